Source: an optimization exercise on an open RTL-to-GDS flow (aim: small area). Production flows keep margins and buffers that such runs may drop.
Where RTL was checked, it was by simulation tests only, not by an equivalence proof against the original.
Runs are listed by start time; runs that overlapped did not see each other's results, and the first one shown may already differ from the original design.
The series may have gaps, and a smaller design here may also do less where the tests do not look.
Function not checked in run 3: the RTL went through the layout flow alone.
No activity file was given, so power comes from the tool's default toggle rates.

--- flow/config.mk ---
export PLATFORM = sky130hd
export DESIGN_NAME = Snake
export DESIGN_NICKNAME = Snake
export VERILOG_FILES = /design/flow/design.v
export SDC_FILE = /design/flow/constraint.sdc
export NUM_CORES = 4
export LEC_CHECK = 0
export CAP_MARGIN = 20
export CORE_MARGIN = 2
export CORE_UTILIZATION = 40
export SLEW_MARGIN = 20
--- flow/constraint.sdc ---
create_clock -name core_clock -period 40.0 [get_ports {clk}]
set_input_delay 8.0000 -clock core_clock [delete_from_list [all_inputs] [get_ports {clk}]]
set_output_delay 8.0000 -clock core_clock [all_outputs]
set_load 0.01 [all_outputs]
--- flow/design.v ---
`timescale 1ns / 1ps
module BCD (input [15:0] binary, output reg [15:0] BCDcode);
	reg [3:0] Thousands;
	reg [3:0] Hundreds;
	reg [3:0] Tens;
	reg [3:0] Ones;
	integer i;
	always @ (*)
	begin
		Thousands = 4'd0;
		Hundreds = 4'd0;
		Tens = 4'd0;
		Ones = 4'd0;
		for (i=10; i>=0; i = i-1)
		begin
			if (Thousands >= 5)
				Thousands = Thousands +3;
			if (Hundreds >= 5)
				Hundreds = Hundreds + 3;
			if (Tens >= 5)
				Tens = Tens + 3;
			if (Ones >= 5)
				Ones = Ones + 3;
			Thousands = Thousands << 1;
			Thousands[0] = Hundreds[3];
			Hundreds = Hundreds << 1;
			Hundreds[0] = Tens[3];
			Tens = Tens << 1;
			Tens[0] = Ones[3];
			Ones = Ones << 1;
			Ones[0] = binary[i];
		end
		BCDcode = {Thousands, Hundreds, Tens, Ones};
	end
endmodule
`timescale 1ns / 1ps
module bin27(bin, seven);
	input [3:0] bin; 
	output reg [6:0] seven;
	always @ (*)
	case (bin)
		4'b0000: seven= 7'b1000000;
		4'b0001: seven= 7'b1111001;
		4'b0010: seven= 7'b0100100;
		4'b0011: seven= 7'b0110000;
		4'b0100: seven= 7'b0011001;
		4'b0101: seven= 7'b0010010;
		4'b0110: seven= 7'b0000010;
		4'b0111: seven= 7'b1111000;
		4'b1000: seven= 7'b0000000;
		4'b1001: seven= 7'b0010000;
		4'b1010: seven= 7'b0001000;
		4'b1011: seven= 7'b0000011;
		4'b1100: seven= 7'b1000110;
		4'b1101: seven= 7'b0100001;
		4'b1110: seven= 7'b0000110;
		4'b1111: seven= 7'b0001110;
		default: seven= 7'b1111111;
	endcase
endmodule
module clk1khz(clk, reset, oclk, tick);
	input clk;
	input reset;
	output reg oclk;
	output tick;
	reg [15:0] count;  
	wire oclk_n = (count >= 16'b1100001101010000);  
	assign tick = oclk_n & ~oclk;
	always @ (posedge clk) begin
		if (reset) begin
			count <= 16'd0;
			oclk <= 1'b0;
		end
		else begin
			count<=count+ 1'b1;
			oclk <= oclk_n;
		end
	end
endmodule
`timescale 1ns / 1ps
module big2small(bigbin, smallbin, AN, clk, reset, en);
	input [15:0] bigbin;
	output reg [3:0] smallbin;
	output reg [3:0] AN;
	input clk;
	input reset;
	input en;
	reg [1:0] count; 
	always @(posedge clk) begin
		if (reset) begin
			AN <= 0;
			smallbin <= 0;
			count <= 2'b00;
		end
		else if (en) begin
			case (count)
			2'b00: begin 
				AN<=4'b1110;
				smallbin <= bigbin[3:0];
			end
			2'b01: begin 
				AN<=4'b1101;
				smallbin<=bigbin[7:4];
			end
			2'b10: begin 
				AN<=4'b1011;
				smallbin<=bigbin[11:8];
			end
			default: begin 
				AN<=4'b0111;
				smallbin<=bigbin[15:12];
			end
			endcase
			count <= count+1'b1;
		end
	end
endmodule
`timescale 1ns / 1ps
module vga_controller (pixel_clk,reset,HS,VS,hcounter,vcounter,blank);
	input pixel_clk;
	input reset;
	output reg HS, VS;
	output reg blank;
	output reg [10:0] hcounter, vcounter;
	parameter HMAX = 800;
	parameter VMAX = 525;
	parameter HLINES = 640;
	parameter HFP = 648;
	parameter HSP = 744;
	parameter VLINES = 480;
	parameter VFP = 482;
	parameter VSP = 484;
	parameter SPP = 0;
	wire video_enable;
	always@(posedge pixel_clk)begin
		if (reset) blank <= 1'b1;
		else blank <= ~video_enable; 
	end
	always@(posedge pixel_clk)begin
		if (reset) hcounter <= 0;
		else if(hcounter == HMAX) hcounter <= 0;
		else hcounter <= hcounter + 1'b1;
	end
	always@(posedge pixel_clk)begin
		if (reset) vcounter <= 0;
		else if(hcounter == HMAX) begin
			if(vcounter == VMAX) vcounter <= 0;
			else vcounter <= vcounter + 1'b1; 
		end
	end
	always@(posedge pixel_clk)begin
		if (reset) HS <= ~SPP;
		else if(hcounter >= HFP && hcounter < HSP) HS <= SPP;
		else HS <= ~SPP; 
	end
	always@(posedge pixel_clk)begin
		if (reset) VS <= ~SPP;
		else if(vcounter >= VFP && vcounter < VSP) VS <= SPP;
		else VS <= ~SPP; 
	end
	assign video_enable = (hcounter < HLINES && vcounter < VLINES) ? 1'b1 : 1'b0;
endmodule
`timescale 1ns / 1ps
module Snake(
	input up, 
	input down, 
	input left, 
	input right, 
	input reset, 
	input clk,
	output reg B, 
	output reg R, 
	output reg G,
	output VS, 
	output HS,  
	output [3:0] AN, 
	output [6:0] seven,
	input speed);
	parameter SLOW_BIT = 17;
	parameter FAST_BIT = 14;
	parameter S_IDLE = 0;
	parameter S_UP = 1;
	parameter S_DOWN = 2;
	parameter S_LEFT = 4;
	parameter S_RIGHT = 8;
	wire [10:0] hcount, vcount;
	wire blank;
	wire snakehead;
	wire food;
	wire [15:0] BCDcode;
	wire [3:0] smallbin;
	wire [15:0] scorewire;
	wire clk1khz;
	wire scan_tick;
	integer i;
	reg [15:0] score;
	reg [10:0] foodx, foody; 
	reg [15:0] foodxcount, foodycount;
	reg [10:0] x, y;
	reg [10:0] x1 [1:25];
	reg [10:0] y1 [1:25];
	reg [SLOW_BIT:0] slow_count;
	reg slow_clk;
	reg [4:0] state, next_state;
	reg d_up, d_down, d_left, d_right;
	reg lose; 
	assign scorewire = score;
	clk1khz 		clock(clk, reset, clk1khz, scan_tick);
	BCD 			bcd(scorewire, BCDcode);
	big2small 	long2short(BCDcode, smallbin, AN, clk, reset, scan_tick);
	bin27 		bin2seven(smallbin, seven);
	vga_controller vc(.pixel_clk(clk), 
							.reset(reset),
							.HS(HS), 
							.VS(VS), 
							.hcounter(hcount), 
							.vcounter(vcount), 
							.blank(blank));
	assign snakehead = ~blank & (hcount >= x & hcount <= x+20 & vcount >= y & vcount <= y+20);
	assign food= ~blank & (hcount >=foodx & hcount <= foodx + 20 &vcount >= foody & vcount <= foody + 20);
	reg [SLOW_BIT:0] n_slow_count;
	reg n_slow_clk, move;
	reg [4:0] n_state, n_next_state;
	reg n_d_up, n_d_down, n_d_left, n_d_right;
	reg n_lose, n_B, n_R, n_G;
	reg [15:0] n_score, n_foodxcount, n_foodycount;
	reg [10:0] n_foodx, n_foody, n_x, n_y;
	reg [25:1] snakeseg;
	reg [4:1] wall;
	reg eaten, is_seg, is_wall, shift;
	always @(*) begin
		n_state = state;
		n_d_up = d_up; n_d_down = d_down; n_d_left = d_left; n_d_right = d_right;
		n_lose = lose;
		n_score = score;
		n_foodx = foodx; n_foody = foody;
		n_foodxcount = foodxcount; n_foodycount = foodycount;
		if (lose==1'b1) begin
			n_d_up =0; n_d_down=0; n_d_left=0; n_d_right =0;
			n_state = next_state;
		end
		else begin
			n_foodxcount = (foodxcount + 5'd20) % 10'd600;
			n_foodycount = (foodycount + 5'd20) % 9'd420;
			if (up==1'b1 && d_down == 1'b0) begin
				n_d_up =1; n_d_down=0; n_d_left=0; n_d_right =0; 
				n_state = next_state;
			end
			else if (down==1'b1 && d_up== 1'b0) begin
				n_d_up =0; n_d_down=1; n_d_left=0; n_d_right =0; 
				n_state = next_state;
			end
			else if (left==1'b1 && d_right==1'b0) begin
				n_d_up =0; n_d_down=0; n_d_left=1; n_d_right =0; 
				n_state = next_state;
			end
			else if (right==1'b1 && d_left==1'b0) begin
				n_d_up =0; n_d_down=0; n_d_left=0; n_d_right =1; 
				n_state = next_state;
			end
		end
		for (i = 1; i<=25; i = i+1)
			snakeseg[i] = (score >= i) & ~blank & (hcount >=x1[i]+1 & hcount <= x1[i] + 19 &vcount >= y1[i]+1 & vcount <= y1[i]+19);
		wall[1]= ~blank & (hcount >= 1 & hcount <= 639 & vcount >= 1 & vcount <= 19);
		wall[2]= ~blank & (hcount >= 1 & hcount <= 639 & vcount >= 461 & vcount <= 479);
		wall[3]= ~blank & (hcount >= 1 & hcount <= 19 & vcount >= 1 & vcount <= 479);
		wall[4]= ~blank & (hcount >= 621 & hcount <= 639 & vcount >= 1 & vcount <= 479);
		for (i = 1; i<=25; i = i+1)
			if (snakehead && snakeseg[i])
				n_lose=1'b1;
		for (i = 1; i<=4; i = i+1)
			if (snakehead && wall[i])
				n_lose=1'b1;
		if (snakehead && food) begin
			n_score = score+1'd1;
			n_foodx = n_foodxcount[10:0];
			n_foody = n_foodycount[10:0];
		end
		eaten = 0;
		for (i = 1; i<=25; i = i+1)
			if (food && snakeseg[i])
				eaten = 1;
		for (i = 1; i<=4; i = i+1)
			if (food && wall[i])
				eaten = 1;
		if(eaten) begin
			n_foodx = n_foodxcount[10:0];
			n_foody = n_foodycount[10:0];
		end
		is_seg = |snakeseg;
		is_wall = |wall;
		n_B = (is_wall||food||((snakehead || is_seg)&&~n_lose));
		n_G = (is_wall||food||((snakehead || is_seg)&&~n_lose));
		n_R = (is_wall||food||(snakehead || is_seg));
		n_slow_count = slow_count + 1'b1;
		n_slow_clk = (speed == 1'b1) ? n_slow_count[FAST_BIT] : n_slow_count[SLOW_BIT];
		move = n_slow_clk & ~slow_clk;
		n_x = x; n_y = y;
		n_next_state = next_state;
		shift = 0;
		if (move) begin
			shift = (state == S_UP || state == S_DOWN || state == S_LEFT || state == S_RIGHT);
			case (state)
				S_UP:
					n_y = y - 11'd20;
				S_DOWN:
					n_y = y + 11'd20;
				S_LEFT:
					n_x = x - 11'd20;
				S_RIGHT:
					n_x = x + 11'd20;
				default: ;
			endcase
			n_next_state = {1'b0, d_right , d_left, d_down, d_up};
		end
	end
	always @(posedge clk) begin
		if (reset == 1'b1) begin
			d_up <=0; d_down<=0; d_left<=0; d_right <=0;
			state <= S_IDLE;
			next_state <= S_IDLE;
			lose <= 1'b0;
			score <= 16'b0;
			foodx <= 11'd400;
			foody <= 11'd400;
			foodxcount <= 16'd400;
			foodycount <= 16'd400;
			slow_count <= 0;
			slow_clk <= 1'b0;
			x <= 11'd100; 
			y <= 11'd100;
			B <= 1'b0; R <= 1'b0; G <= 1'b0;
		end
		else begin
			d_up <= n_d_up; d_down <= n_d_down; d_left <= n_d_left; d_right <= n_d_right;
			state <= n_state;
			next_state <= n_next_state;
			lose <= n_lose;
			score <= n_score;
			foodx <= n_foodx;
			foody <= n_foody;
			foodxcount <= n_foodxcount;
			foodycount <= n_foodycount;
			slow_count <= n_slow_count;
			slow_clk <= n_slow_clk;
			x <= n_x;
			y <= n_y;
			B <= n_B; R <= n_R; G <= n_G;
		end
	end
	always @(posedge clk) begin
		if (reset == 1'b1) begin
			for (i = 1; i<=25; i = i+1) begin
				x1[i] <= 11'd0;
				y1[i] <= 11'd0;
			end
		end
		else if (shift) begin
			for (i = 25; i>1; i = i-1) begin
				x1[i] <= x1[i-1];
				y1[i] <= y1[i-1];
			end
			x1[1] <= x; y1[1] <= y;
		end
	end
endmodule
--- flow/run.sh ---
#!/bin/bash
# synth_recipe.tcl (not shown) runs the flow's synth.tcl, then flattens the netlist and writes it again
# the make line also repeats each setting of config.mk as NAME=value (left out here)
make -C /OpenROAD-flow-scripts/flow DESIGN_CONFIG=/design/flow/config.mk WORK_HOME=/design/flow/orfs CLKGATE_MAP_FILE= SYNTH_SCRIPT=/design/flow/synth_recipe.tcl finish
==> results.json, run 1 <==
{
  "status": "complete, no violations",
  "grt_max_degree": 98,
  "rsz0062_at_grt": "no",
  "syn_area_um2": 57100,
  "cp_top_family": "buffers and inverters",
  "drive_gt1_share_pct": 4.45,
  "pwr_density_cell_nw_per_um2": 28.0,
  "clk_pin_slew_worst_paths_ns": 0.06,
  "wl_per_cell_um": 17.1,
  "finalPower_mw": 1.74,
  "crit_path_cell_trace": "clkdlybuf4s50_1 > mux2_2 > nor2_1 > nor4b_2 > buf_4 > nor2_4 > buf_4 > buf_4 > buf_4 > nand2_1 > a21oi_1",
  "fp.coreArea_um2": 142000,
  "grt_overflow": 0,
  "cts_tree": "done",
  "ys_warn_count": 8,
  "cts_buffers": 78,
  "routed_via_density": 5.50,
  "wl_met1_um": 75100,
  "dr.max_layer_used": "met5",
  "synth_top_cell_by_area": "ha_1",
  "fillCellCount": 14500,
  "finalClockSkew_ns": 0.0238,
  "setup-violations-final": 0,
  "p_leak_nw": 23.7,
  "ys_seq_area_share_pct": 21.8,
  "synth_edf_count": 0,
  "synth_area_leaders": "ha_1 (22%), dfxtp_1 (22%), a21oi_1 (8.0%)",
  "drt_iter0_markers": 2930,
  "cp_num_buf_inv": 5,
  "final_common_cell": "nand2_1",
  "worstSetupPathDepth": 11,
  "wl_met3_um": 6140,
  "ios": 23,
  "start_kind": "input pin",
  "cts.repair.resized": 0,
  "wl_um": 159000,
  "syn_inst": 7481,
  "h-tree-depth": 3,
  "pre_cts_ws_ns": 27.35,
  "slew_viol_final": 0,
  "grt_pass1_vias": 49400,
  "met2_length_um": 74500,
  "final_cell_mix": "nand2_1 (1,104), ha_1 (1,003), a21oi_1 (909)",
  "fin_tns_setup_ns": 0,
  "fin_crit_ns": 11.99,
  "finalHoldViolCount": 0,
  "finalNetCount": 8411,
  "ir_worst_vdd_mv": 0.0316,
  "relSlewSlack_pct": 28.5,
  "drv_cap": 0,
  "port_buffers": 22,
  "period_share_pct": 30.0,
  "place_area_um2": 59200,
  "synthToLayoutAreaGrowth_pct": 8.40,
  "end_kind": "register",
  "min_path_type": "register to register",
  "reg2reg_depth": 42,
  "grt_pass1_wl_um": 261000,
  "avgSynthCellArea_um2": 7.63,
  "drcViolationCount": 0,
  "cts_hold_buffers": 0,
  "ant_nets": 0,
  "setup_slack_ns": 28.01,
  "synth_fp_nets": 8494,
  "clkLatencyLatePin_ns": 0.66,
  "vias": 51400,
  "cts-root-buf": "clkbuf_16",
  "gp_congestion": 0.865,
  "netlist.area_leader.share_pct": 22.0,
  "die_h_um": 382,
  "cpMostUsedCell": "buf_4",
  "hpwl_um": 115000,
  "cts_sinks": 623,
  "clockBufferDepth": 3,
  "initial_core_util_pct": 40.3,
  "async_flop_share_pct": 0,
  "synth-seq-cells": 623,
  "synth_cell_types": 128,
  "worstPathRequired_ns": 40.59,
  "cpMaxStageDelayCell": "buf_4",
  "critPathKind": "input pin to register",
  "final_area_um2": 61900,
  "tightest_slew_ns": 1.07,
  "rows": 138,
  "first_pass_iters": 5,
  "post_cts_buffers": 0,
  "path_max_fanout": 91,
  "max_freq_ghz": 0.0834,
  "slowest_delay_ns": 0.86,
  "ys.flop_type": "dfxtp_1",
  "antenna_found_initial": 4,
  "dieArea_um2": 146000,
  "die_x_um": 382,
  "hold_path_depth": 1,
  "arrival_ns": 12.58,
  "grt_usage_pct": 21.4
}
-- area by class of cell --
cell class	count	area (µm²)	area share [%]
diodes	1	2.50	0.00404
clock buffers	105	2250	3.63
clock inverters	35	418	0.675
inverters	628	2360	3.81
multi-input cells	5986	41300	66.8
flip-flops and latches	623	12500	20.2
well taps	1890	2360	3.82
repair buffers	81	668	1.08
-- metal layers --
metal / vias up / track usage (%)
met1: 24300 / 28.2
met5: - / 0
met3: 219 / 2.35
li1: 25900 / -
met4: 6 / 5.76
met2: 878 / 36.7
-- per-stage QoR --
stage | hold slack [ns] | utilization, % | std cells
detailed placement | 0.439 | 41.8 | 9208
floorplan | 0.418 | - | 7481
global route | 0.475 | 43.7 | 9349
global placement | 0.436 | 41.8 | 9208
finish | 0.449 | 43.7 | 9349
CTS | 0.452 | 43.7 | 9348
-- registers in the layout, indices dropped and copies added, names as in the netlist, 2 cells and up --
signal,cells
x1,225
slow_count,18
clock.count,16
score,16
seven,7
x,9
foody,9
vc.hcounter,11
foodxcount,14
long2short.count,2
vc.vcounter,11
y,9
foodycount,14
next_state,4
state,4
y1,225
long2short.AN,4
foodx,9
long2short.smallbin,4
-- cells by family after synthesis --
logic type / synth area share, %
compound gates: 18.7
xor+xnor: 7.26
fa+ha+maj: 22.1
buf+inv: 5.84
flops: 21.8
mux: 1.32
simple gates: 22.9
-- cells in the mapped netlist (all sizes together), types with 9 or more instances --
master and count:
a31oi 25, inv 620, clkbuf 214, nand2 1104, o221ai 27, nor3 178, and3 90, o311ai 12
o21ai 344, dfxtp 623, ha 1004, nand3 245, nor4b 11, nor2b 216, a21boi 12, a32oi 9
o32ai 27, xnor2 390, mux2 12, o21a 56, or2 15, nand4b 30, o2111ai 16, buf 30
o31ai 21, xor2 69, and4 15, mux2i 62, a21o 114, a2111oi 9, o211ai 24, nor4 38
or4 26, nor2 301, a311oi 16, and2 27, nand2b 244, or3 35, nand4 93, o22ai 20
nor3b 9, a211oi 35, a21oi 919
-- worst reg2reg max path, delay by kind of cell, from the launching register on --
family                     cells  cell delay [ns]
AOI/OAI and AO/OA             13             2.97
and+or+nand+nor                6             0.92
adders and majority gates      9             2.18
muxes                          4             1.38
DFF                            1             0.48
xor gates and xnor gates       5             1.03
buffers and inverters          5             0.51
-- path summary, 6_finish.rpt --
kind | startpoint | endpoint | slack, ns
max reg2reg | score[9] | seven[0] | 30.41
min reg2reg | slow_count[0] | slow_count[0] | 0.45
min | slow_count[0] | slow_count[0] | 0.45
max | speed | x1[10][2] | 28.01
-- power breakdown --
| group | internal (mW) | total, mW | switching, mW | leakage [nW] |
|---|---|---|---|---|
| clock | 0.436 | 0.741 | 0.305 | 1.32 |
| sequential | 0.627 | 0.643 | 0.0160 | 5.03 |
| combinational | 0.130 | 0.352 | 0.222 | 17.4 |
==> run 2: changes to the inputs <==
==> flow/design.v (replaced) <==
`timescale 1ns / 1ps
module Snake(
	input up,
	input down,
	input left,
	input right,
	input reset,
	input clk,
	output reg B,
	output reg R,
	output G,
	output VS,
	output HS,
	output [3:0] AN,
	output [6:0] seven,
	input speed);
	parameter SLOW_BIT = 17;
	parameter FAST_BIT = 14;
	reg [4:0] hr, vr;
	reg [5:0] hq;
	reg [4:0] vq;
	reg blank, hs_r, vs_r;
	assign HS = hs_r;
	assign VS = vs_r;
	wire h_end = (hq == 6'd40) & (hr == 5'd0);
	wire v_end = (vq == 5'd26) & (vr == 5'd5);
	always @(posedge clk) begin
		if (reset) begin
			hq <= 0; hr <= 0; vq <= 0; vr <= 0;
			blank <= 1'b1; hs_r <= 1'b1; vs_r <= 1'b1;
		end else begin
			if (h_end) begin
				hq <= 0; hr <= 0;
				if (v_end) begin
					vq <= 0; vr <= 0;
				end else if (vr == 5'd19) begin
					vr <= 0; vq <= vq + 1'b1;
				end else
					vr <= vr + 1'b1;
			end else if (hr == 5'd19) begin
				hr <= 0; hq <= hq + 1'b1;
			end else
				hr <= hr + 1'b1;
			blank <= ~((hq < 6'd32) & (vq < 5'd24));
			hs_r <= ~(((hq == 6'd32) & (hr >= 5'd8)) | ((hq >= 6'd33) & (hq <= 6'd36)) |
			          ((hq == 6'd37) & (hr <= 5'd3)));
			vs_r <= ~((vq == 5'd24) & (vr[4:1] == 4'd1));
		end
	end
	reg [17:0] sc;
	reg slow_clk;
	reg started;
	reg [3:0] smallbin;
	wire [17:0] n_sc = sc + 1'b1;
	wire n_slow_clk = speed ? n_sc[FAST_BIT] : n_sc[SLOW_BIT];
	wire move = n_slow_clk & ~slow_clk;
	wire tick = (sc[15:0] == 16'd50000);
	wire [1:0] an_idx = sc[17:16] - {1'b0, (sc[15:0] <= 16'd50000)};
	assign AN = started ? ~(4'b0001 << an_idx) : 4'b0000;
	reg [3:0] on, te, hu;
	reg [1:0] th;
	reg [4:0] hi;
	reg [4:0] fxc, fyc, fxi, fyi;
	reg [6:0] xq, yq;                 
	reg [2:0] xr, yr;
	reg d_up, d_down, d_left, d_right;
	reg [3:0] state, next_state;      
	reg lose;
	reg [4:0] ns;                     
	reg [1:0] path [1:25];            
	wire [7:0] Eq = {xq[6], xq} - {2'b0, hq};
	wire [5:0] Er = {1'b0, xr, 2'b0} - {1'b0, hr};
	wire [7:0] Fq = {yq[6], yq} - {3'b0, vq};
	wire [5:0] Fr = {1'b0, yr, 2'b0} - {1'b0, vr};
	wire Er_pos = ~Er[5] & (Er != 0);
	wire Fr_pos = ~Fr[5] & (Fr != 0);
	wire [7:0] ch = Eq + Er_pos;
	wire [7:0] cv = Fq + Fr_pos;
	wire h_ok = (Er != 0) & ~((hq == 0) & Er_pos) & (ch[7:5] == 3'b000 | ch[7:5] == 3'b111);
	wire v_ok = (Fr != 0) & ~((vq == 0) & Fr_pos) & (cv[7:5] == 3'b000 | cv[7:5] == 3'b111);
	wire head_h = ~xq[6] & (((Eq == 0) & (Er[5] | Er == 0)) | ((Eq == 8'hff) & ~Er[5]));
	wire head_v = ~yq[6] & (((Fq == 0) & (Fr[5] | Fr == 0)) | ((Fq == 8'hff) & ~Fr[5]));
	wire snakehead = ~blank & head_h & head_v;
	wire food_h = (hq == {1'b0, fxi}) | ((hq == {1'b0, fxi} + 6'd1) & (hr == 0));
	wire food_v = ({1'b0, vq} == {1'b0, fyi}) | (({1'b0, vq} == {1'b0, fyi} + 6'd1) & (vr == 0));
	wire food = ~blank & food_h & food_v;
	wire v_ge1 = ~((vq == 0) & (vr == 0));
	wire is_wall = ~blank & (
		(~((hq == 6'd32) & (hr == 0)) & (((vq == 0) & (vr != 0)) | ((vq == 5'd23) & (vr != 0)))) |
		(v_ge1 & ((hq == 0) | ((hq == 6'd31) & (hr != 0)))));
	wire sat = (hi != 0) | (th != 0) | (hu != 0) | (te >= 4'd3);
	wire [4:0] s5 = sat ? 5'd31 : te * 4'd10 + on;
	wire [5:0] rx [0:25];
	wire [5:0] ry [0:25];
	wire [25:1] hit;
	assign rx[0] = ch[5:0];
	assign ry[0] = cv[5:0];
	genvar gi;
	generate
		for (gi = 1; gi <= 25; gi = gi + 1) begin : body
			wire [1:0] d = path[gi];
			assign rx[gi] = d[1] ? (d[0] ? rx[gi-1] - 1'b1 : rx[gi-1] + 1'b1) : rx[gi-1];
			assign ry[gi] = d[1] ? ry[gi-1] : (d[0] ? ry[gi-1] - 1'b1 : ry[gi-1] + 1'b1);
			assign hit[gi] = (rx[gi] == 0) & (ry[gi] == 0) & (s5 >= gi) & (ns >= gi);
		end
	endgenerate
	wire is_seg = ~blank & h_ok & v_ok & (|hit);
	wire n_lose = lose | (snakehead & (is_seg | is_wall));
	wire eat = snakehead & food;
	wire eaten = food & (is_seg | is_wall);
	wire [4:0] fxc_inc = (fxc == 5'd29) ? 5'd0 : fxc + 1'b1;
	wire [4:0] fyc_inc = (fyc == 5'd20) ? 5'd0 : fyc + 1'b1;
	wire [4:0] n_fxc = lose ? fxc : fxc_inc;
	wire [4:0] n_fyc = lose ? fyc : fyc_inc;
	wire shift = move & (|state);
	wire [1:0] sdir = {state[3] | state[2], state[3] | state[1]};
	integer i;
	always @(posedge clk) begin
		if (reset) begin
			sc <= 0; slow_clk <= 0; started <= 0; smallbin <= 0;
			on <= 0; te <= 0; hu <= 0; th <= 0; hi <= 0;
			fxc <= 5'd20; fyc <= 5'd20; fxi <= 5'd20; fyi <= 5'd20;
			xq <= 7'd5; xr <= 0; yq <= 7'd5; yr <= 0;
			d_up <= 0; d_down <= 0; d_left <= 0; d_right <= 0;
			state <= 0; next_state <= 0;
			lose <= 0; ns <= 0;
			B <= 0; R <= 0;
		end else begin
			sc <= n_sc;
			slow_clk <= n_slow_clk;
			if (tick) begin
				started <= 1'b1;
				case (sc[17:16])
					2'd0: smallbin <= on;
					2'd1: smallbin <= te;
					2'd2: smallbin <= hu;
					default: smallbin <= {2'b0, th};
				endcase
			end
			if (eat) begin
				if (th == 2'd2 && hu == 4'd0 && te == 4'd4 && on == 4'd7) begin
					th <= 0; hu <= 0; te <= 0; on <= 0; hi <= hi + 1'b1;
				end else if (on != 4'd9)
					on <= on + 1'b1;
				else begin
					on <= 0;
					if (te != 4'd9)
						te <= te + 1'b1;
					else begin
						te <= 0;
						if (hu != 4'd9)
							hu <= hu + 1'b1;
						else begin
							hu <= 0;
							th <= th + 1'b1;
						end
					end
				end
			end
			fxc <= n_fxc; fyc <= n_fyc;
			if (eat | eaten) begin
				fxi <= n_fxc; fyi <= n_fyc;
			end
			lose <= n_lose;
			if (lose) begin
				d_up <= 0; d_down <= 0; d_left <= 0; d_right <= 0;
				state <= next_state;
			end else if (up & ~d_down) begin
				d_up <= 1; d_down <= 0; d_left <= 0; d_right <= 0;
				state <= next_state;
			end else if (down & ~d_up) begin
				d_up <= 0; d_down <= 1; d_left <= 0; d_right <= 0;
				state <= next_state;
			end else if (left & ~d_right) begin
				d_up <= 0; d_down <= 0; d_left <= 1; d_right <= 0;
				state <= next_state;
			end else if (right & ~d_left) begin
				d_up <= 0; d_down <= 0; d_left <= 0; d_right <= 1;
				state <= next_state;
			end
			if (move) begin
				next_state <= {d_right, d_left, d_down, d_up};
				if (state[0]) begin                          
					if (yq == 7'd88) begin
						if (yr >= 3'd3) begin yq <= 7'd62; yr <= yr - 3'd3; end
						else begin yq <= 7'd61; yr <= yr + 3'd2; end
					end else
						yq <= yq - 7'd1;
				end
				if (state[1]) begin                          
					if (yq == 7'd62 || (yq == 7'd61 && yr >= 3'd2)) begin
						if (yr >= 3'd2) begin yq <= 7'd88; yr <= yr - 3'd2; end
						else begin yq <= 7'd88; yr <= yr + 3'd3; end
					end else
						yq <= yq + 7'd1;
				end
				if (state[2]) begin                          
					if (xq == 7'd88) begin
						if (xr >= 3'd3) begin xq <= 7'd62; xr <= xr - 3'd3; end
						else begin xq <= 7'd61; xr <= xr + 3'd2; end
					end else
						xq <= xq - 7'd1;
				end
				if (state[3]) begin                          
					if (xq == 7'd62 || (xq == 7'd61 && xr >= 3'd2)) begin
						if (xr >= 3'd2) begin xq <= 7'd88; xr <= xr - 3'd2; end
						else begin xq <= 7'd88; xr <= xr + 3'd3; end
					end else
						xq <= xq + 7'd1;
				end
			end
			if (shift && ns != 5'd25)
				ns <= ns + 1'b1;
			R <= is_wall | food | snakehead | is_seg;
			B <= is_wall | food | ((snakehead | is_seg) & ~n_lose);
		end
	end
	assign G = B;
	always @(posedge clk) begin
		if (shift) begin
			for (i = 25; i > 1; i = i - 1)
				path[i] <= path[i-1];
			path[1] <= sdir;
		end
	end
	reg [6:0] seg7;
	always @(*) begin
		case (smallbin)
			4'd0: seg7 = 7'b1000000;
			4'd1: seg7 = 7'b1111001;
			4'd2: seg7 = 7'b0100100;
			4'd3: seg7 = 7'b0110000;
			4'd4: seg7 = 7'b0011001;
			4'd5: seg7 = 7'b0010010;
			4'd6: seg7 = 7'b0000010;
			4'd7: seg7 = 7'b1111000;
			4'd8: seg7 = 7'b0000000;
			4'd9: seg7 = 7'b0010000;
			4'd10: seg7 = 7'b0001000;
			4'd11: seg7 = 7'b0000011;
			4'd12: seg7 = 7'b1000110;
			4'd13: seg7 = 7'b0100001;
			4'd14: seg7 = 7'b0000110;
			default: seg7 = 7'b0001110;
		endcase
	end
	assign seven = seg7;
endmodule
==> run 2 against run 1 <==
Net effect:
- fmax decreased by 59%
- flip-flop and latch count decreased by 439
- clock skew decreased by 0.0050 ns
- area after synthesis decreased by 52%
- first-iteration DRC count decreased by 37%
- core utilization decreased by 1.0 points
- sequential power decreased by about 70%
- largest cell class unchanged
==> results.json, run 2 <==
{
  "cts_hold_buffers": 0,
  "reg2reg_depth": 122,
  "max_freq_ghz": 0.0343,
  "netlist.area_leader.share_pct": 15.2,
  "first_pass_iters": 6,
  "hold_slack_ns": 0.472,
  "final_core_util_pct": 42.7,
  "clockBufferDepth": 2,
  "grt_pass1_vias": 23100,
  "avgSynthCellArea_um2": 7.90,
  "die_h_um": 267,
  "grt_pass1_wl_um": 128000,
  "ys_seq_area_share_pct": 15.1,
  "final_common_cell": "ha_1",
  "dpl.cell_count": 4293,
  "worstPathRequired_ns": 40.43,
  "ant_nets": 0,
  "cts.repair.resized": 0,
  "die_x_um": 267,
  "synth_common_cells": "ha_1 (336), nor2_1 (328), nand2_1 (299)",
  "grt_usage_pct": 22.2,
  "slowest_delay_ns": 0.57,
  "cpMostUsedCell": "ha_1",
  "min_to": "sc[0]",
  "cts_sinks": 184,
  "vias": 24900,
  "synthToLayoutAreaGrowth_pct": 5.77,
  "start_kind": "register",
  "fin_tns_setup_ns": 0,
  "r2r_start": "vr[2]",
  "relSlewSlack_pct": 20.7,
  "synth_top_cell_by_area": "ha_1",
  "async_flop_share_pct": 0,
  "syn_inst": 3497,
  "ir_worst_vdd_mv": 0.0518,
  "clkLatencyLatePin_ns": 0.50,
  "rsz0062_at_grt": "no",
  "end_kind": "register",
  "hold_path.startpoint": "sc[0]",
  "synth_area_leaders": "ha_1 (15%), dfxtp_1 (9.7%), xnor2_1 (6.7%)",
  "status": "complete, no violations",
  "routed_via_density": 5.74,
  "setup-violations-final": 0,
  "syn_area_um2": 27600,
  "finalHoldViolCount": 0,
  "largest_reg_flops": 50,
  "ios": 23,
  "synth_edf_count": 50,
  "finalClockSkew_ns": 0.0188,
  "ys.flop_type": "dfxtp_1",
  "synth_fp_nets": 3893,
  "place_area_um2": 28600,
  "synth_cell_types": 103,
  "cts-root-buf": "clkbuf_16",
  "slew_viol_final": 0,
  "drcViolationCount": 0,
  "cts_buffers": 17,
  "cts_tree": "done",
  "cpMaxStageDelayCell": "a21oi_1",
  "min_path_type": "register to register",
  "fin_crit_ns": 29.12,
  "wl_um": 79000,
  "synth-seq-cells": 184,
  "wl_per_cell_um": 18.2,
  "stdcell_count": 4327,
  "pwr_density_cell_nw_per_um2": 33.4,
  "final_cell_mix": "ha_1 (336), nor2_1 (328), nand2_1 (298)",
  "ys_warn_count": 2,
  "tightest_slew_ns": 1.16,
  "initial_core_util_pct": 40.3,
  "pre_cts_ws_ns": 11.38,
  "reg2reg_to": "fyi[1]",
  "post_cts_buffers": 0,
  "dieArea_um2": 71200,
  "p_leak_nw": 12.3,
  "final_area_um2": 29200,
  "path_max_fanout": 6,
  "finalNetCount": 3827,
  "setup_slack_ns": 10.88,
  "period_share_pct": 72.8,
  "drv_cap": 0,
  "grt_overflow": 0,
  "grt_max_degree": 79,
  "reg_top3": "path x50, sc x18",
  "yosysMostFrequentCell": "ha_1",
  "drive_gt1_share_pct": 5.20,
  "largest-register": "path",
  "critPathKind": "register to register",
  "gp_congestion": 0.917,
  "drt_iter0_markers": 1853,
  "fp.coreArea_um2": 68500,
  "arrival_ns": 29.55,
  "hpwl_um": 61400,
  "rows": 96,
  "port_buffers": 22,
  "rrSetupSlack_ns": 10.88,
  "finalPower_mw": 0.977,
  "clk_pin_slew_worst_paths_ns": 0.09,
  "hold_path_depth": 1,
  "antenna_found_initial": 1,
  "h-tree-depth": 4,
  "fillCellCount": 6983
}
-- run 2: cell count changes in the layout (fill, tap and decap cells not counted), moves of 163 or more --
cell      delta
nand2_1    -806
a21oi_1    -679
ha_1       -667
dfxtp_1    -471
inv_1      -372
nand2b_1   -197
xnor2_1    -171
nand3_1    -163
-- run 2: final cells by class --
class | count | area (µm²) | area share [%]
inverter | 255 | 962 | 3.29
antenna | 1 | 2.50 | 0.00856
multi-input combinational | 2922 | 21900 | 75.1
clock inverter | 13 | 156 | 0.535
clock buffer | 19 | 443 | 1.52
tap | 882 | 1100 | 3.78
sequential | 184 | 4180 | 14.3
timing repair buffer | 51 | 435 | 1.49
-- run 2: logic make-up (layout without fill, tap and decap cells) --
group           Yosys count  in the layout  share of synthesized area [%]
xor+xnor                375            375                           14.6
buf+inv                 391            338                           5.49
simple gates           1188           1188                           21.1
fa+ha+maj               389            389                           19.1
other cells               0              1                              0
flops                   184            184                           15.1
mux                      91             91                           3.54
compound gates          879            879                           21.1
-- run 2: critical path: cells and delay by family (launching register included) --
kind,cells,cell delay [ns]
xor gates and xnor gates,14,2.33
buffers and inverters,10,0.94
adders and majority gates,28,10.48
and+or+nand+nor,33,5.20
muxes,3,0.88
DFF,1,0.43
AOI/OAI and AO/OA,34,8.75
-- run 2: worst max-delay path by stage --
stage	from	endpoint	slack [ns]	cells after the start
floorplan	vr[2]	fyi[3]	14.87	113
global placement	vr[2]	fyi[1]	11.20	122
detailed placement	vr[2]	fyi[1]	11.38	112
CTS	vr[2]	fyi[1]	11.22	122
global route	vr[2]	fyi[1]	8.82	122
finish	vr[2]	fyi[1]	10.88	122
-- run 2: power by group --
part / switching (mW) / internal [mW] / leakage, nW
Clock: 0.104 / 0.0863 / 0.293
Sequential: 0.00329 / 0.193 / 1.53
Combinational: 0.331 / 0.260 / 10.5
Total: 0.438 / 0.539 / 12.3
-- run 2: layer usage --
metal / up-vias / global-route usage, % / part of all wire (%)
li1: 12400 / - / -
met1: 11800 / 31.7 / 49
met2: 540 / 35.7 / 45
met3: 89 / 2.24 / 4.2
met4: 2 / 5.33 / 1.9
met5: - / 0 / 0.010
==> run 3: changes to the inputs <==
--- a/flow/design.v
+++ b/flow/design.v
@@ -99,8 +99,16 @@
 	generate
 		for (gi = 1; gi <= 25; gi = gi + 1) begin : body
 			wire [1:0] d = path[gi];
-			assign rx[gi] = d[1] ? (d[0] ? rx[gi-1] - 1'b1 : rx[gi-1] + 1'b1) : rx[gi-1];
-			assign ry[gi] = d[1] ? ry[gi-1] : (d[0] ? ry[gi-1] - 1'b1 : ry[gi-1] + 1'b1);
+			wire [5:0] tx, ty;
+			assign tx[0] = d[1];
+			assign ty[0] = ~d[1];
+			genvar k;
+			for (k = 1; k < 6; k = k + 1) begin : t
+				assign tx[k] = tx[k-1] & (rx[gi-1][k-1] ^ ~d[0]);
+				assign ty[k] = ty[k-1] & (ry[gi-1][k-1] ^ ~d[0]);
+			end
+			assign rx[gi] = rx[gi-1] ^ tx;
+			assign ry[gi] = ry[gi-1] ^ ty;
 			assign hit[gi] = (rx[gi] == 0) & (ry[gi] == 0) & (s5 >= gi) & (ns >= gi);
 		end
 	endgenerate
==> flow/flow/run.sh (new file) <==
#!/bin/bash
set -uo pipefail
HERE=$(pwd)
R=$HERE/orfs/results/$FLOW_PLATFORM/Snake/base
RA=$HERE/orfs_area/results/$FLOW_PLATFORM/Snake/base

# 1. the standard synthesis
bash standard.sh synth > synth_standard.log 2>&1 || { echo "standard synthesis failed"; exit 1; }
cp $R/1_2_yosys.v $HERE/standard_1_2_yosys.v

# 2. the area-oriented synthesis, in a work folder of its own
sed -e "s#log_cmd abc {\*}\$abc_args#log_cmd abc -script $HERE/flow/area.abc {*}[lrange \$abc_args 2 end]#" \
    -e "s#\"-extra-map \$::env(FLOW_HOME)/platforms/common/lcu_kogge_stone.v\"#\"\"#" \
    -e "s#^  extract_fa {\*}\[dont_use_extract_fa_args\]#  \# extract_fa skipped#" \
    $FLOW_HOME/scripts/synth.tcl > $HERE/synth_area.tcl
sed -e "s#source \$::env(SCRIPTS_DIR)/synth.tcl#source $HERE/synth_area.tcl#" synth_recipe.tcl > $HERE/synth_recipe_area.tcl
sed -e "s#WORK_HOME=$HERE/orfs #WORK_HOME=$HERE/orfs_area #" \
    -e "s#SYNTH_SCRIPT=[^ ]*#SYNTH_SCRIPT=$HERE/synth_recipe_area.tcl#" standard.sh > $HERE/standard_area.sh
grep -c "orfs_area" standard_area.sh > /dev/null && grep -c "synth_recipe_area" standard_area.sh > /dev/null && \
  grep -c "extract_fa skipped" synth_area.tcl > /dev/null && \
  bash standard_area.sh synth > synth_area.log 2>&1
ok=0
if [[ -f $RA/1_2_yosys.v ]]; then
  regs() { grep -E '^\s*sky130_fd_sc_hd__(df|edf|sdf|sedf|dl)[a-z0-9_]* ' "$1" | awk '{print $1, $2}' | sort; }
  regs $R/1_2_yosys.v > regs_standard.txt
  regs $RA/1_2_yosys.v > regs_area.txt
  if [[ -s regs_standard.txt ]] && cmp -s regs_standard.txt regs_area.txt; then ok=1; fi
fi
if [[ $ok == 1 ]]; then
  echo "using the area-oriented synthesis ($(wc -l < regs_area.txt) registers match)"
  cp $RA/1_2_yosys.v $R/1_2_yosys.v
  rm -f $R/1_synth.odb $R/1_synth.sdc
else
  echo "registers differ or area synthesis failed: using the standard synthesis"
fi

# 3. the rest of the standard flow
bash standard.sh > layout.log 2>&1 || { echo "layout failed"; tail -20 layout.log; exit 1; }
==> flow/flow/area.abc (new file) <==
strash; &get -n; &fraig -x; &put; scorr; dc2; balance; rewrite; refactor; balance; rewrite; rewrite -z; balance; refactor -z; rewrite -z; balance; dch -f; amap; topo
==> flow/standard.sh (new file) <==
#!/bin/bash
# synth_recipe.tcl (not shown) runs the flow's synth.tcl, then flattens the netlist and writes it again
# the make line also repeats each setting of config.mk as NAME=value (left out here)
make -C /OpenROAD-flow-scripts/flow DESIGN_CONFIG=/design/flow/config.mk WORK_HOME=/design/flow/orfs CLKGATE_MAP_FILE= SYNTH_SCRIPT=/design/flow/synth_recipe.tcl "${@:-finish}"
removed: flow/run.sh
==> run 3 against run 2 <==
Net effect:
- core utilization increased by 1.8 points
- global-route usage decreased by 0.69 points
- die area decreased by 42%
- fmax increased by 68%
- cell count decreased by 29%
- critical endpoint is now fxi[3]
- final area decreased by 41%
- still clean on timing, DRC and antenna
- power decreased by 18%
- area after synthesis decreased by 43%
- flip-flop and latch count unchanged
- clock power decreased by 7%
- via count decreased by 29%
- synthesized cell count decreased by 29%
==> results.json, run 3 <==
{
  "cts-root-buf": "clkbuf_16",
  "dpl.cell_count": 3032,
  "relSlewSlack_pct": 40.0,
  "final_cell_mix": "clkinv_1 (540), nor2_1 (424), o21ai_0 (267)",
  "antenna_found_initial": 0,
  "fin_tns_setup_ns": 0,
  "clockBufferDepth": 2,
  "cts_sinks": 184,
  "end_kind": "register",
  "status": "complete, no violations",
  "worstPathRequired_ns": 40.38,
  "pwr_density_cell_nw_per_um2": 46.8,
  "avgSynthCellArea_um2": 6.33,
  "path_max_fanout": 12,
  "cts.repair.resized": 0,
  "min_path_type": "register to register",
  "finalHoldViolCount": 0,
  "synthToLayoutAreaGrowth_pct": 9.34,
  "die_x_um": 202,
  "clkLatencyLatePin_ns": 0.49,
  "die_h_um": 202,
  "port_buffers": 22,
  "ios": 23,
  "first_pass_iters": 8,
  "largest-register": "path",
  "dieArea_um2": 41000,
  "tightest_slew_ns": 0.891,
  "cts_hold_buffers": 0,
  "wl_per_cell_um": 14.3,
  "stdcell_count": 3062,
  "drcViolationCount": 0,
  "start_kind": "register",
  "cpMostUsedCell": "clkinv_1",
  "fin_crit_ns": 17.32,
  "grt_overflow": 0,
  "max_freq_ghz": 0.0577,
  "slew_viol_final": 0,
  "arrival_ns": 17.70,
  "initial_core_util_pct": 40.7,
  "drt_iter0_markers": 1259,
  "syn_area_um2": 15800,
  "vias": 17600,
  "grt_max_degree": 60,
  "drv_cap": 0,
  "slowest_delay_ns": 0.55,
  "finalPower_mw": 0.806,
  "period_share_pct": 43.3,
  "cts_tree": "done",
  "grt_pass1_wl_um": 74000,
  "clk_pin_slew_worst_paths_ns": 0.07,
  "gp_congestion": 0.920,
  "largest_reg_flops": 50,
  "ys_warn_count": 2,
  "reg_top3": "path x50, sc x18",
  "p_leak_nw": 5.32,
  "grt_usage_pct": 21.5,
  "final_common_cell": "clkinv_1",
  "fillCellCount": 4030,
  "synth_fp_nets": 2496,
  "rows": 72,
  "routed_via_density": 5.74,
  "drive_gt1_share_pct": 1.45,
  "hpwl_um": 34300,
  "grt_pass1_vias": 15900,
  "h-tree-depth": 4,
  "finalNetCount": 2540,
  "critPathKind": "register to register",
  "syn_inst": 2489,
  "post_cts_buffers": 0,
  "finalClockSkew_ns": 0.0209,
  "ant_nets": 0,
  "fp.coreArea_um2": 38700,
  "num_antenna_cells": 0,
  "setup-violations-final": 0,
  "rsz0062_at_grt": "no",
  "ir_worst_vdd_mv": 0.0349,
  "wl_um": 43800,
  "cts_buffers": 17,
  "cpMaxStageDelayCell": "nor4_1"
}
[run 3: routing by layer]
| metal | vias to the layer above | share of wire (%) | track usage (%) | wire [µm] |
|---|---|---|---|---|
| li1 | 9276 | - | - | - |
| met1 | 7913 | 47 | 28.0 | 20700 |
| met3 | 70 | 3.8 | 2.55 | 1660 |
| met5 | - | 0 | 0 | 0 |
| met4 | 0 | 2.4 | 7.66 | 1030 |
| met2 | 314 | 47 | 36.5 | 20400 |
[run 3: critical path: cells and delay by family, from the launching register on]
kind	cells	cell delay (ns)
simple gates	12	2.07
flops	1	0.35
buf+inv	28	4.63
compound gates	34	10.17
[run 3: final timing paths]
path / start / to / slack (ns) / cells past startpoint
hold reg to reg: hr[0] / hr[0] / 0.44 / 1
setup / recovery: vr[0] / fxi[3] / 22.68 / 74
setup reg to reg: vr[0] / fxi[3] / 22.68 / 74
hold / removal: hr[0] / hr[0] / 0.44 / 1
[run 3: layout make-up]
| type | instances | area (µm²) | area share, % |
|---|---|---|---|
| sequential | 184 | 4180 | 24.3 |
| tap | 518 | 648 | 3.76 |
| clock inverter | 12 | 130 | 0.756 |
| multi-input combinational | 1763 | 9530 | 55.4 |
| timing repair buffer | 26 | 245 | 1.42 |
| clock buffer | 18 | 450 | 2.62 |
| inverter | 541 | 2030 | 11.8 |
[run 3: where the power goes]
part	internal (mW)	total, mW	leakage [nW]	switching (mW)
Clock	0.0909	0.176	0.289	0.0850
Sequential	0.197	0.203	1.54	0.00564
Combinational	0.120	0.427	3.49	0.307
[run 3: through the flow]
stage                     utilization (%)  instance area, µm²  worst slack [ns]  hold slack (ns)
after floorplan                         -               15800             26.65            0.410
after global placement               42.9               16600             23.40            0.424
after detailed placement             42.9               16600             22.98            0.428
after CTS                            44.4               17200             22.94            0.440
after global routing                 44.5               17200             20.57            0.462
final                                44.5               17200             22.68            0.438
==> run 4: changes to the inputs <==
--- a/flow/design.v
+++ b/flow/design.v
@@ -19,15 +19,16 @@
 	reg [4:0] hr, vr;
 	reg [5:0] hq;
 	reg [4:0] vq;
-	reg blank, hs_r, vs_r;
-	assign HS = hs_r;
-	assign VS = vs_r;
+	wire h0 = (hq == 0) & (hr == 0);
+	wire blank = ~((((hq < 6'd32) & ~h0) | ((hq == 6'd32) & (hr == 0))) & (vq < 5'd24));
+	assign HS = ~(((hq == 6'd32) & (hr >= 5'd9)) | ((hq >= 6'd33) & (hq <= 6'd36)) |
+	              ((hq == 6'd37) & (hr <= 5'd4)));
+	assign VS = ~((vq == 5'd24) & (h0 ? (vr[4:1] == 4'd1 & vr[0]) | (vr == 5'd4) : (vr[4:1] == 4'd1)));
 	wire h_end = (hq == 6'd40) & (hr == 5'd0);
 	wire v_end = (vq == 5'd26) & (vr == 5'd5);
 	always @(posedge clk) begin
 		if (reset) begin
 			hq <= 0; hr <= 0; vq <= 0; vr <= 0;
-			blank <= 1'b1; hs_r <= 1'b1; vs_r <= 1'b1;
 		end else begin
 			if (h_end) begin
 				hq <= 0; hr <= 0;
@@ -41,10 +42,6 @@
 				hr <= 0; hq <= hq + 1'b1;
 			end else
 				hr <= hr + 1'b1;
-			blank <= ~((hq < 6'd32) & (vq < 5'd24));
-			hs_r <= ~(((hq == 6'd32) & (hr >= 5'd8)) | ((hq >= 6'd33) & (hq <= 6'd36)) |
-			          ((hq == 6'd37) & (hr <= 5'd3)));
-			vs_r <= ~((vq == 5'd24) & (vr[4:1] == 4'd1));
 		end
 	end
 	reg [17:0] sc;
@@ -63,11 +60,13 @@
 	reg [4:0] fxc, fyc, fxi, fyi;
 	reg [6:0] xq, yq;                 
 	reg [2:0] xr, yr;
-	reg d_up, d_down, d_left, d_right;
-	reg [3:0] state, next_state;      
+	reg [2:0] dir, state, next_state;
+	wire d_up = dir == 3'b100, d_down = dir == 3'b101, d_left = dir == 3'b110, d_right = dir == 3'b111;
+	wire s_up = state == 3'b100, s_down = state == 3'b101, s_left = state == 3'b110, s_right = state == 3'b111;
 	reg lose;
 	reg [4:0] ns;                     
 	reg [1:0] path [1:25];            
+	wire shift = move & state[2];
 	wire [7:0] Eq = {xq[6], xq} - {2'b0, hq};
 	wire [5:0] Er = {1'b0, xr, 2'b0} - {1'b0, hr};
 	wire [7:0] Fq = {yq[6], yq} - {3'b0, vq};
@@ -76,8 +75,8 @@
 	wire Fr_pos = ~Fr[5] & (Fr != 0);
 	wire [7:0] ch = Eq + Er_pos;
 	wire [7:0] cv = Fq + Fr_pos;
-	wire h_ok = (Er != 0) & ~((hq == 0) & Er_pos) & (ch[7:5] == 3'b000 | ch[7:5] == 3'b111);
-	wire v_ok = (Fr != 0) & ~((vq == 0) & Fr_pos) & (cv[7:5] == 3'b000 | cv[7:5] == 3'b111);
+	wire h_ok = (Er != 0) & ~((hq == 0) & Er_pos);
+	wire v_ok = (Fr != 0) & ~((vq == 0) & Fr_pos);
 	wire head_h = ~xq[6] & (((Eq == 0) & (Er[5] | Er == 0)) | ((Eq == 8'hff) & ~Er[5]));
 	wire head_v = ~yq[6] & (((Fq == 0) & (Fr[5] | Fr == 0)) | ((Fq == 8'hff) & ~Fr[5]));
 	wire snakehead = ~blank & head_h & head_v;
@@ -90,29 +89,72 @@
 		(v_ge1 & ((hq == 0) | ((hq == 6'd31) & (hr != 0)))));
 	wire sat = (hi != 0) | (th != 0) | (hu != 0) | (te >= 4'd3);
 	wire [4:0] s5 = sat ? 5'd31 : te * 4'd10 + on;
-	wire [5:0] rx [0:25];
-	wire [5:0] ry [0:25];
-	wire [25:1] hit;
-	assign rx[0] = ch[5:0];
-	assign ry[0] = cv[5:0];
-	genvar gi;
-	generate
-		for (gi = 1; gi <= 25; gi = gi + 1) begin : body
-			wire [1:0] d = path[gi];
-			wire [5:0] tx, ty;
-			assign tx[0] = d[1];
-			assign ty[0] = ~d[1];
-			genvar k;
-			for (k = 1; k < 6; k = k + 1) begin : t
-				assign tx[k] = tx[k-1] & (rx[gi-1][k-1] ^ ~d[0]);
-				assign ty[k] = ty[k-1] & (ry[gi-1][k-1] ^ ~d[0]);
-			end
-			assign rx[gi] = rx[gi-1] ^ tx;
-			assign ry[gi] = ry[gi-1] ^ ty;
-			assign hit[gi] = (rx[gi] == 0) & (ry[gi] == 0) & (s5 >= gi) & (ns >= gi);
-		end
-	endgenerate
-	wire is_seg = ~blank & h_ok & v_ok & (|hit);
+	wire ls = (hq >= 6'd32) & ~((hq == 6'd32) & (hr == 0));
+	wire [7:0] ch1 = {xq[6], xq} + (xr != 0);
+	wire [7:0] cvn = cv - {7'b0, (Fr == 6'd1) | (Fr == 6'h2d)};    
+	wire [7:0] tcx = ls ? ch1 : ch;
+	wire [7:0] tcy = ls ? cvn : cv;
+	wire zc_cur = (tcx == 0) & (tcy == 0);           
+	wire zc_nxt = (tcx == 8'd1) & (tcy == 0);        
+	wire cell_end = ~blank & ~((hq == 6'd32) & (hr == 0)) & ((Er == 6'd1) | (Er == 6'h2d));
+	reg [4:0] cur, nxt;
+	reg busy, st;
+	reg [4:0] j, mm;
+	reg [5:0] rmx, rmy;               
+	wire [7:0] twx = tcx - 8'd1;
+	wire tw_in = ((twx[7] ? -twx : twx) <= 8'd25) & ((tcy[7] ? -tcy : tcy) <= 8'd25);
+	reg [1:0] p1, p2;
+	integer k;
+	always @(*) begin
+		p1 = 2'b00; p2 = 2'b00;
+		for (k = 1; k <= 25; k = k + 1) begin
+			if ({27'b0, j} == k - 1) p1 = path[k];
+			if ({27'b0, j} == k - 2) p2 = path[k];
+		end
+	end
+	wire [5:0] r1x = p1[1] ? (p1[0] ? rmx - 1'b1 : rmx + 1'b1) : rmx;
+	wire [5:0] r1y = p1[1] ? rmy : (p1[0] ? rmy - 1'b1 : rmy + 1'b1);
+	wire [5:0] r2x = p2[1] ? (p2[0] ? r1x - 1'b1 : r1x + 1'b1) : r1x;
+	wire [5:0] r2y = p2[1] ? r1y : (p2[0] ? r1y - 1'b1 : r1y + 1'b1);
+	wire z1 = (r1x == 0) & (r1y == 0);
+	wire z2 = (r2x == 0) & (r2y == 0) & (j != 5'd24);
+	wire stepping = busy & (j != 5'd25);
+	wire [4:0] j_s = ~stepping ? j : (j == 5'd24) ? 5'd25 : j + 5'd2;
+	wire [4:0] mm_s = (~stepping | (mm != 5'd31)) ? mm : z1 ? j + 5'd1 : z2 ? j + 5'd2 : 5'd31;
+	wire [5:0] rmx_s = stepping ? r2x : rmx;
+	wire [5:0] rmy_s = stepping ? r2y : rmy;
+	function [4:0] tr;
+		input [4:0] m;
+		input z;
+		tr = z ? 5'd1 : (m >= 5'd25) ? 5'd31 : m + 5'd1;
+	endfunction
+	wire [4:0] mm_m = shift ? tr(mm_s, zc_nxt) : mm_s;
+	wire [4:0] j_m = (shift & (j_s != 5'd25)) ? j_s + 5'd1 : j_s;
+	wire done = busy & (j == 5'd25) & ~st;
+	wire [4:0] cur_m = shift ? tr(cur, zc_cur) : cur;
+	wire [4:0] nxt_m = shift ? tr(nxt, zc_nxt) : nxt;
+	always @(posedge clk) begin
+		begin
+			st <= cell_end | ((hq == 6'd32) & (hr == 5'd1));
+			if (st) begin
+				busy <= 1'b1;
+				rmx <= twx[5:0]; rmy <= tcy[5:0];
+				if (~tw_in) begin
+					j <= 5'd25; mm <= 5'd31;
+				end else begin
+					j <= shift ? 5'd1 : 5'd0;
+					mm <= (shift & zc_nxt) ? 5'd1 : 5'd31;
+				end
+			end else begin
+				if (done) busy <= 1'b0;
+				rmx <= rmx_s; rmy <= rmy_s;
+				j <= j_m; mm <= mm_m;
+			end
+			cur <= cell_end ? nxt_m : cur_m;
+			nxt <= done ? mm_m : nxt_m;
+		end
+	end
+	wire is_seg = ~blank & h_ok & v_ok & (cur <= s5) & (cur <= ns);
 	wire n_lose = lose | (snakehead & (is_seg | is_wall));
 	wire eat = snakehead & food;
 	wire eaten = food & (is_seg | is_wall);
@@ -120,8 +162,6 @@
 	wire [4:0] fyc_inc = (fyc == 5'd20) ? 5'd0 : fyc + 1'b1;
 	wire [4:0] n_fxc = lose ? fxc : fxc_inc;
 	wire [4:0] n_fyc = lose ? fyc : fyc_inc;
-	wire shift = move & (|state);
-	wire [1:0] sdir = {state[3] | state[2], state[3] | state[1]};
 	integer i;
 	always @(posedge clk) begin
 		if (reset) begin
@@ -129,8 +169,7 @@
 			on <= 0; te <= 0; hu <= 0; th <= 0; hi <= 0;
 			fxc <= 5'd20; fyc <= 5'd20; fxi <= 5'd20; fyi <= 5'd20;
 			xq <= 7'd5; xr <= 0; yq <= 7'd5; yr <= 0;
-			d_up <= 0; d_down <= 0; d_left <= 0; d_right <= 0;
-			state <= 0; next_state <= 0;
+			dir <= 0; state <= 0; next_state <= 0;
 			lose <= 0; ns <= 0;
 			B <= 0; R <= 0;
 		end else begin
@@ -171,45 +210,45 @@
 			end
 			lose <= n_lose;
 			if (lose) begin
-				d_up <= 0; d_down <= 0; d_left <= 0; d_right <= 0;
+				dir <= 0;
 				state <= next_state;
 			end else if (up & ~d_down) begin
-				d_up <= 1; d_down <= 0; d_left <= 0; d_right <= 0;
+				dir <= 3'b100;
 				state <= next_state;
 			end else if (down & ~d_up) begin
-				d_up <= 0; d_down <= 1; d_left <= 0; d_right <= 0;
+				dir <= 3'b101;
 				state <= next_state;
 			end else if (left & ~d_right) begin
-				d_up <= 0; d_down <= 0; d_left <= 1; d_right <= 0;
+				dir <= 3'b110;
 				state <= next_state;
 			end else if (right & ~d_left) begin
-				d_up <= 0; d_down <= 0; d_left <= 0; d_right <= 1;
+				dir <= 3'b111;
 				state <= next_state;
 			end
 			if (move) begin
-				next_state <= {d_right, d_left, d_down, d_up};
-				if (state[0]) begin                          
+				next_state <= dir;
+				if (s_up) begin
 					if (yq == 7'd88) begin
 						if (yr >= 3'd3) begin yq <= 7'd62; yr <= yr - 3'd3; end
 						else begin yq <= 7'd61; yr <= yr + 3'd2; end
 					end else
 						yq <= yq - 7'd1;
 				end
-				if (state[1]) begin                          
+				if (s_down) begin
 					if (yq == 7'd62 || (yq == 7'd61 && yr >= 3'd2)) begin
 						if (yr >= 3'd2) begin yq <= 7'd88; yr <= yr - 3'd2; end
 						else begin yq <= 7'd88; yr <= yr + 3'd3; end
 					end else
 						yq <= yq + 7'd1;
 				end
-				if (state[2]) begin                          
+				if (s_left) begin
 					if (xq == 7'd88) begin
 						if (xr >= 3'd3) begin xq <= 7'd62; xr <= xr - 3'd3; end
 						else begin xq <= 7'd61; xr <= xr + 3'd2; end
 					end else
 						xq <= xq - 7'd1;
 				end
-				if (state[3]) begin                          
+				if (s_right) begin
 					if (xq == 7'd62 || (xq == 7'd61 && xr >= 3'd2)) begin
 						if (xr >= 3'd2) begin xq <= 7'd88; xr <= xr - 3'd2; end
 						else begin xq <= 7'd88; xr <= xr + 3'd3; end
@@ -225,10 +264,13 @@
 	end
 	assign G = B;
 	always @(posedge clk) begin
-		if (shift) begin
+		if (reset) begin
+			for (i = 1; i <= 25; i = i + 1)
+				path[i] <= 2'b00;
+		end else if (shift) begin
 			for (i = 25; i > 1; i = i - 1)
 				path[i] <= path[i-1];
-			path[1] <= sdir;
+			path[1] <= state[1:0];
 		end
 	end
 	reg [6:0] seg7;
--- a/flow/flow/run.sh
+++ b/flow/flow/run.sh
@@ -34,5 +34,8 @@
   echo "registers differ or area synthesis failed: using the standard synthesis"
 fi
 
-# 3. the rest of the standard flow
-bash standard.sh > layout.log 2>&1 || { echo "layout failed"; tail -20 layout.log; exit 1; }
+# 3. the rest of the standard flow, with a clock tree of fewer, larger
+#    clusters and no dummy loads, and the smallest buffer on the ports
+bash standard.sh finish \
+  "CTS_ARGS=-sink_clustering_enable -repair_clock_nets -dont_use_dummy_load -sink_clustering_size 40 -sink_clustering_max_diameter 100" \
+  "BUFFER_PORTS_ARGS=-buffer_cell sky130_fd_sc_hd__buf_1" > layout.log 2>&1 || { echo "layout failed"; tail -20 layout.log; exit 1; }
==> run 4 against run 3 <==
Net effect:
- still clean on timing, DRC and antenna
- wire length down 22%
- core utilization down 0.91 points
- clock-buffer cell count down 5
- final area down 23%
- power down 28%
- hold slack better by 0.037 ns
==> results.json, run 4 <==
{
  "wl_per_cell_um": 15.8,
  "clockBufferDepth": 3,
  "grt_pass1_vias": 11500,
  "syn_area_um2": 12300,
  "cts.repair.resized": 0,
  "largest-register": "path",
  "cts_buffers": 13,
  "die_x_um": 179,
  "path_max_fanout": 67,
  "grt_max_degree": 74,
  "fillCellCount": 3192,
  "num_antenna_cells": 0,
  "finalNetCount": 1786,
  "period_share_pct": 28.7,
  "post_cts_buffers": 0,
  "drt_iter0_markers": 1163,
  "relSlewSlack_pct": 44.9,
  "dpl.cell_count": 2160,
  "min_path_type": "register to register",
  "fin_crit_ns": 11.47,
  "final_cell_mix": "nor2_1 (324), clkinv_1 (254), dfxtp_1 (195)",
  "vias": 12700,
  "drcViolationCount": 0,
  "arrival_ns": 11.85,
  "antenna_found_initial": 0,
  "wl_um": 34300,
  "die_h_um": 179,
  "drv_cap": 0,
  "h-tree-depth": 1,
  "finalHoldViolCount": 0,
  "worstPathRequired_ns": 40.38,
  "cts_sinks": 212,
  "setup-violations-final": 0,
  "slew_viol_final": 0,
  "pwr_density_cell_nw_per_um2": 43.8,
  "clkLatencyLatePin_ns": 0.50,
  "ios": 23,
  "dieArea_um2": 32200,
  "fp.coreArea_um2": 30400,
  "ir_worst_vdd_mv": 0.0355,
  "final_common_cell": "nor2_1",
  "reg_top3": "path x50, sc x18",
  "stdcell_count": 2173,
  "avgSynthCellArea_um2": 7.08,
  "start_kind": "input pin",
  "cts_tree": "done",
  "critPathKind": "input pin to register",
  "place_area_um2": 12900,
  "grt_usage_pct": 21.3,
  "grt_pass1_wl_um": 56900,
  "internal_power_mw": 0.366,
  "first_pass_iters": 5,
  "cts-root-buf": "clkbuf_16",
  "gp_congestion": 0.930,
  "cts_hold_buffers": 0,
  "status": "complete, no violations",
  "p_seq_share_pct": 43.0,
  "end_kind": "register",
  "rsz0062_at_grt": "no",
  "routed_via_density": 5.85,
  "ys_warn_count": 2,
  "hpwl_um": 25800,
  "p_sw_mw": 0.215,
  "synth_fp_nets": 1745,
  "final_area_um2": 13300,
  "p_sw_share_pct": 37.0,
  "p_leak_nw": 4.24,
  "hold_slack_ns": 0.475,
  "largest_reg_flops": 50,
  "combPwrFrac_pct": 34.6,
  "syn_inst": 1738,
  "tightest_slew_ns": 0.824,
  "rows": 64,
  "fin_tns_setup_ns": 0,
  "synthToLayoutAreaGrowth_pct": 7.71,
  "clk_pin_slew_worst_paths_ns": 0.12,
  "max_freq_ghz": 0.0872,
  "port_buffers": 22,
  "clkPwrFrac_pct": 22.4,
  "ant_nets": 0,
  "drive_gt1_share_pct": 1.18,
  "finalClockSkew_ns": 0.0460,
  "grt_overflow": 0,
  "initial_core_util_pct": 40.4
}
## run 4: cell types whose count changed in the layout (fill, tap and decap cells not counted), moves of 21 or more
cell,before,now
o21ai_0,267,145
clkdlybuf4s50_1,21,0
clkinv_1,540,254
a21oi_1,138,114
nand2_1,213,129
o221ai_1,162,22
nor2_1,424,324
dfxtp_1,134,195
a221oi_1,19,48
buf_1,0,21
edfxtp_1,50,17
o22ai_1,174,73
## run 4: stage by stage
stage	total power [mW]	util, %	worst slack, ns
floorplan	0.408	-	25.96
global placement	0.450	42.5	28.17
detailed placement	0.452	42.5	28.05
CTS	0.582	43.5	28.52
global route	0.621	43.5	27.92
finish	0.581	43.5	28.53
## run 4: area by class of cell
cell class / instances / area (µm²) / share of cell area (%)
multi-input combinational: 1270 / 6930 / 52.3
timing repair buffer: 28 / 131 / 0.992
tap: 396 / 495 / 3.74
clock buffer: 13 / 325 / 2.46
sequential: 212 / 4410 / 33.3
inverter: 254 / 953 / 7.20
## run 4: path summary, 6_finish.rpt
| check | from | slack (ns) | cells after the start | end |
|---|---|---|---|---|
| worst max-delay path | speed | 28.53 | 15 | yq[4] |
| worst min-delay path | hu[3] | 0.48 | 1 | hu[3] |
| worst max register to register | j[2] | 29.84 | 45 | nxt[3] |
| worst min register to register | hu[3] | 0.48 | 1 | hu[3] |
## run 4: power groups by stage
stage | Clock (mW) | Sequential [mW] | Combinational [mW]
6_report | 0.130 | 0.250 | 0.201
5_1_grt | 0.141 | 0.252 | 0.228
4_1_cts | 0.134 | 0.249 | 0.199
3_5_place_dp | 0 | 0.254 | 0.198
3_3_place_gp | 0 | 0.254 | 0.196
2_1_floorplan | 0 | 0.250 | 0.158
## run 4: worst max-delay path: stages
cell	delay, ns
buf_1	0.08
nand2_1	0.05
o21ai_0	0.10
nor2_1	0.10
buf_4	0.18
clkinv_1	0.23
nor2_4	0.13
buf_4	0.53
clkinv_1	0.70
buf_4	0.47
nor2_1	0.48
clkinv_1	0.32
nor2_1	0.21
nor2_1	0.06
a211oi_1	0.15
## run 4: layer usage
layer | track usage (%) | vias to the layer above | wire (µm)
met5 | 0 | - | 0
met4 | 4.94 | 0 | 684
met3 | 2.38 | 51 | 1670
met2 | 35.3 | 301 | 15600
met1 | 29.7 | 5876 | 16300
li1 | - | 6490 | -
==> run 5: changes to the inputs <==
--- a/flow/design.v
+++ b/flow/design.v
@@ -67,10 +67,15 @@
 	reg [4:0] ns;                     
 	reg [1:0] path [1:25];            
 	wire shift = move & state[2];
-	wire [7:0] Eq = {xq[6], xq} - {2'b0, hq};
-	wire [5:0] Er = {1'b0, xr, 2'b0} - {1'b0, hr};
-	wire [7:0] Fq = {yq[6], yq} - {3'b0, vq};
-	wire [5:0] Fr = {1'b0, yr, 2'b0} - {1'b0, vr};
+	wire ls = (hq >= 6'd32) & ~((hq == 6'd32) & (hr == 0));
+	wire [5:0] hq_e = ls ? 6'd0 : hq;
+	wire [4:0] hr_e = ls ? 5'd1 : hr;
+	wire [7:0] Eq = {xq[6], xq} - {2'b0, hq_e};
+	wire [5:0] Er = {1'b0, xr, 2'b0} - {1'b0, hr_e};
+	wire [4:0] vq_e = (ls & (vr == 5'd19)) ? vq + 5'd1 : vq;
+	wire [4:0] vr_e = ls ? ((vr == 5'd19) ? 5'd0 : vr + 5'd1) : vr;
+	wire [7:0] Fq = {yq[6], yq} - {3'b0, vq_e};
+	wire [5:0] Fr = {1'b0, yr, 2'b0} - {1'b0, vr_e};
 	wire Er_pos = ~Er[5] & (Er != 0);
 	wire Fr_pos = ~Fr[5] & (Fr != 0);
 	wire [7:0] ch = Eq + Er_pos;
@@ -89,69 +94,84 @@
 		(v_ge1 & ((hq == 0) | ((hq == 6'd31) & (hr != 0)))));
 	wire sat = (hi != 0) | (th != 0) | (hu != 0) | (te >= 4'd3);
 	wire [4:0] s5 = sat ? 5'd31 : te * 4'd10 + on;
-	wire ls = (hq >= 6'd32) & ~((hq == 6'd32) & (hr == 0));
-	wire [7:0] ch1 = {xq[6], xq} + (xr != 0);
-	wire [7:0] cvn = cv - {7'b0, (Fr == 6'd1) | (Fr == 6'h2d)};    
-	wire [7:0] tcx = ls ? ch1 : ch;
-	wire [7:0] tcy = ls ? cvn : cv;
-	wire zc_cur = (tcx == 0) & (tcy == 0);           
-	wire zc_nxt = (tcx == 8'd1) & (tcy == 0);        
+	wire zc_cur = (ch == 0) & (cv == 0);             
+	wire zc_nxt = (ch == 8'd1) & (cv == 0);          
 	wire cell_end = ~blank & ~((hq == 6'd32) & (hr == 0)) & ((Er == 6'd1) | (Er == 6'h2d));
-	reg [4:0] cur, nxt;
-	reg busy, st;
-	reg [4:0] j, mm;
+	reg [4:0] cur;
+	reg st;
+	reg [4:0] j;                      
+	reg [4:0] mm;                     
 	reg [5:0] rmx, rmy;               
-	wire [7:0] twx = tcx - 8'd1;
-	wire tw_in = ((twx[7] ? -twx : twx) <= 8'd25) & ((tcy[7] ? -tcy : tcy) <= 8'd25);
-	reg [1:0] p1, p2;
+	wire tw_in = ((ch[7] ? (ch >= 8'hE8) : (ch <= 8'd26))) & (cv[7] ? (cv >= 8'hE7) : (cv <= 8'd25));
+	reg [1:0] q1, q2;
 	integer k;
 	always @(*) begin
-		p1 = 2'b00; p2 = 2'b00;
-		for (k = 1; k <= 25; k = k + 1) begin
-			if ({27'b0, j} == k - 1) p1 = path[k];
-			if ({27'b0, j} == k - 2) p2 = path[k];
+		q1 = 2'b00; q2 = 2'b00;
+		for (k = 0; k <= 12; k = k + 1) begin
+			q1 = q1 | (path[2 * k + 1] & {2{j[4:1] == k}});
+			if (k < 12) q2 = q2 | (path[2 * k + 2] & {2{j[4:1] == k}});
 		end
 	end
-	wire [5:0] r1x = p1[1] ? (p1[0] ? rmx - 1'b1 : rmx + 1'b1) : rmx;
-	wire [5:0] r1y = p1[1] ? rmy : (p1[0] ? rmy - 1'b1 : rmy + 1'b1);
-	wire [5:0] r2x = p2[1] ? (p2[0] ? r1x - 1'b1 : r1x + 1'b1) : r1x;
-	wire [5:0] r2y = p2[1] ? r1y : (p2[0] ? r1y - 1'b1 : r1y + 1'b1);
-	wire z1 = (r1x == 0) & (r1y == 0);
-	wire z2 = (r2x == 0) & (r2y == 0) & (j != 5'd24);
-	wire stepping = busy & (j != 5'd25);
-	wire [4:0] j_s = ~stepping ? j : (j == 5'd24) ? 5'd25 : j + 5'd2;
+	wire [1:0] p1 = j[0] ? q2 : q1;
+	wire [1:0] p2 = q2;
+	function [5:0] incdec;            
+		input [5:0] r;
+		input en, dn;
+		reg [5:0] t;
+		integer b;
+		begin
+			t[0] = en;
+			for (b = 1; b < 6; b = b + 1)
+				t[b] = t[b-1] & (r[b-1] ^ dn);
+			incdec = r ^ t;
+		end
+	endfunction
+	wire [5:0] r1x = incdec(rmx, p1[1], p1[0]);
+	wire [5:0] r1y = incdec(rmy, ~p1[1], p1[0]);
+	wire [5:0] r2x = incdec(r1x, p2[1], p2[0]);
+	wire [5:0] r2y = incdec(r1y, ~p2[1], p2[0]);
+	wire two = ~j[0] & (j != 5'd24);
+	wire z1 = (r1x == 6'd1) & (r1y == 0);
+	wire z2 = (r2x == 6'd1) & (r2y == 0) & two;
+	wire stepping = j != 5'd25;
+	wire [4:0] j_s = ~stepping ? j : two ? j + 5'd2 : j + 5'd1;
 	wire [4:0] mm_s = (~stepping | (mm != 5'd31)) ? mm : z1 ? j + 5'd1 : z2 ? j + 5'd2 : 5'd31;
-	wire [5:0] rmx_s = stepping ? r2x : rmx;
-	wire [5:0] rmy_s = stepping ? r2y : rmy;
+	wire [5:0] rmx_s = ~stepping ? rmx : two ? r2x : r1x;
+	wire [5:0] rmy_s = ~stepping ? rmy : two ? r2y : r1y;
 	function [4:0] tr;
 		input [4:0] m;
 		input z;
 		tr = z ? 5'd1 : (m >= 5'd25) ? 5'd31 : m + 5'd1;
 	endfunction
+	wire xwrap = (s_right & ((xq == 7'd62) | ((xq == 7'd61) & (xr >= 3'd2)))) | (s_left & (xq == 7'd88));
+	wire ywrap = (s_down & ((yq == 7'd62) | ((yq == 7'd61) & (yr >= 3'd2)))) | (s_up & (yq == 7'd88));
+	wire jump = shift & (xwrap | ywrap);
 	wire [4:0] mm_m = shift ? tr(mm_s, zc_nxt) : mm_s;
 	wire [4:0] j_m = (shift & (j_s != 5'd25)) ? j_s + 5'd1 : j_s;
-	wire done = busy & (j == 5'd25) & ~st;
 	wire [4:0] cur_m = shift ? tr(cur, zc_cur) : cur;
-	wire [4:0] nxt_m = shift ? tr(nxt, zc_nxt) : nxt;
 	always @(posedge clk) begin
 		begin
 			st <= cell_end | ((hq == 6'd32) & (hr == 5'd1));
 			if (st) begin
-				busy <= 1'b1;
-				rmx <= twx[5:0]; rmy <= tcy[5:0];
-				if (~tw_in) begin
+				rmx <= ch[5:0]; rmy <= cv[5:0];
+				if (~tw_in | jump) begin
 					j <= 5'd25; mm <= 5'd31;
 				end else begin
 					j <= shift ? 5'd1 : 5'd0;
 					mm <= (shift & zc_nxt) ? 5'd1 : 5'd31;
 				end
 			end else begin
-				if (done) busy <= 1'b0;
 				rmx <= rmx_s; rmy <= rmy_s;
-				j <= j_m; mm <= mm_m;
+				if (jump) begin
+					j <= 5'd25; mm <= 5'd31;
+				end else begin
+					j <= j_m; mm <= mm_m;
+				end
 			end
-			cur <= cell_end ? nxt_m : cur_m;
-			nxt <= done ? mm_m : nxt_m;
+			if (jump)
+				cur <= 5'd31;
+			else
+				cur <= cell_end ? mm_m : cur_m;
 		end
 	end
 	wire is_seg = ~blank & h_ok & v_ok & (cur <= s5) & (cur <= ns);
--- a/flow/flow/run.sh
+++ b/flow/flow/run.sh
@@ -37,5 +37,5 @@
 # 3. the rest of the standard flow, with a clock tree of fewer, larger
 #    clusters and no dummy loads, and the smallest buffer on the ports
 bash standard.sh finish \
-  "CTS_ARGS=-sink_clustering_enable -repair_clock_nets -dont_use_dummy_load -sink_clustering_size 40 -sink_clustering_max_diameter 100" \
+  "CTS_ARGS=-sink_clustering_enable -repair_clock_nets -dont_use_dummy_load -sink_clustering_size 25 -sink_clustering_max_diameter 80" \
   "BUFFER_PORTS_ARGS=-buffer_cell sky130_fd_sc_hd__buf_1" > layout.log 2>&1 || { echo "layout failed"; tail -20 layout.log; exit 1; }
==> run 5 against run 4 <==
Net effect:
- synthesized cell count fell by 12%
- fmax fell by 7.6%
- area after synthesis fell by 8.8%
- final area decreased by 7.8%
- cell count down 11%
- largest power group unchanged
- highest routed layer unchanged
==> results.json, run 5 <==
{
  "slew_viol_final": 0,
  "ir_worst_vdd_mv": 0.0407,
  "grt_pass1_vias": 10100,
  "hpwl_um": 22500,
  "ios": 23,
  "syn_area_um2": 11200,
  "fp.coreArea_um2": 27700,
  "syn_inst": 1522,
  "grt_usage_pct": 20.7,
  "rows": 61,
  "grt_use_met3_pct": 2.72,
  "reg_top3": "path x50, sc x18",
  "relSlewSlack_pct": 40.0,
  "cts_sinks": 206,
  "h-tree-depth": 1,
  "worstPathRequired_ns": 40.43,
  "ant_nets": 0,
  "clk_pin_slew_worst_paths_ns": 0.10,
  "slowest_delay_ns": 0.92,
  "busiest_layer": "met2",
  "cts_hold_buffers": 0,
  "drt_iter0_markers": 706,
  "final_cell_mix": "nor2_1 (265), clkinv_1 (218), dfxtp_1 (194)",
  "cts-root-buf": "clkbuf_16",
  "crit_path_cell_trace": "buf_1 > nor2_1 > a21oi_1 > nor2_1 > clkinv_1 > nor2_4 > buf_4 > clkinv_1 > buf_4 > nor2_1 > clkinv_1 > a211oi_1 > o21ai_0 > a21oi_1",
  "critPathKind": "input pin to register",
  "initial_core_util_pct": 40.5,
  "hold_path_depth": 1,
  "grt_max_degree": 75,
  "fin_crit_ns": 12.42,
  "routed_via_density": 5.74,
  "synth_fp_nets": 1529,
  "clkLatencyLatePin_ns": 0.50,
  "p_leak_nw": 4.02,
  "pwr_density_cell_nw_per_um2": 41.1,
  "multi_input_area_um2": 6170,
  "clkPwrFrac_pct": 27.6,
  "drive_gt1_share_pct": 1.66,
  "wl_per_cell_um": 15.6,
  "final_common_cell": "nor2_1",
  "avgSynthCellArea_um2": 7.37,
  "dieArea_um2": 29400,
  "finalHoldViolCount": 0,
  "grtUsageMet1_pct": 28.8,
  "fin_tns_setup_ns": 0,
  "met2_usage_pct": 33.5,
  "p_seq_share_pct": 48.0,
  "start_kind": "input pin",
  "status": "complete, no violations",
  "cts.repair.resized": 0,
  "final-seq-area_um2": 4240,
  "combPwrFrac_pct": 24.4,
  "num_antenna_cells": 0,
  "die_x_um": 171,
  "finalNetCount": 1574,
  "vias": 11100,
  "cpMaxStageDelayCell": "clkinv_1",
  "drcViolationCount": 0,
  "clockBufferDepth": 3,
  "setup-violations-final": 0,
  "die_h_um": 171,
  "antenna_found_initial": 0,
  "path_max_fanout": 60,
  "synthToLayoutAreaGrowth_pct": 8.95,
  "grt_overflow": 0,
  "largest-register": "path",
  "min_path_type": "register to register",
  "p_sw_share_pct": 33.0,
  "arrival_ns": 12.86,
  "first_pass_iters": 5,
  "finalPower_mw": 0.502,
  "post_cts_buffers": 0,
  "cts_buffers": 15,
  "ys_warn_count": 2,
  "port_buffers": 22,
  "gp_congestion": 0.906,
  "internal_power_mw": 0.336,
  "end_kind": "register",
  "reg2reg_depth": 30,
  "cts_tree": "done",
  "finalClockSkew_ns": 0.0557,
  "fillCellCount": 2790,
  "largest_reg_flops": 50,
  "tightest_slew_ns": 0.894,
  "max_freq_ghz": 0.0805,
  "drv_cap": 0,
  "period_share_pct": 31.1,
  "grt_pass1_wl_um": 50300,
  "rsz0062_at_grt": "no",
  "wl_um": 30400,
  "p_sw_mw": 0.166
}
## run 5: critical path: cells and delay by family
kind,cells,cell delay (ns)
buffers and inverters,6,2.92
AO/OA/AOI/OAI,4,0.66
AND/OR/NAND/NOR,4,1.26
## run 5: worst paths after layout
check         from     to  slack [ns]
max          speed  yq[4]       27.58
min reg2reg  hr[4]  hr[4]        0.45
min          hr[4]  hr[4]        0.45
max reg2reg   j[1]  mm[3]       32.26
## run 5: layout make-up
class	count	share of cell area [%]
timing repair buffer	29	1.12
tap	378	3.87
inverter	219	6.73
clock buffer	15	3.07
multi-input combinational	1096	50.5
sequential	206	34.7
## run 5: power groups by stage
stage | logic (mW) | clock network (mW) | registers (mW)
final | 0.122 | 0.138 | 0.241
after global placement | 0.119 | 0 | 0.245
after CTS | 0.122 | 0.144 | 0.241
after floorplan | 0.0955 | 0 | 0.241
after detailed placement | 0.121 | 0 | 0.246
after global routing | 0.140 | 0.151 | 0.243
## run 5: routing by layer
metal / vias up / wire [µm]
met4: 0 / 807
met2: 200 / 13600
li1: 5728 / -
met1: 5178 / 14800
met5: - / 0
met3: 42 / 1200
## run 5: stage by stage
stage	worst slack (ns)	instance area, µm²	hold slack (ns)	util (%)	cells
6_report	27.58	12200	0.452	44.1	1943
5_1_grt	27.00	12200	0.463	44.1	1943
4_1_cts	27.57	12200	0.456	44.1	1943
3_5_place_dp	27.02	11800	0.442	42.7	1928
3_3_place_gp	27.09	11800	0.433	42.7	1928
2_1_floorplan	26.02	11200	0.416	-	1522
==> run 6: changes to the inputs <==
--- a/flow/flow/run.sh
+++ b/flow/flow/run.sh
@@ -34,8 +34,8 @@
   echo "registers differ or area synthesis failed: using the standard synthesis"
 fi
 
-# 3. the rest of the standard flow, with a clock tree of fewer, larger
-#    clusters and no dummy loads, and the smallest buffer on the ports
+# 3. the rest of the standard flow, with a clock tree of small clusters of
+#    small buffers and no dummy loads, and the smallest buffer on the ports
 bash standard.sh finish \
-  "CTS_ARGS=-sink_clustering_enable -repair_clock_nets -dont_use_dummy_load -sink_clustering_size 25 -sink_clustering_max_diameter 80" \
+  "CTS_ARGS=-sink_clustering_enable -repair_clock_nets -dont_use_dummy_load -sink_clustering_size 10 -sink_clustering_max_diameter 50 -buf_list sky130_fd_sc_hd__clkbuf_4" \
   "BUFFER_PORTS_ARGS=-buffer_cell sky130_fd_sc_hd__buf_1" > layout.log 2>&1 || { echo "layout failed"; tail -20 layout.log; exit 1; }
==> run 6 against run 5 <==
Net effect:
- sequential share of layout area rose by 0.42 points
- synthesized cell count is the same
- final area decreased by 1.2%
- global-route usage barely moved
- clock skew up 0.026 ns
- cell count grew 0.87%
- setup slack improved by 0.25 ns
- first-iteration DRC count shrank 1.1%
- clock-buffer cell count up 15
- critical path type unchanged
==> results.json, run 6 <==
{
  "wl_um": 30300,
  "cts_buffers": 30,
  "drt_iter0_markers": 698,
  "ios": 23,
  "end_kind": "register",
  "critPathKind": "input pin to register",
  "fp.coreArea_um2": 27700,
  "cp_top_family": "buffers and inverters",
  "relSlewSlack_pct": 40.5,
  "cts_sinks": 206,
  "rrSetupSlack_ns": 32.29,
  "r2r_start": "j[1]",
  "gp_congestion": 0.906,
  "finalHoldViolCount": 0,
  "syn_area_um2": 11200,
  "reg_top3": "path x50, sc x18",
  "antenna_found_initial": 2,
  "grt_max_degree": 75,
  "die_h_um": 171,
  "cp-endpoint": "yq[4]",
  "avgSynthCellArea_um2": 7.37,
  "min_path_type": "register to register",
  "drcViolationCount": 0,
  "max_freq_ghz": 0.0822,
  "clockBufferDepth": 3,
  "largest-register": "path",
  "routed_via_density": 5.75,
  "cts_hold_buffers": 0,
  "arrival_ns": 12.82,
  "syn_inst": 1522,
  "final_common_cell": "nor2_1",
  "status": "complete, no violations",
  "start_kind": "input pin",
  "port_buffers": 22,
  "synthToLayoutAreaGrowth_pct": 7.65,
  "slowest_delay_ns": 0.90,
  "pwr_density_cell_nw_per_um2": 38.7,
  "cts-root-buf": "clkbuf_4",
  "h-tree-depth": 1,
  "tightest_slew_ns": 0.887,
  "fillCellCount": 2809,
  "grt_usage_pct": 20.7,
  "finalClockSkew_ns": 0.0813,
  "fin_tns_setup_ns": 0,
  "grt_pass1_wl_um": 50600,
  "crit_path_cell_trace": "buf_1 > nor2_1 > a21oi_1 > nor2_1 > clkinv_1 > nor2_4 > buf_4 > clkinv_1 > buf_4 > nor2_1 > clkinv_1 > a211oi_1 > o21ai_0 > a21oi_1",
  "hold_path.startpoint": "hr[4]",
  "largest_reg_flops": 50,
  "ys_warn_count": 2,
  "worstPathRequired_ns": 40.64,
  "period_share_pct": 30.4,
  "cp_num_buf_inv": 6,
  "drive_gt1_share_pct": 2.59,
  "rsz0062_at_grt": "no",
  "hold_path_depth": 1,
  "final_cell_mix": "nor2_1 (265), clkinv_1 (218), dfxtp_1 (194)",
  "rows": 61,
  "setup-violations-final": 0,
  "ir_worst_vdd_mv": 0.0268,
  "cts_tree": "done",
  "vias": 11300,
  "clk_pin_slew_worst_paths_ns": 0.09,
  "worstSetupPathDepth": 14,
  "slew_viol_final": 0,
  "wl_per_cell_um": 15.5,
  "drv_cap": 0,
  "finalNetCount": 1589,
  "cts.repair.resized": 0,
  "initial_core_util_pct": 40.5,
  "path_max_fanout": 60,
  "fin_crit_ns": 12.17,
  "grt_overflow": 0,
  "cpMaxStageDelayCell": "clkinv_1",
  "die_x_um": 171,
  "p_leak_nw": 3.98,
  "startpoint": "speed",
  "reg2reg_to": "mm[3]",
  "synth_fp_nets": 1529,
  "dieArea_um2": 29400,
  "grt_pass1_vias": 10300,
  "ant_nets": 0,
  "hold_slack_ns": 0.457,
  "post_cts_buffers": 0,
  "clkLatencyLatePin_ns": 0.71,
  "reg2reg_depth": 30,
  "first_pass_iters": 5,
  "hpwl_um": 22500
}
## run 6: cell count changes in the layout (fill, tap and decap cells not counted), sizes merged
cell / change
clkbuf: +15
diode: +2
## run 6: cell type report
type,instances,area [µm²],area share (%)
flip-flops and latches,206,4240,35.2
multi-input cells,1096,6170,51.1
repair buffers,29,136,1.13
clock buffers,30,225,1.87
diodes,2,5.00,0.0415
inverters,219,822,6.81
well taps,378,473,3.92
## run 6: per-stage QoR
step | cell area [µm²] | power [mW] | setup WS [ns] | cells | util, %
6_report | 12100 | 0.467 | 27.83 | 1960 | 43.6
5_1_grt | 12100 | 0.499 | 27.25 | 1960 | 43.6
4_1_cts | 12100 | 0.472 | 27.82 | 1958 | 43.5
3_5_place_dp | 11800 | 0.367 | 27.02 | 1928 | 42.7
3_3_place_gp | 11800 | 0.364 | 27.09 | 1928 | 42.7
2_1_floorplan | 11200 | 0.337 | 26.02 | 1522 | -
## run 6: layer usage
layer,global-route usage [%],part of all wire [%]
met1,28.4,48
met2,33.7,45
met3,3.34,4.5
met4,5.75,2.5
met5,0,0.043
## run 6: power by group
| part | internal, mW | total [mW] | switching (mW) |
|---|---|---|---|
| clock | 0.0341 | 0.103 | 0.0694 |
| sequential | 0.225 | 0.241 | 0.0160 |
| combinational | 0.0446 | 0.123 | 0.0779 |
| total | 0.304 | 0.467 | 0.163 |
## run 6: worst min path at each step
stage	to	slack (ns)
2_1_floorplan	sc[0]	0.42
3_3_place_gp	sc[0]	0.43
3_5_place_dp	sc[0]	0.44
4_1_cts	hr[4]	0.46
5_1_grt	hr[4]	0.47
6_report	hr[4]	0.46
==> run 7: changes to the inputs <==
--- a/flow/design.v
+++ b/flow/design.v
@@ -21,15 +21,19 @@
 	reg [4:0] vq;
 	wire h0 = (hq == 0) & (hr == 0);
 	wire blank = ~((((hq < 6'd32) & ~h0) | ((hq == 6'd32) & (hr == 0))) & (vq < 5'd24));
-	assign HS = ~(((hq == 6'd32) & (hr >= 5'd9)) | ((hq >= 6'd33) & (hq <= 6'd36)) |
-	              ((hq == 6'd37) & (hr <= 5'd4)));
-	assign VS = ~((vq == 5'd24) & (h0 ? (vr[4:1] == 4'd1 & vr[0]) | (vr == 5'd4) : (vr[4:1] == 4'd1)));
+	reg hs_r, vs_r;
+	assign HS = hs_r;
+	assign VS = vs_r;
 	wire h_end = (hq == 6'd40) & (hr == 5'd0);
 	wire v_end = (vq == 5'd26) & (vr == 5'd5);
 	always @(posedge clk) begin
 		if (reset) begin
 			hq <= 0; hr <= 0; vq <= 0; vr <= 0;
+			hs_r <= 1'b1; vs_r <= 1'b1;
 		end else begin
+			hs_r <= ~(((hq == 6'd32) & (hr >= 5'd8)) | ((hq >= 6'd33) & (hq <= 6'd36)) |
+			          ((hq == 6'd37) & (hr <= 5'd3)));
+			vs_r <= ~((vq == 5'd24) & (vr[4:1] == 4'd1));
 			if (h_end) begin
 				hq <= 0; hr <= 0;
 				if (v_end) begin
==> run 7 against run 6 <==
Net effect:
- still clean on timing, DRC and antenna
- die area about the same
- register-to-register slack better by 0.15 ns
- area after synthesis about the same
- flip-flop and latch count increased by 2
- largest cell class unchanged
- highest routed layer is now met4
==> results.json, run 7 <==
{
  "clockBufferDepth": 3,
  "clk_pin_slew_worst_paths_ns": 0.10,
  "final_common_cell": "nor2_1",
  "rsz0062_at_grt": "no",
  "finalNetCount": 1639,
  "port_buffers": 22,
  "pre_cts_ws_ns": 28.14,
  "wl_per_cell_um": 15.0,
  "final_core_util_pct": 43.6,
  "syn_area_um2": 11200,
  "drv_cap": 0,
  "largest-register": "path",
  "die_h_um": 171,
  "p_sw_mw": 0.184,
  "fin_tns_setup_ns": 0,
  "pwr_density_cell_nw_per_um2": 41.4,
  "hpwl_um": 22000,
  "arrival_ns": 11.82,
  "grt_max_degree": 64,
  "fin_crit_ns": 11.22,
  "min_path_type": "register to register",
  "fp.coreArea_um2": 27700,
  "critPathKind": "input pin to register",
  "grtUsageMet1_pct": 28.5,
  "largest_reg_flops": 50,
  "first_pass_iters": 6,
  "period_share_pct": 28.1,
  "drive_gt1_share_pct": 2.64,
  "cts_hold_buffers": 0,
  "grt_pass1_wl_um": 50200,
  "ios": 23,
  "drt_iter0_markers": 812,
  "wl_um": 30100,
  "antenna_found_initial": 1,
  "dieArea_um2": 29400,
  "max_freq_ghz": 0.0891,
  "combPwrFrac_pct": 29.3,
  "cts-root-buf": "clkbuf_4",
  "post_cts_buffers": 0,
  "relSlewSlack_pct": 32.6,
  "p_sw_share_pct": 36.7,
  "slew_viol_final": 0,
  "drcViolationCount": 0,
  "status": "complete, no violations",
  "finalHoldViolCount": 0,
  "worstPathRequired_ns": 40.60,
  "p_leak_nw": 3.96,
  "clkPwrFrac_pct": 21.4,
  "routed_via_density": 5.70,
  "path_max_fanout": 63,
  "die_x_um": 171,
  "ys_warn_count": 2,
  "grt_usage_pct": 20.5,
  "final_cell_mix": "nor2_1 (302), clkinv_1 (216), dfxtp_1 (196)",
  "finalClockSkew_ns": 0.100,
  "internal_power_mw": 0.316,
  "cts_tree": "done",
  "vias": 11500,
  "gp_congestion": 0.898,
  "setup-violations-final": 0,
  "tightest_slew_ns": 0.997,
  "final_area_um2": 12100,
  "finalPower_mw": 0.500,
  "place_area_um2": 11800,
  "p_seq_share_pct": 49.3,
  "h-tree-depth": 1,
  "rows": 61,
  "reg_top3": "path x50, sc x18",
  "cts_buffers": 31,
  "setup_slack_ns": 28.78,
  "ant_nets": 0,
  "clkLatencyLatePin_ns": 0.74,
  "syn_inst": 1569,
  "avgSynthCellArea_um2": 7.15,
  "grt_pass1_vias": 10400,
  "synth_fp_nets": 1576,
  "start_kind": "input pin",
  "end_kind": "register",
  "busiest_layer": "met2",
  "ir_worst_vdd_mv": 0.0237,
  "met2_usage_pct": 33.0,
  "cts_sinks": 208,
  "grt_use_met3_pct": 2.88,
  "grt_overflow": 0,
  "synthToLayoutAreaGrowth_pct": 7.68,
  "cts.repair.resized": 0,
  "initial_core_util_pct": 40.5
}
-- run 7: final timing paths --
check         from  slack (ns)      to  cells past startpoint
max          speed       28.78   xq[4]                     14
min          sc[0]        0.44   sc[0]                      1
max reg2reg   j[4]       32.44  cur[3]                     31
min reg2reg  sc[0]        0.44   sc[0]                      1
-- run 7: cell type report --
cell class | count | area, µm²
clock buffer | 31 | 233
antenna | 1 | 2.50
multi-input combinational | 1143 | 6120
inverter | 217 | 815
tap | 378 | 473
timing repair buffer | 31 | 154
sequential | 208 | 4280
fill | 2842 | 15600
-- run 7: per-stage QoR --
stage,hold slack (ns),std cells
after floorplan,0.402,1569
after global placement,0.423,1977
after detailed placement,0.424,1977
after CTS,0.446,2008
after global routing,0.465,2009
final,0.441,2009
-- run 7: metal layers --
layer | vias up | share of wire [%]
li1 | 5880 | -
met1 | 5222 | 48
met2 | 297 | 44
met3 | 56 | 5.2
met4 | 0 | 2.3
met5 | - | 0
-- run 7: power by group through the flow --
stage / combinational, mW / clock [mW] / sequential [mW]
after global routing: 0.167 / 0.119 / 0.249
after CTS: 0.145 / 0.112 / 0.247
final: 0.146 / 0.107 / 0.247
after detailed placement: 0.145 / 0 / 0.251
after floorplan: 0.113 / 0 / 0.247
after global placement: 0.144 / 0 / 0.251
-- run 7: critical path, stage by stage --
cell,delay (ns)
buf_1,0.08
nand2_1,0.05
o21ai_0,0.11
nor2_1,0.53
clkinv_1,0.50
nor2_4,0.17
buf_4,0.51
clkinv_1,0.18
buf_4,0.32
nor2_1,0.42
clkinv_1,0.32
a211oi_1,0.38
nor2_1,0.07
a211oi_1,0.17

what the ideal ports hide:
No port has a modelled driver above. Below, the same layouts with a new extraction and two added sets of constraints. Step 1 (the two cells are an assumption about what drives the block):
set clk [get_ports {clk}]
set_driving_cell -lib_cell sky130_fd_sc_hd__clkbuf_16 $clk
set_driving_cell -lib_cell sky130_fd_sc_hd__buf_2 [delete_from_list [all_inputs] $clk]
Step 2 moves the port delays by t, midway between the first and last clock arrival at a register: inputs arrive t later, outputs are due t later. That takes back most of the time a late clock gives input paths. Slacks: no drivers / after step 1 / after step 2; pairs: no drivers / after step 1.
run	t (ns)	setup slack, ns	worst hold slack (ns)	worst setup path after step 2	cell pins on the clock port's net
run 1	0.732	28.010 / 28.067 / 27.335	0.449 / 0.449 / 0.449	input to register	1
run 2	0.553	10.884 / 10.884 / 10.884	0.472 / 0.472 / 0.472	register to register	1
run 3	0.532	22.681 / 22.681 / 22.681	0.438 / 0.438 / 0.438	register to register	1
run 4	0.527	28.526 / 28.559 / 28.032	0.475 / 0.475 / 0.475	input to register	1
run 5	0.521	27.577 / 27.605 / 27.084	0.452 / 0.452 / 0.452	input to register	1
run 6	0.718	27.828 / 27.854 / 27.136	0.457 / 0.457 / 0.457	input to register	1
run 7	0.733	28.777 / 28.802 / 28.069	0.441 / 0.441 / 0.441	input to register	1
After both steps every run listed still meets setup and hold. The setup slack of run 7, which loses most, moves by +0.025 ns with the drivers and by -0.708 ns with both steps.
